Context: an optimization exercise on an open-source flow, tuned for a short achievable clock period and few clock cycles per item. The choices shown serve that exercise and are no tape-out recipe.
Only simulation tests tie the RTL to the original design; equivalence was not proved.
Order is by start time. A run may have started before the one above it ended, and the first run may already hold edits.
The series may have gaps, and a smaller design here may also do less where the tests do not look.
No activity file was given, so power comes from the tool's default toggle rates.

===== flow/run.sh =====
#!/bin/bash
# synth_recipe.tcl (not shown) runs the flow's synth.tcl, then flattens the netlist and writes it again
# the make line also repeats each setting of config.mk as NAME=value (left out here)
make -C /OpenROAD-flow-scripts/flow DESIGN_CONFIG=/design/flow/config.mk WORK_HOME=/design/flow/orfs CLKGATE_MAP_FILE= SYNTH_SCRIPT=/design/flow/synth_recipe.tcl finish

===== flow/config.mk =====
export PLATFORM = sky130hd
export DESIGN_NAME = myCPU
export DESIGN_NICKNAME = myCPU
export VERILOG_FILES = /design/flow/design.v
export SDC_FILE = /design/flow/constraint.sdc
export NUM_CORES = 4
export LEC_CHECK = 0
export CAP_MARGIN = 20
export CORE_MARGIN = 2
export CORE_UTILIZATION = 40
export SLEW_MARGIN = 20

===== flow/constraint.sdc =====
create_clock -name core_clock -period 10.0 [get_ports {cpu_clk}]
set_input_delay 2.0000 -clock core_clock [delete_from_list [all_inputs] [get_ports {cpu_clk}]]
set_output_delay 2.0000 -clock core_clock [all_outputs]
set_load 0.01 [all_outputs]

===== flow/design.v =====
module ALU (
   input wire [31:0] A,
   input wire [31:0] B,
   input wire [ 2:0] alu_op,
   input wire [ 2:0] br_op,
   output reg [31:0] ALU_C,
   output reg        ALU_F
);
reg [31:0] sub_result;
always @(*) begin
   case (alu_op)
      3'b000: ALU_C = A + B;
      3'b001: ALU_C = A - B;
      3'b010: ALU_C = A & B;
      3'b011:  ALU_C = A | B;
      3'b100: ALU_C = A ^ B;
      3'b101: ALU_C = A << B[4:0];
      3'b110: ALU_C = A >> B[4:0];
      3'b111: ALU_C = $signed(A) >>> B[4:0];
      default: ALU_C = 0;
   endcase
end
always @(*) begin
   sub_result = A - B; 
   case (br_op)
      3'b111:
         ALU_F = 1'b0;
      3'b000:
         if (sub_result == 0)
            ALU_F = 1'b1;
         else
            ALU_F = 1'b0;
      3'b010:
         if ($signed(A) < $signed(B))
            ALU_F = 1'b1;
         else
            ALU_F = 1'b0;
      3'b001:
         if (sub_result != 0)
            ALU_F = 1'b1;
         else
            ALU_F = 1'b0;
      3'b011:
         if (!($signed(A) < $signed(B)))
            ALU_F = 1'b1;
         else
            ALU_F = 1'b0;
      default: ALU_F = 1'b0;
   endcase
end
endmodule   
module ALUB_MUX (
   input wire        alub_sel,
   input wire [31:0] rD2,
   input wire [31:0] ext,
   output reg [31:0] B
);
   always @(*) begin
      case (alub_sel)
         1'b0: B = rD2;
         1'b1: B = ext;
         default: B = rD2;
      endcase
   end
endmodule  
module BMHU (  
   input cpu_rst,
   input cpu_clk,
   input wire is_B,    
   input wire real_br,   
   input wire pre_br,    
   input wire [31:0] pc_EX_out,
   input wire [31:0] pc4_EX_out,
   input wire [31:0] ext_EX_out,
   output wire Flush_B,
   output wire [31:0] br_pc
);
   reg pre_br_ex;
   always @(posedge cpu_clk or posedge cpu_rst) begin
      if (cpu_rst)
         pre_br_ex <= 1'b0;
      else 
         pre_br_ex <= pre_br;
   end
   assign Flush_B = is_B && (pre_br_ex != real_br); 
   assign br_pc = real_br? (pc_EX_out + ext_EX_out) : pc4_EX_out;
endmodule  
module BrPredictor (
   input wire cpu_rst,
   input wire cpu_clk,
   input wire is_B,      
   input wire real_br,   
   output wire pre_br
);
   reg [1:0] current_state;
   reg [1:0] next_state;
   always @(posedge cpu_clk or posedge cpu_rst) begin
      if (cpu_rst) 
         current_state <= 2'b01;    
      else if (is_B)
         current_state <= next_state;
      else 
         current_state <= current_state;
   end
   always @(*) begin
      case (current_state)
         2'b11:  
            if (real_br) 
               next_state = 2'b11;
            else 
               next_state = 2'b10;
         2'b10:
            if (real_br) 
               next_state = 2'b11;
            else 
               next_state = 2'b01;            
         2'b01:
            if (real_br) 
               next_state = 2'b10;
            else 
               next_state = 2'b00;
         2'b00:
            if (real_br) 
               next_state = 2'b01;
            else 
               next_state = 2'b00;
         default: next_state = 2'b01;
      endcase
   end
   assign pre_br = current_state[1];
endmodule  
module Controller (
   input  wire [31:0] inst,
   output wire [ 2:0] sext_op,
   output wire        ram_we,
   output wire [ 2:0] alu_op,
   output wire        alub_sel,
   output wire        rf_we,
   output wire [ 1:0] rf_wsel,
   output wire [ 2:0] br_op,
   output wire        rR1_read,
   output wire        rR2_read,
   output wire        is_load,
   output wire        is_B,
   output wire        is_jal,
   output wire        is_jalr
);
   assign rR1_read = ~ ((opcode == 7'b0110111) || (opcode == 7'b1101111));
   assign rR2_read = ((opcode == 7'b1100011) || (opcode == 7'b0100011) || (opcode == 7'b0110011));
   assign is_load = (opcode == 7'b0000011);
   assign is_B = (opcode == 7'b1100011);
   assign is_jal = (opcode == 7'b1101111);
   assign is_jalr = (opcode == 7'b1100111);
   wire [6:0] opcode = inst[6:0];
   wire [2:0] funct3 = inst[14:12];
   wire [6:0] funct7 = inst[31:25];
   reg [16:0] ctrl_info;
   always @(*) begin
      case (opcode)
         7'b0110011:
            case (funct3)
               3'b000:
                  case (funct7)
                     7'b0000000: ctrl_info = 16'b111_00_0_000_0_1_00_111;      
                     7'b0100000: ctrl_info = 16'b111_00_0_001_0_1_00_111;      
                     default:    ctrl_info = 16'b111_00_0_000_0_0_00_111;     
                  endcase
               3'b111:  ctrl_info = 16'b111_00_0_010_0_1_00_111;      
               3'b110:  ctrl_info = 16'b111_00_0_011_0_1_00_111;      
               3'b100:  ctrl_info = 16'b111_00_0_100_0_1_00_111;      
               3'b001:  ctrl_info = 16'b111_00_0_101_0_1_00_111;      
               3'b101: 
                  case (funct7)
                     7'b0000000: ctrl_info = 16'b111_00_0_110_0_1_00_111;      
                     7'b0100000: ctrl_info = 16'b111_00_0_111_0_1_00_111;      
                     default:    ctrl_info = 16'b111_00_0_000_0_0_00_111;     
                  endcase
               default: ctrl_info = 16'b111_00_0_000_0_0_00_111;
            endcase
         7'b0010011:
            case (funct3)
               3'b000:  ctrl_info = 16'b000_00_0_000_1_1_00_111;      
               3'b111:  ctrl_info = 16'b000_00_0_010_1_1_00_111;      
               3'b110:  ctrl_info = 16'b000_00_0_011_1_1_00_111;      
               3'b100:  ctrl_info = 16'b000_00_0_100_1_1_00_111;      
               3'b001:  ctrl_info = 16'b000_00_0_101_1_1_00_111;      
               3'b101:
                  case(funct7)
                     7'b0000000:  ctrl_info = 16'b000_00_0_110_1_1_00_111;      
                     7'b0100000:  ctrl_info = 16'b000_00_0_111_1_1_00_111;      
                     default:     ctrl_info = 16'b111_00_0_000_0_0_00_111;     
                  endcase
               default: ctrl_info = 16'b111_00_0_000_0_0_00_111;    
            endcase
         7'b0000011: ctrl_info = 16'b000_00_0_000_1_1_01_111;   
         7'b1100111: ctrl_info = 16'b000_11_0_000_0_1_10_111;     
         7'b0100011: ctrl_info = 16'b001_00_1_000_1_0_10_111;     
         7'b1100011: 
            case (funct3)
               3'b000:  ctrl_info = 16'b010_10_0_000_0_0_00_000;      
               3'b001:  ctrl_info = 16'b010_10_0_000_0_0_00_001;      
               3'b100:  ctrl_info = 16'b010_10_0_000_0_0_00_010;      
               3'b101:  ctrl_info = 16'b010_10_0_000_0_0_00_011;      
               default: ctrl_info = 16'b111_00_0_000_0_0_00_111;     
            endcase
         7'b0110111: ctrl_info = 16'b011_00_0_000_0_1_11_111;    
         7'b1101111: ctrl_info = 16'b100_01_0_000_0_1_10_111;    
         default:   ctrl_info = 16'b111_00_0_000_0_0_00_111;   
      endcase
   end
   assign sext_op  = ctrl_info[15:13];
   assign ram_we   = ctrl_info[10];
   assign alu_op   = ctrl_info[9:7];
   assign alub_sel = ctrl_info[6];
   assign rf_we    = ctrl_info[5];
   assign rf_wsel  = ctrl_info[4:3];
   assign br_op    = ctrl_info[2:0];
endmodule   
module DHDU (   
   input wire is_load,     
   input wire rR1_read,
   input wire rR2_read,
   input wire [4:0] rR1_ID_in,
   input wire [4:0] rR2_ID_in,
   input wire rf_we_EX_in,
   input wire rf_we_MEM_in,
   input wire rf_we_WB_in,
   input wire [4:0] wR_EX_in,
   input wire [4:0] wR_MEM_in,
   input wire [4:0] wR_WB_in,
   output wire RAW_A_rR1,
   output wire RAW_A_rR2,
   output wire RAW_B_rR1,
   output wire RAW_B_rR2,
   output wire RAW_C_rR1,
   output wire RAW_C_rR2,
   output wire nop_data
);
   wire load_use_hazard;
   assign RAW_A_rR1 = wR_EX_in && rR1_read && rf_we_EX_in && (rR1_ID_in == wR_EX_in); 
   assign RAW_A_rR2 = wR_EX_in && rR2_read && rf_we_EX_in && (rR2_ID_in == wR_EX_in);
   assign RAW_B_rR1 = wR_MEM_in && rR1_read && rf_we_MEM_in && (rR1_ID_in == wR_MEM_in);
   assign RAW_B_rR2 = wR_MEM_in && rR2_read && rf_we_MEM_in && (rR2_ID_in == wR_MEM_in);
   assign RAW_C_rR1 = wR_WB_in && rR1_read && rf_we_WB_in && (rR1_ID_in == wR_WB_in);
   assign RAW_C_rR2 = wR_WB_in && rR2_read && rf_we_WB_in && (rR2_ID_in == wR_WB_in);
   assign load_use_hazard = is_load && (RAW_A_rR1 || RAW_A_rR2);  
   assign nop_data = load_use_hazard;
endmodule  
module ForwardU (  
   input wire RAW_A_rR1,
   input wire RAW_A_rR2,
   input wire RAW_B_rR1,
   input wire RAW_B_rR2,
   input wire RAW_C_rR1,
   input wire RAW_C_rR2,
   input wire [31:0] ALU_C_EX_out,   
   input wire [31:0] ext_EX_out,
   input wire [31:0] pc4_EX_out,
   input wire [ 1:0] rf_wsel_EX_out, 
   input wire [31:0] wD_MEM_out,   
   input wire [31:0] wD_WB_in,    
   output wire forward_en_rD1,
   output wire forward_en_rD2,
   output reg [31:0] forward_rD1,
   output reg [31:0] forward_rD2
);
   reg [31:0] wD_RAW_A;   
   always @(*) begin
      case (rf_wsel_EX_out)
         2'b00 : wD_RAW_A = ALU_C_EX_out;
         2'b10 : wD_RAW_A = pc4_EX_out;
         2'b11 : wD_RAW_A = ext_EX_out;
         default : wD_RAW_A = 32'h0;
      endcase
   end
   assign forward_en_rD1 = (RAW_A_rR1 || RAW_B_rR1 || RAW_C_rR1);
   assign forward_en_rD2 = (RAW_A_rR2 || RAW_B_rR2 || RAW_C_rR2);
   always @(*) begin
      if (RAW_A_rR1)
         forward_rD1 = wD_RAW_A;
      else if (RAW_B_rR1)
         forward_rD1 = wD_MEM_out;
      else if (RAW_C_rR1)
         forward_rD1 = wD_WB_in;
      else
         forward_rD1 = 32'h0;
   end
   always @(*) begin
      if (RAW_A_rR2)
         forward_rD2 = wD_RAW_A;
      else if (RAW_B_rR2)
         forward_rD2 = wD_MEM_out;
      else if (RAW_C_rR2)
         forward_rD2 = wD_WB_in;
      else
         forward_rD2 = 32'h0;         
   end
endmodule  
module JumpDU (     
   input wire is_jal,
   input wire is_jalr,
   input wire is_B,    
   input wire pre_br,
   output wire Flush_jump,
   output wire B_jump
);
   assign Flush_jump = is_jal || is_jalr || B_jump;
   assign B_jump = is_B && pre_br;
endmodule
module NPC (
   input wire [31:0] pc,
   input wire        op,
   input wire [31:0] new_pc,
   output reg [31:0] npc,
   output reg [31:0] pc4
);
   always @(*) begin
      case (op)
         2'b0:   npc = pc + 4;
         2'b1:   npc = new_pc;
         default:    npc = pc + 4;
      endcase  
   end
   always @(*) begin
      pc4 = pc + 4;
   end
endmodule   
module NPC_Sel (
   input wire is_jal,
   input wire is_jalr,
   input wire Flush_B,
   input wire B_jump,       
   input wire [31:0] br_pc,   
   input wire [31:0] pc_ID_in,
   input wire [31:0] ext_ID_out,
   input wire [31:0] rD1_ID_out,
   input wire forward_en_rD1,
   input wire [31:0] forward_rD1,
   output reg [31:0] new_pc,
   output wire npc_op
);
   always @(*) begin
      new_pc = 32'h0;
      if (Flush_B) 
         new_pc = br_pc;
      else if (is_jal || B_jump) 
         new_pc = pc_ID_in + ext_ID_out;
      else if (is_jalr)
         if (forward_en_rD1) 
            new_pc = forward_rD1 + ext_ID_out;
         else
            new_pc = rD1_ID_out + ext_ID_out;
   end
   assign npc_op = is_jal || is_jalr || Flush_B || B_jump;
endmodule
module PC (
   input wire        cpu_rst,
   input wire        cpu_clk,
   input wire [31:0] din,
   input wire        nop_data,
   output reg [31:0] pc
);
   always @(posedge cpu_clk or posedge cpu_rst) begin
      if (cpu_rst) 
         pc <= 32'h0;
      else if (nop_data)
         pc <= pc;
      else
         pc <= din;
   end
endmodule   
module REG_EX_MEM (
   input wire cpu_rst,
   input wire cpu_clk,
   input wire [31:0] ext_EX_out,
   output reg [31:0] ext_MEM_in,
   input wire [31:0] pc4_EX_out,
   output reg [31:0] pc4_MEM_in,
   input wire [4:0] wR_EX_out,
   output reg [4:0] wR_MEM_in,
   input wire ram_we_EX_out,
   output reg ram_we_MEM_in,
   input wire [1:0] rf_wsel_EX_out,
   output reg [1:0] rf_wsel_MEM_in,
   input wire rf_we_EX_out,
   output reg rf_we_MEM_in,
   input wire [31:0] rD2_EX_out,
   output reg [31:0] rD2_MEM_in,
   input wire [31:0] ALU_C_EX_out,
   output reg [31:0] ALU_C_MEM_in,
   input wire [31:0] pc_EX_out,
   output reg [31:0] pc_MEM_in
   , 
   input wire inst_valid_EX_out,
   output reg inst_valid_MEM_in
);
   always @(posedge cpu_clk or posedge cpu_rst) begin
      if (cpu_rst) begin
         ext_MEM_in <= 32'h0;
      end
      else begin
         ext_MEM_in <= ext_EX_out;
      end
   end
   always @(posedge cpu_clk or posedge cpu_rst) begin
      if (cpu_rst) begin
         pc4_MEM_in <= 32'h0;
      end
      else begin
         pc4_MEM_in <= pc4_EX_out;
      end
   end
   always @(posedge cpu_clk or posedge cpu_rst) begin
      if (cpu_rst) begin
         wR_MEM_in <= 5'b0;
      end
      else begin
         wR_MEM_in <= wR_EX_out;
      end
   end
   always @(posedge cpu_clk or posedge cpu_rst) begin
      if (cpu_rst) begin
         ram_we_MEM_in <= 1'b0;
      end
      else begin
         ram_we_MEM_in <= ram_we_EX_out;
      end
   end
   always @(posedge cpu_clk or posedge cpu_rst) begin
      if (cpu_rst) begin
         rf_wsel_MEM_in <= 2'b0;
      end
      else begin
         rf_wsel_MEM_in <= rf_wsel_EX_out;
      end
   end
   always @(posedge cpu_clk or posedge cpu_rst) begin
      if (cpu_rst) begin
         rf_we_MEM_in <= 1'b0;
      end
      else begin
         rf_we_MEM_in <= rf_we_EX_out;
      end
   end
   always @(posedge cpu_clk or posedge cpu_rst) begin
      if (cpu_rst) begin
         rD2_MEM_in <= 32'h0;
      end
      else begin
         rD2_MEM_in <= rD2_EX_out;
      end
   end
   always @(posedge cpu_clk or posedge cpu_rst) begin
      if (cpu_rst) begin
         ALU_C_MEM_in <= 32'h0;
      end
      else begin
         ALU_C_MEM_in <= ALU_C_EX_out;
      end
   end
   always @(posedge cpu_clk or posedge cpu_rst) begin
      if (cpu_rst) begin
         pc_MEM_in <= 32'h0;
      end
      else begin
         pc_MEM_in <= pc_EX_out;
      end
   end
   always @(posedge cpu_clk or posedge cpu_rst) begin
      if (cpu_rst)
         inst_valid_MEM_in <= 1'b0;
      else 
         inst_valid_MEM_in <= inst_valid_EX_out;
   end
endmodule  
module REG_ID_EX (
   input wire cpu_rst,
   input wire cpu_clk,
   input wire [31:0] ext_ID_out,
   output reg [31:0] ext_EX_in,
   input wire [31:0] pc4_ID_out,
   output reg [31:0] pc4_EX_in,
   input wire [4:0] wR_ID_out,
   output reg [4:0] wR_EX_in,
   input wire ram_we_ID_out,
   output reg ram_we_EX_in,
   input wire [2:0] alu_op_ID_out,
   output reg [2:0] alu_op_EX_in,
   input wire alub_sel_ID_out,
   output reg alub_sel_EX_in,
   input wire [1:0] rf_wsel_ID_out,
   output reg [1:0] rf_wsel_EX_in,
   input wire rf_we_ID_out,
   output reg rf_we_EX_in,
   input wire [2:0] br_op_ID_out,
   output reg [2:0] br_op_EX_in,
   input wire [31:0] rD1_ID_out,
   output reg [31:0] rD1_EX_in,
   input wire [31:0] rD2_ID_out,
   output reg [31:0] rD2_EX_in,
   input wire forward_en_rD1,
   input wire forward_en_rD2,
   input wire [31:0] forward_rD1,
   input wire [31:0] forward_rD2,
   input wire is_load_ID_out,
   output reg is_load_EX_in,
   input wire is_B_ID_out,
   output reg is_B_EX_in,
   input wire [31:0] pc_ID_out,
   output reg [31:0] pc_EX_in,
   input wire nop_data,
   input wire Flush_B
   , 
   input wire inst_valid_ID_out,
   output reg inst_valid_EX_in
);
   always @(posedge cpu_clk or posedge cpu_rst) begin
      if (cpu_rst)
         ext_EX_in <= 32'h0;
      else
         ext_EX_in <= ext_ID_out;
   end
   always @(posedge cpu_clk or posedge cpu_rst) begin
      if (cpu_rst)
         pc4_EX_in <= 32'h0;
      else
         pc4_EX_in <= pc4_ID_out;
   end
   always @(posedge cpu_clk or posedge cpu_rst) begin
      if (cpu_rst)
         wR_EX_in <= 5'b0;
      else if (Flush_B || nop_data)
         wR_EX_in <= 5'b0;
      else
         wR_EX_in <= wR_ID_out;
   end
   always @(posedge cpu_clk or posedge cpu_rst) begin
      if (cpu_rst)
         ram_we_EX_in <= 1'b0;
      else if (Flush_B || nop_data)
         ram_we_EX_in <= 1'b0;
      else
         ram_we_EX_in <= ram_we_ID_out;
   end
   always @(posedge cpu_clk or posedge cpu_rst) begin
      if (cpu_rst)
         alu_op_EX_in <= 3'b0;
      else if (Flush_B || nop_data)
         alu_op_EX_in <= 3'b0;
      else
         alu_op_EX_in <= alu_op_ID_out;
   end
   always @(posedge cpu_clk or posedge cpu_rst) begin
      if (cpu_rst)
         alub_sel_EX_in <= 1'b0;
      else
         alub_sel_EX_in <= alub_sel_ID_out;
   end
   always @(posedge cpu_clk or posedge cpu_rst) begin
      if (cpu_rst)
         rf_wsel_EX_in <= 2'b0;
      else if (Flush_B || nop_data)
         rf_wsel_EX_in <= 2'b0;
      else
         rf_wsel_EX_in <= rf_wsel_ID_out;
   end
   always @(posedge cpu_clk or posedge cpu_rst) begin
      if (cpu_rst)
         rf_we_EX_in <= 1'b0;
      else if (Flush_B || nop_data)
         rf_we_EX_in <= 1'b0;
      else
         rf_we_EX_in <= rf_we_ID_out;
   end
   always @(posedge cpu_clk or posedge cpu_rst) begin
      if (cpu_rst)
         br_op_EX_in <= 3'b111;
      else if (Flush_B || nop_data)
         br_op_EX_in <= 3'b111;
      else
         br_op_EX_in <= br_op_ID_out;
   end
   always @(posedge cpu_clk or posedge cpu_rst) begin
      if (cpu_rst)
         rD1_EX_in <= 32'h0;
      else if (forward_en_rD1)
         rD1_EX_in <= forward_rD1;
      else
         rD1_EX_in <= rD1_ID_out;
   end
   always @(posedge cpu_clk or posedge cpu_rst) begin
      if (cpu_rst)
         rD2_EX_in <= 32'h0;
      else if (forward_en_rD2)
         rD2_EX_in <= forward_rD2;
      else
         rD2_EX_in <= rD2_ID_out;
   end
   always @(posedge cpu_clk or posedge cpu_rst) begin
      if (cpu_rst)
         is_load_EX_in <= 1'b0;
      else if (Flush_B || nop_data)
         is_load_EX_in <= 1'b0;
      else
         is_load_EX_in <= is_load_ID_out;
   end  
   always @(posedge cpu_clk or posedge cpu_rst) begin
      if (cpu_rst)
         is_B_EX_in <= 1'b0;
      else if (Flush_B || nop_data)
         is_B_EX_in <= 1'b0;
      else
         is_B_EX_in <= is_B_ID_out;
   end  
   always @(posedge cpu_clk or posedge cpu_rst) begin
      if (cpu_rst)
         pc_EX_in <= 32'h0;
      else if (Flush_B || nop_data)
         pc_EX_in <= 32'h0;
      else
         pc_EX_in <= pc_ID_out;
   end
   always @(posedge cpu_clk or posedge cpu_rst) begin
      if (cpu_rst)
         inst_valid_EX_in <= 1'b0;
      else if (Flush_B || nop_data)
         inst_valid_EX_in <= 1'b0;
      else
         inst_valid_EX_in <= inst_valid_ID_out;
   end
endmodule  
module REG_IF_ID (
   input cpu_rst,
   input cpu_clk,
   input wire [31:0] pc4_IF_out,
   output reg [31:0] pc4_ID_in,
   input wire [31:0] inst_IF_out,
   output reg [31:0] inst_ID_in,
   input wire [31:0] pc_IF_out,
   output reg [31:0] pc_ID_in,
   input wire nop_data,
   input wire Flush_B,
   input wire Flush_jump
   , 
   output reg inst_valid_ID_in
);
   always @(posedge cpu_clk or posedge cpu_rst ) begin
      if (cpu_rst) 
         pc4_ID_in <= 32'h0;
      else if (Flush_B || (Flush_jump && !nop_data)) 
         pc4_ID_in <= 32'h0;
      else if (nop_data) 
         pc4_ID_in <= pc4_ID_in;
      else 
         pc4_ID_in <= pc4_IF_out;
   end
   always @(posedge cpu_clk or posedge cpu_rst) begin
      if (cpu_rst)
         inst_ID_in <= 32'h0;
      else if (Flush_B || (Flush_jump && !nop_data)) 
         inst_ID_in <= 32'h0;
      else if (nop_data)
         inst_ID_in <= inst_ID_in;
      else
         inst_ID_in <= inst_IF_out;
   end
   always @(posedge cpu_clk or posedge cpu_rst) begin
      if (cpu_rst)
         pc_ID_in <= 32'h0;
      else if (Flush_B || (Flush_jump && !nop_data))
         pc_ID_in <= 32'h0;
      else if (nop_data)
         pc_ID_in <= pc_ID_in;
      else
         pc_ID_in <= pc_IF_out;
   end   
   always @(posedge cpu_clk or posedge cpu_rst) begin
      if (cpu_rst)
         inst_valid_ID_in <= 1'b0;
      else if (Flush_B || (Flush_jump && !nop_data))
         inst_valid_ID_in <= 1'b0;
      else
         inst_valid_ID_in <= 1'b1;
   end
endmodule  
module REG_MEM_WB (
   input wire cpu_rst,
   input wire cpu_clk,
   input wire [4:0] wR_MEM_out,
   output reg [4:0] wR_WB_in,
   input wire rf_we_MEM_out,
   output reg rf_we_WB_in,
   input wire [31:0] wD_MEM_out,
   output reg [31:0] wD_WB_in,
   input wire [31:0] pc_MEM_out,
   output reg [31:0] pc_WB_in   
   , 
   input wire inst_valid_MEM_out,
   output reg inst_valid_WB_in
);
   always @(posedge cpu_clk or posedge cpu_rst) begin
      if (cpu_rst) begin
         wR_WB_in <= 5'b0;
      end
      else begin
         wR_WB_in <= wR_MEM_out;
      end
   end
   always @(posedge cpu_clk or posedge cpu_rst) begin
      if (cpu_rst) begin
         rf_we_WB_in <= 1'b0;
      end
      else begin
         rf_we_WB_in <= rf_we_MEM_out;
      end
   end
   always @(posedge cpu_clk or posedge cpu_rst) begin
      if (cpu_rst) begin
         wD_WB_in <= 32'h0;
      end
      else begin
         wD_WB_in <= wD_MEM_out;
      end
   end
   always @(posedge cpu_clk or posedge cpu_rst) begin
      if (cpu_rst) begin
         pc_WB_in <= 32'h0;
      end
      else begin
         pc_WB_in <= pc_MEM_out;
      end
   end
   always @(posedge cpu_clk or posedge cpu_rst) begin
      if (cpu_rst)
         inst_valid_WB_in <= 1'b0;
      else 
         inst_valid_WB_in <= inst_valid_MEM_out;
   end
endmodule  
module RF (
   input  wire        cpu_clk,
   input  wire        cpu_rst,
   input  wire [ 4:0] rR1,    
   input  wire [ 4:0] rR2,    
   input  wire [ 4:0] wR,     
   input  wire        we,     
   input  wire [31:0] wD,     
   output reg  [31:0] rD1,    
   output reg  [31:0] rD2     
);
   reg [31:0] registers [31:0];    
   integer i;
   always @(posedge cpu_clk) begin
      if (cpu_rst) begin
         for (i = 0; i < 32; i = i + 1) begin
            registers[i] <= 0;
         end
      end
      if (we) begin
         if (wR == 0) begin
            registers[wR] <= 0;
         end
         else registers[wR] <= wD;
      end
   end
   always @(*) begin
      rD1 = registers[rR1];
      rD2 = registers[rR2];
   end
endmodule   
module RF_MUX (
   input wire [ 1:0] rf_wsel,
   input wire [31:0] pc4,
   input wire [31:0] ext,
   input wire [31:0] ALU_C,
   input wire [31:0] rdo,
   output reg [31:0] wD
);
   always @(*) begin
      case (rf_wsel)
         2'b00: wD = ALU_C;
         2'b01: wD = rdo;
         2'b10: wD = pc4;
         2'b11: wD = ext;
         default: wD = 32'h00000000;
      endcase
   end
endmodule   
module SEXT (
   input wire [ 2:0] op,
   input wire [24:0] din,
   output reg [31:0] ext
);
   always @(*) begin
      case (op)
         3'b000: ext = {(din[24]? 20'hFFFFF : 20'h00000), din[24:13]};
         3'b001: ext = {(din[24]? 20'hFFFFF : 20'h00000), din[24:18], din[4:0]};
         3'b010: ext = {(din[24]? 20'hFFFFF : 20'h00000), din[0], din[23:18], din[4:1], 1'b0};
         3'b011: ext = {din[24:5], 12'h000};
         3'b100: ext = {(din[24]? 12'hFFF : 12'h000), din[12:5], din[13], din[23:14], 1'b0};
         default: ext = 32'h00000000;
      endcase
   end
endmodule  
`timescale 1ns / 1ps
module myCPU (
    input  wire         cpu_rst,
    input  wire         cpu_clk,
    output wire [15:0]  inst_addr,
    input  wire [31:0]  inst
    ,
    output wire [31:0] ram_addr,
    input  wire [31:0] ram_rdata,
    output wire        ram_wen,
    output wire [31:0] ram_wdata,
    output reg         debug_wb_have_inst,
    output reg [31:0]  debug_wb_pc,
    output reg         debug_wb_ena,
    output reg [ 4:0]  debug_wb_reg,
    output reg [31:0]  debug_wb_value
);
    wire [31:0] pc4_IF_out;
    wire [31:0] pc4_ID_in; 
    wire [31:0] inst_ID_in;
    wire [31:0] ext_ID_out;
    wire [31:0] ext_EX_in;
    wire [31:0] pc4_ID_out = pc4_ID_in;
    wire [31:0] pc4_EX_in;
    wire [4:0] wR_ID_out = wR_ID_in;
    wire [4:0] wR_EX_in;
    wire ram_we_ID_out;
    wire ram_we_EX_in;
    wire [2:0] alu_op_ID_out;
    wire [2:0] alu_op_EX_in;
    wire alub_sel_ID_out;
    wire alub_sel_EX_in;
    wire [1:0] rf_wsel_ID_out;
    wire [1:0] rf_wsel_EX_in;
    wire rf_we_ID_out;
    wire rf_we_EX_in;
    wire [2:0] br_op_ID_out;
    wire [2:0] br_op_EX_in;
    wire [31:0] rD1_ID_out;
    wire [31:0] rD1_EX_in;
    wire [31:0] rD2_ID_out;
    wire [31:0] rD2_EX_in;
    wire is_load_ID_out;
    wire is_load_EX_in;
    wire is_B_ID_out;
    wire is_B_EX_in;
    wire [31:0] ext_EX_out = ext_EX_in;
    wire [31:0] ext_MEM_in;
    wire [31:0] pc4_EX_out = pc4_EX_in;
    wire [31:0] pc4_MEM_in;
    wire [4:0] wR_EX_out = wR_EX_in;
    wire [4:0] wR_MEM_in;
    wire ram_we_EX_out = ram_we_EX_in;
    wire ram_we_MEM_in;
    wire [1:0] rf_wsel_EX_out = rf_wsel_EX_in;
    wire [1:0] rf_wsel_MEM_in;
    wire rf_we_EX_out = rf_we_EX_in;
    wire rf_we_MEM_in;
    wire [31:0] rD2_EX_out = rD2_EX_in;
    wire [31:0] rD2_MEM_in;
    wire [31:0] ALU_C_EX_out;
    wire [31:0] ALU_C_MEM_in; 
    wire [4:0] wR_MEM_out = wR_MEM_in;
    wire [4:0] wR_WB_in;
    wire rf_we_MEM_out = rf_we_MEM_in;
    wire rf_we_WB_in;
    wire [31:0] wD_MEM_out;
    wire [31:0] wD_WB_in; 
    wire [31:0] pc_ID_in;
    wire [31:0] pc_ID_out = pc_ID_in;
    wire [31:0] pc_EX_in;
    wire [31:0] pc_EX_out = pc_EX_in;
    wire [31:0] pc_MEM_in;
    wire [31:0] pc_MEM_out = pc_MEM_in;
    wire [31:0] pc_WB_in;
    wire inst_valid_ID_in;
    wire inst_valid_ID_out = inst_valid_ID_in;
    wire inst_valid_EX_in;
    wire inst_valid_EX_out = inst_valid_EX_in;
    wire inst_valid_MEM_in;
    wire inst_valid_MEM_out = inst_valid_MEM_in;
    wire inst_valid_WB_in;
    wire [31:0] npc_IF_out;
    wire [31:0] pc_IF_out;
    wire [2:0] sext_op_ID_out;
    wire [31:0] B_EX_out;
    wire [24:0] sext_din_ID_in = inst_ID_in[31:7];
    wire [4:0] rR1_ID_in = inst_ID_in[19:15];
    wire [4:0] rR2_ID_in = inst_ID_in[24:20];
    wire [4:0] wR_ID_in  = inst_ID_in[11:7];
    wire ALU_F_EX_out;
    wire rR1_read;
    wire rR2_read;
    wire RAW_A_rR1;
    wire RAW_A_rR2;
    wire RAW_B_rR1;
    wire RAW_B_rR2;
    wire RAW_C_rR1;
    wire RAW_C_rR2;
    wire nop_data;
    wire forward_en_rD1;
    wire forward_en_rD2;
    wire [31:0] forward_rD1;
    wire [31:0] forward_rD2;
    wire pre_br;
    wire [31:0] br_pc;
    wire Flush_B;
    wire is_jal;
    wire is_jalr;
    wire Flush_jump;
    wire B_jump;
    wire npc_op;
    wire [31:0] new_pc;
    wire [31:0] rdo_MEM_out = ram_rdata;
    assign ram_addr = ALU_C_MEM_in;
    assign ram_wen = ram_we_MEM_in;
    assign ram_wdata = rD2_MEM_in;
    assign inst_addr = pc_IF_out[17:2]; 
    DHDU data_hazard_detection_unit (
        .is_load(is_load_EX_in),
        .rR1_read(rR1_read),
        .rR2_read(rR2_read),
        .rR1_ID_in(rR1_ID_in),
        .rR2_ID_in(rR2_ID_in),
        .rf_we_EX_in(rf_we_EX_in),
        .rf_we_MEM_in(rf_we_MEM_in),
        .rf_we_WB_in(rf_we_WB_in),
        .wR_EX_in(wR_EX_in),
        .wR_MEM_in(wR_MEM_in),
        .wR_WB_in(wR_WB_in),
        .RAW_A_rR1(RAW_A_rR1),
        .RAW_A_rR2(RAW_A_rR2),
        .RAW_B_rR1(RAW_B_rR1),
        .RAW_B_rR2(RAW_B_rR2),
        .RAW_C_rR1(RAW_C_rR1),
        .RAW_C_rR2(RAW_C_rR2),
        .nop_data(nop_data)
    );
    ForwardU forwarding_unit (
        .RAW_A_rR1(RAW_A_rR1),
        .RAW_A_rR2(RAW_A_rR2),
        .RAW_B_rR1(RAW_B_rR1),
        .RAW_B_rR2(RAW_B_rR2),
        .RAW_C_rR1(RAW_C_rR1),
        .RAW_C_rR2(RAW_C_rR2),
        .ALU_C_EX_out(ALU_C_EX_out),
        .ext_EX_out(ext_EX_out),
        .pc4_EX_out(pc4_EX_out),
        .rf_wsel_EX_out(rf_wsel_EX_out),
        .wD_MEM_out(wD_MEM_out),
        .wD_WB_in(wD_WB_in),
        .forward_en_rD1(forward_en_rD1),
        .forward_en_rD2(forward_en_rD2),
        .forward_rD1(forward_rD1),
        .forward_rD2(forward_rD2)
    );
    BrPredictor branch_predictor_inst (
        .cpu_rst(cpu_rst),
        .cpu_clk(cpu_clk),
        .is_B(is_B_EX_in),
        .real_br(ALU_F_EX_out),
        .pre_br(pre_br)
    );
    BMHU bmhu_inst (
        .cpu_rst(cpu_rst),
        .cpu_clk(cpu_clk),
        .is_B(is_B_EX_in),
        .real_br(ALU_F_EX_out),
        .pre_br(pre_br),
        .pc_EX_out(pc_EX_out),
        .pc4_EX_out(pc4_EX_out),
        .ext_EX_out(ext_EX_out),
        .Flush_B(Flush_B),
        .br_pc(br_pc)
    );
    JumpDU jump_detection_unit (
        .is_jal(is_jal),
        .is_jalr(is_jalr),
        .is_B(is_B_ID_out),
        .pre_br(pre_br),
        .Flush_jump(Flush_jump),
        .B_jump(B_jump)
    );
    NPC_Sel npc_select (
        .is_jal(is_jal),
        .is_jalr(is_jalr),
        .Flush_B(Flush_B),
        .B_jump(B_jump),
        .br_pc(br_pc),
        .pc_ID_in(pc_ID_in),
        .ext_ID_out(ext_ID_out),
        .rD1_ID_out(rD1_ID_out),
        .forward_en_rD1(forward_en_rD1),
        .forward_rD1(forward_rD1),
        .new_pc(new_pc),
        .npc_op(npc_op)
    );
    PC pc_inst (
        .cpu_rst(cpu_rst),
        .cpu_clk(cpu_clk),
        .din(npc_IF_out),
        .nop_data(nop_data),
        .pc(pc_IF_out)
    );
    NPC npc_inst (
        .pc(pc_IF_out),
        .op(npc_op),
        .new_pc(new_pc),
        .npc(npc_IF_out),
        .pc4(pc4_IF_out)
    );
    REG_IF_ID reg_if_id (
        .cpu_rst(cpu_rst),  
        .cpu_clk(cpu_clk),
        .pc4_IF_out(pc4_IF_out),
        .pc4_ID_in(pc4_ID_in),
        .inst_IF_out(inst),
        .inst_ID_in(inst_ID_in),
        .pc_IF_out(pc_IF_out),
        .pc_ID_in(pc_ID_in),
        .nop_data(nop_data),
        .Flush_B(Flush_B),
        .Flush_jump(Flush_jump)
        ,
        .inst_valid_ID_in(inst_valid_ID_in)
    );
    SEXT sext_inst (
        .op(sext_op_ID_out),
        .din(sext_din_ID_in),
        .ext(ext_ID_out)
    );
    RF rf_inst (
        .cpu_clk(cpu_clk),
        .cpu_rst(cpu_rst),
        .rR1(rR1_ID_in),
        .rR2(rR2_ID_in),
        .wR(wR_WB_in),
        .we(rf_we_WB_in),
        .wD(wD_WB_in),
        .rD1(rD1_ID_out),
        .rD2(rD2_ID_out)
    );
    Controller controller_inst (
        .inst(inst_ID_in),
        .sext_op(sext_op_ID_out),
        .ram_we(ram_we_ID_out),
        .alu_op(alu_op_ID_out),
        .alub_sel(alub_sel_ID_out),
        .rf_we(rf_we_ID_out),
        .rf_wsel(rf_wsel_ID_out),
        .br_op(br_op_ID_out),
        .rR1_read(rR1_read),
        .rR2_read(rR2_read),
        .is_load(is_load_ID_out),
        .is_B(is_B_ID_out),
        .is_jal(is_jal),
        .is_jalr(is_jalr)
    );
    REG_ID_EX reg_id_ex (
        .cpu_rst(cpu_rst),   
        .cpu_clk(cpu_clk),
        .ext_ID_out(ext_ID_out),
        .ext_EX_in(ext_EX_in),
        .pc4_ID_out(pc4_ID_out),
        .pc4_EX_in(pc4_EX_in),
        .wR_ID_out(wR_ID_out),
        .wR_EX_in(wR_EX_in),
        .ram_we_ID_out(ram_we_ID_out),
        .ram_we_EX_in(ram_we_EX_in),
        .alu_op_ID_out(alu_op_ID_out),
        .alu_op_EX_in(alu_op_EX_in),
        .alub_sel_ID_out(alub_sel_ID_out),
        .alub_sel_EX_in(alub_sel_EX_in),
        .rf_wsel_ID_out(rf_wsel_ID_out),
        .rf_wsel_EX_in(rf_wsel_EX_in),
        .rf_we_ID_out(rf_we_ID_out),
        .rf_we_EX_in(rf_we_EX_in),
        .br_op_ID_out(br_op_ID_out),
        .br_op_EX_in(br_op_EX_in),
        .rD1_ID_out(rD1_ID_out),
        .rD1_EX_in(rD1_EX_in),
        .rD2_ID_out(rD2_ID_out),
        .rD2_EX_in(rD2_EX_in),
        .forward_en_rD1(forward_en_rD1),
        .forward_en_rD2(forward_en_rD2),
        .forward_rD1(forward_rD1),
        .forward_rD2(forward_rD2),
        .is_load_ID_out(is_load_ID_out),
        .is_load_EX_in(is_load_EX_in),
        .is_B_ID_out(is_B_ID_out),
        .is_B_EX_in(is_B_EX_in),
        .pc_ID_out(pc_ID_out),
        .pc_EX_in(pc_EX_in),
        .nop_data(nop_data),
        .Flush_B(Flush_B)
        ,
        .inst_valid_ID_out(inst_valid_ID_out),
        .inst_valid_EX_in(inst_valid_EX_in)
    );
    ALUB_MUX alub_mux_inst (
        .alub_sel(alub_sel_EX_in),
        .rD2(rD2_EX_in),
        .ext(ext_EX_in),
        .B(B_EX_out)
    );
    ALU alu_inst (
        .A(rD1_EX_in),
        .B(B_EX_out),
        .alu_op(alu_op_EX_in),
        .br_op(br_op_EX_in),
        .ALU_C(ALU_C_EX_out),
        .ALU_F(ALU_F_EX_out)
    );
    REG_EX_MEM reg_ex_mem (
    .cpu_rst(cpu_rst),
    .cpu_clk(cpu_clk),
    .ext_EX_out(ext_EX_out),
    .ext_MEM_in(ext_MEM_in),
    .pc4_EX_out(pc4_EX_out),
    .pc4_MEM_in(pc4_MEM_in),
    .wR_EX_out(wR_EX_out),
    .wR_MEM_in(wR_MEM_in),
    .ram_we_EX_out(ram_we_EX_out),
    .ram_we_MEM_in(ram_we_MEM_in),
    .rf_wsel_EX_out(rf_wsel_EX_out),
    .rf_wsel_MEM_in(rf_wsel_MEM_in),
    .rf_we_EX_out(rf_we_EX_out),
    .rf_we_MEM_in(rf_we_MEM_in),
    .rD2_EX_out(rD2_EX_out),
    .rD2_MEM_in(rD2_MEM_in),
    .ALU_C_EX_out(ALU_C_EX_out),
    .ALU_C_MEM_in(ALU_C_MEM_in),
    .pc_EX_out(pc_EX_out),
    .pc_MEM_in(pc_MEM_in)
    ,
    .inst_valid_EX_out(inst_valid_EX_out),
    .inst_valid_MEM_in(inst_valid_MEM_in)
    );
    RF_MUX rf_mux_inst (
        .rf_wsel(rf_wsel_MEM_in),
        .pc4(pc4_MEM_in),
        .ext(ext_MEM_in),
        .ALU_C(ALU_C_MEM_in),
        .rdo(rdo_MEM_out),
        .wD(wD_MEM_out)
    );
    REG_MEM_WB reg_mem_wb (
    .cpu_rst(cpu_rst),
    .cpu_clk(cpu_clk),
    .wR_MEM_out(wR_MEM_out),
    .wR_WB_in(wR_WB_in),
    .rf_we_MEM_out(rf_we_MEM_out),
    .rf_we_WB_in(rf_we_WB_in),
    .wD_MEM_out(wD_MEM_out),
    .wD_WB_in(wD_WB_in),
    .pc_MEM_out(pc_MEM_out),
    .pc_WB_in(pc_WB_in)
    ,
    .inst_valid_MEM_out(inst_valid_MEM_out),
    .inst_valid_WB_in(inst_valid_WB_in)
);
    always @(posedge cpu_clk) begin
        debug_wb_have_inst <= inst_valid_WB_in ;
        debug_wb_pc        <= pc_WB_in ;
        debug_wb_ena       <= rf_we_WB_in ;
        debug_wb_reg       <= wR_WB_in ;
        debug_wb_value     <= wD_WB_in;
    end
endmodule

==> flow_summary.yaml, run 1 <==
placed_design:
  place.gp.congestion: 1.04
  io_buffer_count: 217
  dpl-instance-area_sq_um: 95000
  hpwl_mm: 255
  placedCellCount: 9970
logic_synthesis:
  synth_enable_flop_cells: 1024
  yosys_warnings: 17
  synth-seq-area-share_pct: 51.7
  synthCells: 7110
  synth_top_area_share_pct: 34.6
  synthFlopType: "edfxtp_1"
  async_reset_ff_share_pct: 33.4
  yosys_register_bits: 1645
  yosysTopAreaCell: "edfxtp_1"
  ys_types: 103
  syn_area_sq_um: 88900
  synth_common_cells: "nor2_1, edfxtp_1, mux4_2"
  synth_area_per_cell_sq_um: 12.5
  yosysMostFrequentCell: "nor2_1"
  synth_top_cells_by_area: "edfxtp_1, mux4_2, dfrtp_1, nor2_1, ha_1"
cells_and_area:
  area_delta_synth_final_pct: 13.5
  largest_register_ffs: 1024
  final_cells: 10311
  postLayoutCellArea_sq_um: 101000
  regMostFlops: "rf_inst.registers"
  seqCellArea_sq_um: 46000
  nFillCells: 19876
  multi_input_area_sq_um: 40500
  fin_nets: 7450
  fin_util_pct: 45.5
  drive_gt1_share_pct: 19.2
detailed_routing:
  drt_first_pass_iters: 9
  dr.first_iter.drc_count: 10519
  num_vias: 67620
  routedWlPerCell_um: 37.1
  wl_mm: 382
  avgViaCountPerCell: 6.56
  drt.antenna.violating_nets: 0
  drc: 0
outcome:
  run_status: "finished clean"
floorplanning:
  num_rows: 173
  start_util_pct: 40.1
  die_h_um: 475
  ioPinCount: 218
  die_area_sq_um: 226000
  core_area_sq_um: 222000
  dieWidth_um: 475
pwr:
  power_leakage_nw: 37.0
  netSwitchingFraction_pct: 34.0
  ir_worst_vdd_mv: 0.194
  total_power_mw: 21.0
  p_sw_mw: 7.16
  p_per_area_nw_per_um2: 209
  seqPwrFrac_pct: 43.3
  p_comb_share_pct: 24.8
  internal_power_mw: 13.9
  power_frac_clock_pct: 31.9
clock_tree:
  cts.sinks: 1645
  cts_max_level: 4
  cts_tree: "yes"
  cts_setup_buffers: 0
  clk_pin_slew_ps: 60
  clockBufferDepth: 3
  numCtsBuffers: 179
  clk_latency_ps: 860
  cts_hold_buf: 0
  ctsResizeCount: 0
  cts_root_buffer: "clkbuf_16"
timing:
  rsz0062_at_grt: "no"
  clock-skew-final_ps: 58.5
  tightest_slew_ps: 1200
  fin_tns_setup_ps: 0
  finalCritPeriodShare_pct: 92.4
  final-max-slew-violation-count: 0
  max_freq_mhz: 108
  finalCriticalPeriod_ps: 9240
  final_hold_viol_count: 0
  setup_violations: 0
  relSlewSlack_pct: 17.4
global_routing:
  grt_first_pass_wirelength_mm: 524
  track_usage_pct: 33.4
  grt_overflow: 0
  grt_pass1_vias: 65418
  grt_max_degree: 155
  antenna_found_initial: 27
worst_setup_path:
  crit_arrival_ps: 9960
  critPathLaunchType: "flop"
  critPathRequiredTime_ps: 10730
  crit_fanout: 23
  critical_path.slowest_cell: "dfrtp_2"
  crit_path_end_kind: "flop"
  path_class: "flop to flop"
  cpPeakStageDelay_ps: 840
  r2r_cells: 34
min_path:
  hp-class: "flop to flop"
  hold_path_depth: 0
run:
  cap_violations: 0
metrics by stage:
| step | setup WS, ps | hold slack, ps |
|---|---|---|
| 5_1_grt | 428 | 338 |
| 3_3_place_gp | 983 | 325 |
| 2_1_floorplan | 587 | 324 |
| 6_report | 764 | 328 |
| 3_5_place_dp | 944 | 327 |
| 4_1_cts | 915 | 325 |
cells in the final DEF (no fill, tap or decap), drive strengths merged, types with 19 or more instances in the layout:
cell           instances
a211o                 19
a211oi                43
a21boi                31
a21o                  79
a21oi                293
a221oi                25
a22o                  85
a22oi                 73
a31oi                 30
and2                  51
and3                  28
buf                  247
clkbuf               240
clkdlybuf4s50        217
clkinv                61
conb                  32
dfrtp                546
dfxtp                 71
edfxtp              1024
ha                   202
inv                  164
mux2                  37
mux2i                198
mux4                 706
nand2                356
nand2b                35
nand3                 66
nor2                1295
nor2b                 34
nor3                  94
nor4                  24
o211ai                52
o21ai                270
o221ai                34
o22a                  23
o22ai                 61
or2                   19
xnor2                110
xor2                  55
power groups by stage:
stage | Clock (mW) | Combinational [mW] | Sequential [mW]
after detailed placement | 0 | 5.05 | 9.18
after CTS | 6.75 | 5.08 | 9.04
after global placement | 0 | 5.07 | 9.15
after floorplan | 0 | 2.88 | 8.64
after global routing | 7.03 | 5.43 | 9.13
final | 6.72 | 5.22 | 9.10
layout make-up:
class / instances / share of cell area (%)
diodes: 13 / 0.0322
clock buffers: 240 / 4.84
clock inverters: 87 / 0.974
inverters: 158 / 0.595
multi-input cells: 4729 / 40.2
flip-flops and latches: 1645 / 45.6
well taps: 2975 / 3.69
repair buffers: 464 / 4.16
path summary, 6_finish.rpt:
path | from | slack (ps) | end
worst max-delay path | reg_id_ex.alub_sel_EX_in | 760 | pc_inst.pc[31]
worst min-delay path | reg_ex_mem.pc_MEM_in[26] | 330 | reg_mem_wb.pc_WB_in[26]
worst max register to register | reg_id_ex.alub_sel_EX_in | 760 | pc_inst.pc[31]
worst min register to register | reg_ex_mem.pc_MEM_in[26] | 330 | reg_mem_wb.pc_WB_in[26]
max in group asynchronous | cpu_rst | 5360 | reg_ex_mem.pc4_MEM_in[8]
min in group asynchronous | cpu_rst | 2300 | reg_mem_wb.wD_WB_in[6]
routing by layer:
| metal | part of all wire, % | vias to the layer above | GRT usage (%) |
|---|---|---|---|
| met1 | 37 | 34833 | 43.1 |
| li1 | - | 27016 | - |
| met2 | 45 | 4767 | 52.0 |
| met3 | 11 | 988 | 8.38 |
| met5 | 0.045 | - | 0 |
| met4 | 6.3 | 16 | 17.6 |
cells by family (layout without fill, tap and decap cells):
| kind of cell | Yosys count | after routing | share of synthesized area, % |
|---|---|---|---|
| AOI/OAI and AO/OA | 1300 | 1300 | 9.82 |
| and+or+nand+nor | 2083 | 2083 | 9.92 |
| adders and majority gates | 208 | 208 | 2.97 |
| DFF | 1645 | 1645 | 51.7 |
| muxes | 941 | 941 | 20.6 |
| buffers and inverters | 767 | 949 | 3.40 |
| xor gates and xnor gates | 165 | 165 | 1.63 |
| other | 1 | 45 | 0.00422 |
critical path, delay by kind of cell (launching register included):
| family | cells | cell delay [ps] |
|---|---|---|
| muxes | 2 | 610 |
| AOI/OAI and AO/OA | 22 | 5480 |
| DFF | 1 | 840 |
| and+or+nand+nor | 3 | 440 |
| buffers and inverters | 4 | 810 |
| adders and majority gates | 3 | 950 |
Testbench counts, summed over its fixed seeds: cycles 30,546, instrs 22,862.
==> run 2: changes to the inputs <==
==> flow/design.v (replaced) <==
`timescale 1ns / 1ps
module myCPU (
    input  wire         cpu_rst,
    input  wire         cpu_clk,
    output wire [15:0]  inst_addr,
    input  wire [31:0]  inst,
    output wire [31:0]  ram_addr,
    input  wire [31:0]  ram_rdata,
    output wire         ram_wen,
    output wire [31:0]  ram_wdata,
    output reg          debug_wb_have_inst,
    output reg  [31:0]  debug_wb_pc,
    output reg          debug_wb_ena,
    output reg  [ 4:0]  debug_wb_reg,
    output reg  [31:0]  debug_wb_value
);
    localparam NB = 16;    
    localparam NR = 4;     
    integer k;
    reg [31:0] pc_f;
    reg        v_d;
    reg [31:0] inst_d, pc_d;
    reg        pt_d;
    reg [31:0] ptgt_d;
    reg [31:0] rv1_d, rv2_d;
    reg        v_e;
    reg [31:0] pc_e, a_e, b_e, const_e, tgt_e, pc4_e, ptgt_e;
    reg        pt_e, ptf_e;
    reg        is_br_e, is_jal_e, is_jalr_e;
    reg        sel_lw_e, sel_const_e;
    reg [2:0]  f3_e;
    reg        op_add_e, op_sub_e, op_and_e, op_or_e, op_xor_e, op_sll_e, op_srl_e, op_sra_e;
    reg        wen_e, hasrd_e;
    reg [4:0]  rd_e;
    reg [31:0] ram_addr_e, ram_wdata_e;
    reg        ram_wen_e;
    reg        wbw;
    reg [4:0]  wb_rd;
    reg [31:0] wb_val;
    reg        rst_q;       
    reg [15:0] pc_o;        
    reg [31:0] rf [1:31];
    reg        bv   [0:NB-1];
    reg [15:0] btag [0:NB-1];
    reg [15:0] btgt [0:NB-1];
    reg        bjmp [0:NB-1];
    reg        bret [0:NB-1];
    reg [1:0]  bctr [0:NB-1];
    reg [3:0]  bptr;
    reg [31:0] ras  [0:NR-1];
    assign inst_addr = pc_o;
    assign ram_addr  = ram_addr_e;
    assign ram_wdata = ram_wdata_e;
    assign ram_wen   = ram_wen_e;
    reg [NB-1:0] hit_f;
    reg          pred_f;
    reg [31:0]   ptgt_f;
    reg [15:0]   btsel_f;
    reg          rsel_f;
    always @(*) begin
        pred_f = 1'b0;
        btsel_f = 16'h0;
        rsel_f = 1'b0;
        for (k = 0; k < NB; k = k + 1) begin
            hit_f[k] = bv[k] && (btag[k] == pc_f[17:2]);
            pred_f = pred_f | (hit_f[k] & (bjmp[k] | bctr[k][1]));
            btsel_f = btsel_f | ({16{hit_f[k] & ~bret[k]}} & btgt[k]);
            rsel_f = rsel_f | (hit_f[k] & bret[k]);
        end
        ptgt_f = rsel_f ? ras[0] : {pc_f[31:18], btsel_f, 2'b00};
    end
    wire        is_jal_f = (inst[6:0] == 7'b1101111);
    wire        is_bb_f  = (inst[6:0] == 7'b1100011) & inst[31];
    wire        st_f     = ~(|hit_f) & (is_jal_f | is_bb_f);
    wire [32:0] tj_s, tb_s;
    ksadd32 u_tj_s (.a(pc_f), .b({{12{inst[31]}}, inst[19:12], inst[20], inst[30:21], 1'b0}), .cin(1'b0), .s(tj_s));
    ksadd32 u_tb_s (.a(pc_f), .b({{20{inst[31]}}, inst[7], inst[30:25], inst[11:8], 1'b0}), .cin(1'b0), .s(tb_s));
    wire [31:0] stgt_f = is_jal_f ? tj_s[31:0] : tb_s[31:0];
    wire [4:0]  rs1_f = inst[19:15];
    wire [4:0]  rs2_f = inst[24:20];
    wire [31:0] rf_rd1 = (rs1_f == 5'd0) ? 32'h0 :
                         (wbw && wb_rd == rs1_f) ? wb_val : rf[rs1_f];
    wire [31:0] rf_rd2 = (rs2_f == 5'd0) ? 32'h0 :
                         (wbw && wb_rd == rs2_f) ? wb_val : rf[rs2_f];
    wire [6:0] op_d  = inst_d[6:0];
    wire [2:0] f3_d  = inst_d[14:12];
    wire [4:0] rd_d  = inst_d[11:7];
    wire [4:0] rs1_d = inst_d[19:15];
    wire [4:0] rs2_d = inst_d[24:20];
    wire is_lui_d  = (op_d == 7'b0110111);
    wire is_jal_d  = (op_d == 7'b1101111);
    wire is_jalr_d = (op_d == 7'b1100111);
    wire is_br_d   = (op_d == 7'b1100011);
    wire is_lw_d   = (op_d == 7'b0000011);
    wire is_sw_d   = (op_d == 7'b0100011);
    wire is_r_d    = (op_d == 7'b0110011);
    wire is_i_d    = (op_d == 7'b0010011);
    wire hasrd_d = is_r_d | is_i_d | is_lw_d | is_lui_d | is_jal_d | is_jalr_d;
    wire wen_d   = hasrd_d & (rd_d != 5'd0);
    wire [31:0] immI = {{20{inst_d[31]}}, inst_d[31:20]};
    wire [31:0] immS = {{20{inst_d[31]}}, inst_d[31:25], inst_d[11:7]};
    wire [31:0] immB = {{20{inst_d[31]}}, inst_d[7], inst_d[30:25], inst_d[11:8], 1'b0};
    wire [31:0] immU = {inst_d[31:12], 12'h0};
    wire [31:0] immJ = {{12{inst_d[31]}}, inst_d[19:12], inst_d[20], inst_d[30:21], 1'b0};
    wire alu_d = is_r_d | is_i_d;
    wire op_add_d = alu_d & (f3_d == 3'b000) & ~(is_r_d & inst_d[30]);
    wire op_sub_d = is_r_d & (f3_d == 3'b000) & inst_d[30];
    wire op_and_d = alu_d & (f3_d == 3'b111);
    wire op_or_d  = alu_d & (f3_d == 3'b110);
    wire op_xor_d = alu_d & (f3_d == 3'b100);
    wire op_sll_d = alu_d & (f3_d == 3'b001);
    wire op_srl_d = alu_d & (f3_d == 3'b101) & ~inst_d[30];
    wire op_sra_d = alu_d & (f3_d == 3'b101) & inst_d[30];
    wire [31:0] pc4_d = pc_d + 32'd4;
    wire [32:0] tgtj_s, tgtb_s;
    ksadd32 u_tgtj_s (.a(pc_d), .b(immJ), .cin(1'b0), .s(tgtj_s));
    ksadd32 u_tgtb_s (.a(pc_d), .b(immB), .cin(1'b0), .s(tgtb_s));
    wire [31:0] tgt_d = is_jal_d ? tgtj_s[31:0] : tgtb_s[31:0];
    wire [31:0] res_e;
    reg fe1, fe2, fw1, fw2;
    wire [31:0] old1 = fw1 ? wb_val : rv1_d;
    wire [31:0] old2 = fw2 ? wb_val : rv2_d;
    wire [31:0] fwd1 = fe1 ? res_e : old1;
    wire [31:0] fwd2 = fe2 ? res_e : old2;
    wire [32:0] agui_s, agus_s;
    ksadd32 u_agui_s (.a(old1), .b(immI), .cin(1'b0), .s(agui_s));
    ksadd32 u_agus_s (.a(old1), .b(immS), .cin(1'b0), .s(agus_s));
    wire [31:0] agu_d = is_sw_d ? agus_s[31:0] : agui_s[31:0];
    wire stall = v_d & (is_lw_d | is_sw_d) & fe1;
    wire [32:0] add_s;
    ksadd32 u_add_s (.a(a_e), .b(b_e), .cin(1'b0), .s(add_s));
    wire [32:0] sub_s;
    ksadd32 u_sub_s (.a(a_e), .b(~b_e), .cin(1'b1), .s(sub_s));
    wire [31:0] add_e = add_s[31:0];
    wire [31:0] sub_e = sub_s[31:0];
    wire [31:0] sra_e = $signed(a_e) >>> b_e[4:0];
    wire [31:0] alu_e =
          ({32{op_add_e}} & add_e)
        | ({32{op_sub_e}} & sub_e)
        | ({32{op_and_e}} & (a_e & b_e))
        | ({32{op_or_e }} & (a_e | b_e))
        | ({32{op_xor_e}} & (a_e ^ b_e))
        | ({32{op_sll_e}} & (a_e << b_e[4:0]))
        | ({32{op_srl_e}} & (a_e >> b_e[4:0]))
        | ({32{op_sra_e}} & sra_e);
    assign res_e = alu_e
                 | ({32{sel_lw_e}} & ram_rdata)
                 | ({32{sel_const_e}} & const_e);
    wire eq_e = (a_e == b_e);
    wire [32:0] cmp_s;
    ksadd32 u_cmp_s (.a({~a_e[31], a_e[30:0]}), .b({b_e[31], ~b_e[30:0]}), .cin(1'b1), .s(cmp_s));
    wire lt_e = ~cmp_s[32];
    wire taken_e = f3_e[2] ? (lt_e ^ f3_e[0]) : (eq_e ^ f3_e[0]);
    wire [31:0] jc  = {ptgt_e[31:1], a_e[0] ^ b_e[0]};
    wire [31:0] jx  = a_e ^ b_e;
    wire jmatch_e = ((jx ^ jc) == {((a_e[30:0] & b_e[30:0]) | (jx[30:0] & ~jc[30:0])), 1'b0});
    wire [31:0] rc  = {ras[0][31:1], a_e[0] ^ b_e[0]};
    wire rmatch_e = ((jx ^ rc) == {((a_e[30:0] & b_e[30:0]) | (jx[30:0] & ~rc[30:0])), 1'b0});
    wire [31:0] jt_e = {add_e[31:1], 1'b0};
    wire tne_e = (tgt_e != ptgt_e);
    wire ctl_e = is_br_e | is_jal_e | is_jalr_e;
    wire mis_o = v_e & (  (is_jalr_e & ~(pt_e & jmatch_e))
                        | (~ctl_e & pt_e)
                        | (is_jal_e & ptf_e & tne_e));
    wire mis_t = mis_o | (v_e & is_br_e & (~pt_e | (ptf_e & tne_e)));
    wire mis_n = mis_o | (v_e & is_br_e & pt_e);
    wire mis_e = taken_e ? mis_t : mis_n;
    wire [31:0] redir_t = is_jalr_e ? jt_e : ctl_e ? tgt_e : pc4_e;
    wire [31:0] redir_n = is_jalr_e ? jt_e : is_jal_e ? tgt_e : pc4_e;
    wire [32:0] cmpd_s;
    ksadd32 u_cmpd_s (.a({~old1[31], old1[30:0]}), .b({old2[31], ~old2[30:0]}), .cin(1'b1), .s(cmpd_s));
    wire eq_d = (old1 == old2);
    wire lt_d = ~cmpd_s[32];
    wire taken_d = f3_d[2] ? (lt_d ^ f3_d[0]) : (eq_d ^ f3_d[0]);
    wire fixb_d = v_d & is_br_d & ~fe1 & ~fe2 & (taken_d ^ pt_d);
    wire [31:0] jtd = {agui_s[31:1], 1'b0};
    wire [31:0] jdc = {ptgt_d[31:1], old1[0] ^ immI[0]};
    wire [31:0] jdx = old1 ^ immI;
    wire jdmatch = ((jdx ^ jdc) == {((old1[30:0] & immI[30:0]) | (jdx[30:0] & ~jdc[30:0])), 1'b0});
    wire fixj_d = v_d & is_jalr_d & ~fe1 & ~(pt_d & jdmatch);
    wire fix_d = fixb_d | fixj_d;
    wire [31:0] fixpc_d = is_jalr_d ? jtd : taken_d ? tgt_d : pc4_d;
    wire pt_id = fixb_d ? taken_d : (pt_d | fixj_d);
    wire [31:0] pc_nm = fix_d ? fixpc_d : stall ? pc_f : pred_f ? ptgt_f : st_f ? stgt_f : pc_f + 32'd4;
    wire [31:0] pc_next = taken_e ? (mis_t ? redir_t : pc_nm) : (mis_n ? redir_n : pc_nm);
    always @(posedge cpu_clk) begin
        rst_q <= cpu_rst;
        if (cpu_rst)
            pc_o <= 16'h0;
        else
            pc_o <= pc_next[17:2];
    end
    always @(posedge cpu_clk or posedge cpu_rst) begin
        if (cpu_rst) begin
            pc_f <= 32'h0;
            v_d  <= 1'b0;
            pt_d <= 1'b0;
            fe1  <= 1'b0;
            fe2  <= 1'b0;
            fw1  <= 1'b0;
            fw2  <= 1'b0;
        end else begin
            if (stall) begin
                fe1 <= 1'b0;
                fe2 <= 1'b0;
                fw1 <= 1'b0;
                fw2 <= 1'b0;
            end else begin
                fe1 <= v_d & wen_d & (rd_d == rs1_f);
                fe2 <= v_d & wen_d & (rd_d == rs2_f);
                fw1 <= v_e & wen_e & (rd_e == rs1_f);
                fw2 <= v_e & wen_e & (rd_e == rs2_f);
            end
            pc_f <= pc_next;
            if (mis_e | fix_d)
                v_d <= 1'b0;
            else if (!stall)
                v_d <= 1'b1;
            if (!stall)
                pt_d <= pred_f | st_f;
        end
    end
    always @(posedge cpu_clk) begin
        if (stall) begin
            rv1_d <= fwd1;
            rv2_d <= fwd2;
        end else begin
            inst_d <= inst;
            pc_d   <= pc_f;
            ptgt_d <= pred_f ? ptgt_f : stgt_f;
            rv1_d  <= rf_rd1;
            rv2_d  <= rf_rd2;
        end
    end
    always @(posedge cpu_clk or posedge cpu_rst) begin
        if (cpu_rst) begin
            v_e       <= 1'b0;
            ram_wen_e <= 1'b0;
        end else begin
            v_e       <= v_d & ~mis_e & ~stall;
            ram_wen_e <= v_d & is_sw_d & ~mis_e & ~stall;
        end
    end
    always @(posedge cpu_clk) begin
        pc_e      <= pc_d;
        a_e       <= fwd1;
        b_e       <= ((is_r_d | is_br_d) & fe2) ? res_e :
                     (is_r_d | is_br_d) ? old2 : immI;
        const_e   <= is_lui_d ? immU : pc4_d;
        tgt_e     <= tgt_d;
        pc4_e     <= pc4_d;
        ptgt_e    <= fixj_d ? jtd : ptgt_d;
        pt_e      <= pt_id;
        ptf_e     <= pt_d & ~fix_d;
        is_br_e   <= is_br_d;
        is_jal_e  <= is_jal_d;
        is_jalr_e <= is_jalr_d;
        sel_lw_e    <= is_lw_d;
        sel_const_e <= is_lui_d | is_jal_d | is_jalr_d;
        f3_e      <= f3_d;
        op_add_e  <= op_add_d;
        op_sub_e  <= op_sub_d;
        op_and_e  <= op_and_d;
        op_or_e   <= op_or_d;
        op_xor_e  <= op_xor_d;
        op_sll_e  <= op_sll_d;
        op_srl_e  <= op_srl_d;
        op_sra_e  <= op_sra_d;
        wen_e     <= wen_d;
        hasrd_e   <= hasrd_d;
        rd_e      <= rd_d;
        ram_addr_e  <= agu_d;
        ram_wdata_e <= fwd2;
    end
    always @(posedge cpu_clk or posedge cpu_rst) begin
        if (cpu_rst) begin
            debug_wb_have_inst <= 1'b0;
            wbw <= 1'b0;
        end else begin
            debug_wb_have_inst <= v_e;
            wbw <= v_e & wen_e;
        end
    end
    always @(posedge cpu_clk) begin
        debug_wb_pc    <= pc_e;
        debug_wb_ena   <= hasrd_e;
        wb_rd          <= rd_e;
        wb_val         <= res_e;
        if (v_e) begin
            debug_wb_reg   <= rd_e;
            debug_wb_value <= res_e;
        end
    end
    always @(posedge cpu_clk) begin
        for (k = 1; k < 32; k = k + 1) begin
            if (rst_q)
                rf[k] <= 32'h0;
            else if (wbw && wb_rd == k)
                rf[k] <= wb_val;
        end
    end
    reg [NB-1:0] hit_e;
    always @(*) begin
        for (k = 0; k < NB; k = k + 1)
            hit_e[k] = bv[k] && (btag[k] == pc_e[17:2]);
    end
    wire hitany_e = |hit_e;
    wire upd_e = v_e & ctl_e;
    wire ret_e = is_jalr_e & (rd_e == 5'd0) & rmatch_e;
    wire alloc_e = v_e & ~hitany_e & ctl_e;
    wire push_e = v_e & (is_jal_e | is_jalr_e) & wen_e;
    wire pop_e  = v_e & ret_e;
    always @(posedge cpu_clk or posedge cpu_rst) begin
        if (cpu_rst) begin
            for (k = 0; k < NB; k = k + 1) begin
                bv[k]   <= 1'b0;
                bjmp[k] <= 1'b0;
                bret[k] <= 1'b0;
                bctr[k] <= 2'b00;
            end
            bptr <= 4'd0;
        end else begin
            for (k = 0; k < NB; k = k + 1) begin
                if (alloc_e && bptr == k) begin
                    bv[k]   <= 1'b1;
                    bjmp[k] <= ~is_br_e;
                    bret[k] <= ret_e;
                    bctr[k] <= taken_e ? 2'b10 : 2'b01;
                end else if (upd_e && hit_e[k]) begin
                    if (is_br_e) begin
                        if (taken_e && bctr[k] != 2'b11) bctr[k] <= bctr[k] + 2'b01;
                        if (!taken_e && bctr[k] != 2'b00) bctr[k] <= bctr[k] - 2'b01;
                    end
                    if (is_jalr_e) bret[k] <= ret_e;
                end
            end
            if (alloc_e) bptr <= bptr + 4'd1;
        end
    end
    reg [NB-1:0] jw_slot;
    reg [31:0]   jw_tgt;
    always @(posedge cpu_clk or posedge cpu_rst) begin
        if (cpu_rst)
            jw_slot <= {NB{1'b0}};
        else
            for (k = 0; k < NB; k = k + 1)
                jw_slot[k] <= v_e & is_jalr_e & (alloc_e ? (bptr == k) : hit_e[k]);
    end
    always @(posedge cpu_clk) begin
        jw_tgt <= jt_e;
        for (k = 0; k < NB; k = k + 1) begin
            if (alloc_e && bptr == k) begin
                btag[k] <= pc_e[17:2];
                btgt[k] <= tgt_e[17:2];
            end else if (jw_slot[k])
                btgt[k] <= jw_tgt[17:2];
        end
    end
    always @(posedge cpu_clk or posedge cpu_rst) begin
        if (cpu_rst) begin
            for (k = 0; k < NR; k = k + 1) ras[k] <= 32'h0;
        end else if (push_e) begin
            ras[0] <= pc4_e;
            for (k = 1; k < NR; k = k + 1) ras[k] <= ras[k-1];
        end else if (pop_e) begin
            for (k = 0; k < NR - 1; k = k + 1) ras[k] <= ras[k+1];
        end
    end
endmodule
module ksadd32 (
    input  wire [31:0] a,
    input  wire [31:0] b,
    input  wire        cin,
    output wire [32:0] s
);
    wire [31:0] x = a ^ b;
    wire [31:0] g0 = (a & b) | {31'b0, x[0] & cin};
    wire [31:0] g1, p1, g2, p2, g3, p3, g4, p4, g5, p5;
    assign g1 = g0 | (x  & {g0[30:0], 1'b0});  assign p1 = x  & {x[30:0],  1'b0};
    assign g2 = g1 | (p1 & {g1[29:0], 2'b0});  assign p2 = p1 & {p1[29:0], 2'b0};
    assign g3 = g2 | (p2 & {g2[27:0], 4'b0});  assign p3 = p2 & {p2[27:0], 4'b0};
    assign g4 = g3 | (p3 & {g3[23:0], 8'b0});  assign p4 = p3 & {p3[23:0], 8'b0};
    assign g5 = g4 | (p4 & {g4[15:0], 16'b0}); assign p5 = p4 & {p4[15:0], 16'b0};
    assign s = {g5[31], x ^ {g5[30:0], cin}};
endmodule
--- a/flow/config.mk
+++ b/flow/config.mk
@@ -7,5 +7,10 @@
 export LEC_CHECK = 0
 export CAP_MARGIN = 20
 export CORE_MARGIN = 2
-export CORE_UTILIZATION = 40
+export CORE_UTILIZATION = 35
+export PLACE_DENSITY = 0.45
+export SETUP_SLACK_MARGIN = 5
 export SLEW_MARGIN = 20
+export SYNTH_HIERARCHICAL = 1
+export SYNTH_MINIMUM_KEEP_SIZE = 0
+export TNS_END_PERCENT = 100
==> flow_summary.yaml, run 2 <==
timing:
  finalCriticalPeriod_ps: 5150
  setup_slack_ps: 4850
  clock-skew-final_ps: 71.5
  fin_tns_setup_ps: 0
  tightest_slew_ps: 1350
  relSlewSlack_pct: 9.98
  final-max-slew-violation-count: 0
  setup_violations: 0
  max_freq_mhz: 194
  holdWs_ps: 325
  finalCritPeriodShare_pct: 51.5
  rsz0062_at_grt: "yes"
  final_hold_viol_count: 0
clock_tree:
  numCtsBuffers: 290
  clockBufferDepth: 4
  cts_root_buffer: "clkbuf_16"
  cts_max_level: 5
  clk_pin_slew_ps: 60
  cts_tree: "yes"
  clk_latency_ps: 960
  cts.sinks: 2384
  cts_hold_buf: 0
detailed_routing:
  dr.first_iter.drc_count: 21246
  drt_first_pass_iters: 11
  avgViaCountPerCell: 6.39
  routedWlPerCell_um: 37.8
  wl_mm: 777
  drt.antenna.violating_nets: 0
  drc: 0
  num_vias: 131390
global_routing:
  antenna_found_initial: 56
  grt.busiest_layer: "met2"
  grt_first_pass_wirelength_mm: 1040
  grt_max_degree: 191
  grt_pass1_vias: 120245
  track_usage_pct: 38.2
  grt_overflow: 0
  use_met1_pct: 49.7
  use_met2_pct: 55.6
  met3_usage_pct: 9.85
worst_setup_path:
  crit_path_end_kind: "flop"
  critPathRequiredTime_ps: 10790
  r2r_cells: 16
  critPathLaunchType: "primary input"
  r2r_end: "pc_f[13]"
  rrSetupSlack_ps: 4980
  crit_fanout: 24
  crit_arrival_ps: 5940
  r2r-start: "b_e[28]"
  path_class: "primary input to flop"
cells_and_area:
  postLayoutCellArea_sq_um: 155000
  top_regs: "rf x992, btag x256, btgt x256"
  final_cell_mix: "nand2_1, a21oi_1, dfxtp_1"
  drive_gt1_share_pct: 13.6
  final_common_cell: "nand2_1"
  area_delta_synth_final_pct: 15.0
  fin_nets: 15748
  regMostFlops: "rf"
  largest_register_ffs: 992
floorplanning:
  die_area_sq_um: 391000
  start_util_pct: 35.1
  ioPinCount: 218
  die_h_um: 625
  core_area_sq_um: 385000
  num_rows: 228
  dieWidth_um: 625
min_path:
  min_from: "pc_e[30]"
  hold_path_depth: 0
  min_to: "debug_wb_pc[30]"
  hp-class: "flop to flop"
placed_design:
  io_buffer_count: 217
  hpwl_mm: 509
  place.gp.congestion: 0.999
  preCtsSetupSlack_ps: 3090
  dpl-instance-area_sq_um: 144000
logic_synthesis:
  synth_area_per_cell_sq_um: 8.82
  synthCells: 15326
  yosys_warnings: 47
  syn_area_sq_um: 135000
pwr:
  internal_power_mw: 20.8
  p_comb_share_pct: 30.3
  power_frac_clock_pct: 32.6
  netSwitchingFraction_pct: 38.3
  ir_worst_vdd_mv: 0.179
  p_sw_mw: 12.9
  power_leakage_nw: 55.7
  total_power_mw: 33.7
  p_per_area_nw_per_um2: 217
  seqPwrFrac_pct: 37.1
run:
  cap_violations: 0
outcome:
  run_status: "finished clean"
run 2: worst max path at each step:
| stage | slack (ps) | from | cells past startpoint | end |
|---|---|---|---|---|
| finish | 4850 | inst[21] | 12 | rv2_d[24] |
| CTS | 5000 | inst[19] | 12 | rv1_d[28] |
| floorplan | 4140 | cpu_rst | 3 | bctr[0][0] |
| detailed placement | 3090 | b_e[0] | 21 | pc_o[3] |
| global placement | 3190 | b_e[0] | 22 | pc_f[5] |
| global route | 4900 | tgt_e[11] | 13 | pc_o[3] |
run 2: what timing repair did:
| action | 4_1_cts | 5_1_grt |
|---|---|---|
| resized for setup | 130 | 151 |
| hold endpoints to repair | 0 | 0 |
| setup buffers | 31 | 33 |
| pin swaps | 11 | 17 |
| setup endpoints to repair | 458 | 190 |
| gates cloned | 6 | 2 |
run 2: power by group through the flow:
stage,combinational [mW],clock (mW),sequential [mW]
floorplan,6.16,0,11.7
global placement,9.84,0,12.7
detailed placement,9.80,0,12.6
CTS,9.94,11.1,12.4
global route,10.8,11.4,12.5
finish,10.2,11.0,12.5
run 2: layer usage:
metal | vias to the layer above | wire length, um
met4 | 22 | 64200
met2 | 8981 | 321000
met1 | 64723 | 310000
met5 | - | 335
met3 | 2480 | 81800
li1 | 55184 | -
run 2: worst max-delay path, cell delays in order:
cell and delay (ps):
clkdlybuf4s50_1 480, buf_6 220, nand2_1 630, nor2_4 270, buf_4 450, a22o_1 300
a221oi_1 210, nand4_1 120, nor3_1 790, nor3_1 90, a21oi_1 170, o22ai_1 100
run 2: through the flow:
| stage | utilization [%] | std cells |
|---|---|---|
| final | 40.4 | 20560 |
| after global placement | 37.3 | 19886 |
| after detailed placement | 37.3 | 19887 |
| after CTS | 40.0 | 20455 |
| after floorplan | - | 15338 |
| after global routing | 40.3 | 20523 |
run 2: area by class of cell:
class | instances | area (sq um)
diodes | 68 | 170
clock buffers | 415 | 8380
clock inverters | 116 | 1210
fillers | 38345 | 230000
inverters | 452 | 1720
multi-input cells | 11307 | 75100
flip-flops and latches | 2384 | 55700
well taps | 5060 | 6330
repair buffers | 758 | 6860
Testbench counts for the RTL of run 2, summed over its fixed seeds: cycles 24,186, instrs 22,862.
==> run 3: changes to the inputs <==
--- a/flow/design.v
+++ b/flow/design.v
@@ -167,21 +167,8 @@
     wire mis_e = taken_e ? mis_t : mis_n;
     wire [31:0] redir_t = is_jalr_e ? jt_e : ctl_e ? tgt_e : pc4_e;
     wire [31:0] redir_n = is_jalr_e ? jt_e : is_jal_e ? tgt_e : pc4_e;
-    wire [32:0] cmpd_s;
-    ksadd32 u_cmpd_s (.a({~old1[31], old1[30:0]}), .b({old2[31], ~old2[30:0]}), .cin(1'b1), .s(cmpd_s));
-    wire eq_d = (old1 == old2);
-    wire lt_d = ~cmpd_s[32];
-    wire taken_d = f3_d[2] ? (lt_d ^ f3_d[0]) : (eq_d ^ f3_d[0]);
-    wire fixb_d = v_d & is_br_d & ~fe1 & ~fe2 & (taken_d ^ pt_d);
-    wire [31:0] jtd = {agui_s[31:1], 1'b0};
-    wire [31:0] jdc = {ptgt_d[31:1], old1[0] ^ immI[0]};
-    wire [31:0] jdx = old1 ^ immI;
-    wire jdmatch = ((jdx ^ jdc) == {((old1[30:0] & immI[30:0]) | (jdx[30:0] & ~jdc[30:0])), 1'b0});
-    wire fixj_d = v_d & is_jalr_d & ~fe1 & ~(pt_d & jdmatch);
-    wire fix_d = fixb_d | fixj_d;
-    wire [31:0] fixpc_d = is_jalr_d ? jtd : taken_d ? tgt_d : pc4_d;
-    wire pt_id = fixb_d ? taken_d : (pt_d | fixj_d);
-    wire [31:0] pc_nm = fix_d ? fixpc_d : stall ? pc_f : pred_f ? ptgt_f : st_f ? stgt_f : pc_f + 32'd4;
+    wire pt_id = pt_d;
+    wire [31:0] pc_nm = stall ? pc_f : pred_f ? ptgt_f : st_f ? stgt_f : pc_f + 32'd4;
     wire [31:0] pc_next = taken_e ? (mis_t ? redir_t : pc_nm) : (mis_n ? redir_n : pc_nm);
     always @(posedge cpu_clk) begin
         rst_q <= cpu_rst;
@@ -212,7 +199,7 @@
                 fw2 <= v_e & wen_e & (rd_e == rs2_f);
             end
             pc_f <= pc_next;
-            if (mis_e | fix_d)
+            if (mis_e)
                 v_d <= 1'b0;
             else if (!stall)
                 v_d <= 1'b1;
@@ -249,9 +236,9 @@
         const_e   <= is_lui_d ? immU : pc4_d;
         tgt_e     <= tgt_d;
         pc4_e     <= pc4_d;
-        ptgt_e    <= fixj_d ? jtd : ptgt_d;
+        ptgt_e    <= ptgt_d;
         pt_e      <= pt_id;
-        ptf_e     <= pt_d & ~fix_d;
+        ptf_e     <= pt_d;
         is_br_e   <= is_br_d;
         is_jal_e  <= is_jal_d;
         is_jalr_e <= is_jalr_d;
==> flow/flow/run.sh (new file) <==
#!/bin/bash
set -euo pipefail
MARGIN=6.5
export BUFFER_PORTS_ARGS="-buffer_cell sky130_fd_sc_hd__buf_4"
sed -e "s/SETUP_SLACK_MARGIN=[0-9.]*/SETUP_SLACK_MARGIN=${MARGIN}/" standard.sh > standard_margin.sh
grep -q "SETUP_SLACK_MARGIN=${MARGIN}" standard_margin.sh
bash standard_margin.sh > flow_make.log 2>&1
==> flow/standard.sh (new file) <==
#!/bin/bash
# synth_recipe.tcl (not shown) runs the flow's synth.tcl, then flattens the netlist and writes it again
# the make line also repeats each setting of config.mk as NAME=value (left out here)
make -C /OpenROAD-flow-scripts/flow DESIGN_CONFIG=/design/flow/config.mk WORK_HOME=/design/flow/orfs CLKGATE_MAP_FILE= SYNTH_SCRIPT=/design/flow/synth_recipe.tcl "${@:-finish}"
--- a/flow/config.mk
+++ b/flow/config.mk
@@ -6,11 +6,13 @@
 export NUM_CORES = 4
 export LEC_CHECK = 0
 export CAP_MARGIN = 20
+export CELL_PAD_IN_SITES_DETAIL_PLACEMENT = 1
+export CELL_PAD_IN_SITES_GLOBAL_PLACEMENT = 1
 export CORE_MARGIN = 2
-export CORE_UTILIZATION = 35
-export PLACE_DENSITY = 0.45
+export CORE_UTILIZATION = 25
+export PLACE_DENSITY = 0.35
 export SETUP_SLACK_MARGIN = 5
 export SLEW_MARGIN = 20
 export SYNTH_HIERARCHICAL = 1
 export SYNTH_MINIMUM_KEEP_SIZE = 0
-export TNS_END_PERCENT = 100
+export TNS_END_PERCENT = 10
removed: flow/run.sh
==> flow_summary.yaml, run 3 <==
global_routing:
  antenna_found_initial: 134
  grt_overflow: 0
  track_usage_pct: 35.4
  use_met2_pct: 53.7
  met3_usage_pct: 6.96
  grt_pass1_vias: 130362
  grt_max_degree: 166
  grt.busiest_layer: "met2"
  use_met1_pct: 49.0
  grt_first_pass_wirelength_mm: 1280
timing:
  final_hold_viol_count: 0
  setup_violations: 0
  setup_slack_ps: 5530
  finalCritPeriodShare_pct: 44.7
  fin_tns_setup_ps: 0
  tightest_slew_ps: 1360
  max_freq_mhz: 224
  final-max-slew-violation-count: 0
  rsz0062_at_grt: "yes"
  relSlewSlack_pct: 9.33
  finalCriticalPeriod_ps: 4470
  holdWs_ps: 303
  clock-skew-final_ps: 66.8
cells_and_area:
  final_cell_mix: "nand2_1, a21oi_1, dfxtp_1"
  regMostFlops: "rf"
  nFillCells: 59193
  top_regs: "rf x992, btag x256, btgt x256"
  final_common_cell: "nand2_1"
  drive_gt1_share_pct: 22.8
  area_delta_synth_final_pct: 28.3
  fin_nets: 15872
  fin_util_pct: 32.1
  largest_register_ffs: 992
clock_tree:
  cts.sinks: 2383
  clockBufferDepth: 4
  cts_root_buffer: "clkbuf_16"
  cts_tree: "yes"
  cts_max_level: 5
  clk_latency_ps: 1030
  numCtsBuffers: 325
  clk_pin_slew_ps: 70
detailed_routing:
  drt.antenna.violating_nets: 0
  wl_mm: 1000
  drt_first_pass_iters: 9
  num_vias: 134591
  dr.first_iter.drc_count: 17566
  avgViaCountPerCell: 5.93
  routedWlPerCell_um: 44.2
  drc: 0
worst_setup_path:
  critPathRequiredTime_ps: 10880
  critPathLaunchType: "flop"
  crit_path_end_kind: "flop"
  path_class: "flop to flop"
  crit_arrival_ps: 5350
  crit_fanout: 3
min_path:
  hp-class: "flop to flop"
floorplanning:
  num_rows: 267
  ioPinCount: 218
  dieWidth_um: 731
  die_h_um: 731
  die_area_sq_um: 534000
  start_util_pct: 25.1
  core_area_sq_um: 527000
logic_synthesis:
  synth_area_per_cell_sq_um: 8.93
  yosys_warnings: 47
  synthCells: 14801
  syn_area_sq_um: 132000
placed_design:
  io_buffer_count: 217
  place.gp.congestion: 0.914
  preCtsSetupSlack_ps: 3390
  hpwl_mm: 628
pwr:
  total_power_mw: 36.0
  ir_worst_vdd_mv: 0.178
  p_per_area_nw_per_um2: 212
  power_leakage_nw: 61.4
run:
  cap_violations: 0
outcome:
  run_status: "finished clean"
[run 3: changes by cell type in the layout (fill, tap and decap cells not counted), sizes merged, moves of 107 or more]
cell           delta
inv             -143
nand4           +115
xor2            -218
a22oi           +107
xnor2           +146
nor3            -128
nand4b          +122
a22o            -125
clkdlybuf4s50   -212
a221oi          -173
buf             +842
[run 3: routing by layer]
layer | vias up | part of all wire (%)
met3 | 1739 | 8.3
li1 | 54907 | -
met5 | - | 0.041
met1 | 70896 | 44
met4 | 32 | 5.1
met2 | 7017 | 43
[run 3: worst paths after layout]
path	slack [ps]	start	depth (start not counted)	to
max in group asynchronous	6670	cpu_rst	4	bjmp[12]
max reg2reg	5530	b_e[0]	17	b_e[16]
min reg2reg	300	ptgt_d[1]	0	ptgt_e[1]
min in group asynchronous	1280	cpu_rst	2	pc_f[16]
min	300	ptgt_d[1]	0	ptgt_e[1]
max	5530	b_e[0]	17	b_e[16]
[run 3: power breakdown]
group          internal [mW]  switching (mW)  leakage (nW)
clock network           7.29            5.23          5.41
logic                   4.18            6.92          34.4
registers               10.9            1.48          21.7
[run 3: per-stage QoR]
stage                     std cells  area [sq um]
after detailed placement      21323        143000
after floorplan               14812        133000
final                         22692        170000
after global routing          22657        169000
after CTS                     22422        164000
after global placement        21318        143000
[run 3: worst max-delay path: stages, from the launching register on]
cell	delay, ps
dfxtp_4	400
buf_4	140
fa_2	220
inv_2	50
fa_2	340
nand2b_4	170
a21oi_4	240
buf_4	180
o2111ai_4	140
a21oi_2	170
nor2b_2	80
xnor2_4	150
a222oi_1	750
nand3_1	370
a2111oi_4	400
a21oi_1	120
buf_4	170
mux2_2	250
[run 3: what timing repair did]
item	4_1_cts	5_1_grt
gates resized for setup	1035	551
cloned	54	43
buffers inserted	451	173
hold buffers	0	0
pin swaps	220	246
setup endpoints to repair	1839	1598
[run 3: final cells by class]
class                   instances  area [sq um]  area share (%)
multi-input cells           10899         76300            45.0
well taps                    6994          8750            5.16
clock inverters               126          1660           0.979
flip-flops and latches       2383         55700            32.9
clock buffers                 468          9400            5.54
inverters                     328          1340           0.788
diodes                         52           130          0.0767
repair buffers               1440         16200            9.58
repair inverters                2          36.3          0.0214
Testbench counts for the RTL of run 3, summed over its fixed seeds: cycles 24,429, instrs 22,862.
==> run 4: changes to the inputs <==
--- a/flow/config.mk
+++ b/flow/config.mk
@@ -9,8 +9,8 @@
 export CELL_PAD_IN_SITES_DETAIL_PLACEMENT = 1
 export CELL_PAD_IN_SITES_GLOBAL_PLACEMENT = 1
 export CORE_MARGIN = 2
-export CORE_UTILIZATION = 25
-export PLACE_DENSITY = 0.35
+export CORE_UTILIZATION = 35
+export PLACE_DENSITY = 0.45
 export SETUP_SLACK_MARGIN = 5
 export SLEW_MARGIN = 20
 export SYNTH_HIERARCHICAL = 1
==> flow_summary.yaml, run 4 <==
floorplanning:
  start_util_pct: 35.2
  num_rows: 225
  ioPinCount: 218
  die_h_um: 618
  die_area_sq_um: 382000
  dieWidth_um: 618
  core_area_sq_um: 376000
detailed_routing:
  routedWlPerCell_um: 42.3
  drt.antenna.violating_nets: 0
  avgViaCountPerCell: 6.68
  top_layer_used: "met5"
  wl_mm: 873
  wl_met1_mm: 344
  wl_met2_mm: 357
  dr.first_iter.drc_count: 21107
  drc: 0
  drt_first_pass_iters: 10
  met3_length_mm: 105
  num_vias: 137907
worst_setup_path:
  crit_fanout: 5
  critPathRequiredTime_ps: 10790
  path_class: "flop to flop"
  critPathLaunchType: "flop"
  critical_path.slowest_cell: "a222oi_1"
  crit_arrival_ps: 5050
  cpPeakStageDelay_ps: 620
  crit_path_end_kind: "flop"
  worstPathCellList: "buf_12 > fa_2 > buf_6 > a21oi_4 > nand4b_1 > buf_4 > a21oi_4 > a2111oi_4 > o221a_4 > o31ai_4 > xor2_2 > a222oi_1 > o2111ai_2 > buf_6 > mux2_4 > o2bb2ai_2"
placed_design:
  place.gp.congestion: 0.969
  io_buffer_count: 217
  hpwl_mm: 535
timing:
  final-max-slew-violation-count: 0
  setup_violations: 0
  rsz0062_at_grt: "yes"
  clock-skew-final_ps: 83.8
  final_hold_viol_count: 0
  tightest_slew_ps: 1290
  fin_tns_setup_ps: 0
  relSlewSlack_pct: 14.1
  max_freq_mhz: 235
  finalCriticalPeriod_ps: 4260
  finalCritPeriodShare_pct: 42.6
cells_and_area:
  final_common_cell: "nand2_1"
  regMostFlops: "rf"
  top_regs: "rf x992, btag x256, btgt x256"
  final_cell_mix: "nand2_1, a21oi_1, dfxtp_1"
  largest_register_ffs: 992
  drive_gt1_share_pct: 22.4
  area_delta_synth_final_pct: 25.5
  fin_nets: 15842
pwr:
  power_leakage_nw: 60.3
  p_per_area_nw_per_um2: 209
  ir_worst_vdd_mv: 0.168
  total_power_mw: 34.6
clock_tree:
  numCtsBuffers: 298
  clk_pin_slew_ps: 60
  cts_tree: "yes"
  cts.sinks: 2383
  cts_root_buffer: "clkbuf_16"
  clk_latency_ps: 990
  cts_max_level: 5
  cts_hold_buf: 0
  clockBufferDepth: 4
logic_synthesis:
  syn_area_sq_um: 132000
  synthCells: 14801
  synth_area_per_cell_sq_um: 8.93
  yosys_warnings: 47
outcome:
  run_status: "finished clean"
global_routing:
  antenna_found_initial: 93
  grt_pass1_vias: 131945
  grt_overflow: 0
  track_usage_pct: 43.0
  grt_first_pass_wirelength_mm: 1140
  grt_max_degree: 195
run:
  cap_violations: 0
min_path:
  hp-class: "flop to flop"
run 4: worst max-delay path: cells and delay by family, from the launching register on:
family | cells | cell delay [ps]
flops | 1 | 380
compound gates | 8 | 1900
mux | 1 | 280
xor+xnor | 1 | 230
fa+ha+maj | 1 | 360
simple gates | 1 | 300
buf+inv | 4 | 650
run 4: metrics by stage:
step           cell area (sq um)  std cells  utilization (%)  hold slack, ps  setup slack, ps
3_3_place_gp              140000      19284             37.2             312             3680
3_5_place_dp              140000      19286             37.2             314             3670
4_1_cts                   159000      20236             42.3             320             5820
6_report                  166000      20635             44.1             327             5740
5_1_grt                   166000      20587             44.1             335             5670
2_1_floorplan             133000      14812                -             310             5740
run 4: report_power, final:
group | internal (mW) | total [mW] | leakage [nW] | switching (mW)
Sequential | 10.9 | 12.3 | 21.7 | 1.41
Clock | 6.55 | 11.3 | 4.89 | 4.77
Combinational | 4.30 | 11.0 | 33.7 | 6.70
run 4: layout make-up:
cell class	count	area, sq um
fill	41753	210000
clock buffer	427	8580
multi-input combinational	10895	76400
tap	4994	6250
timing repair buffer	1441	16000
clock inverter	113	1360
sequential	2383	55700
antenna	52	130
timing repair inverter	2	27.5
inverter	328	1340
run 4: what timing repair did:
action / CTS / global route
gates resized for setup: 994 / 729
cloned: 42 / 34
setup endpoints to repair: 1518 / 1274
setup buffers: 368 / 311
pin swaps: 206 / 242
run 4: worst paths after layout:
kind / start / to / slack [ps] / cells after the start
setup / recovery: b_e[0] / rv1_d[29] / 5740 / 16
hold / removal: pc_e[21] / debug_wb_pc[21] / 330 / 0
setup reg to reg: b_e[0] / rv1_d[29] / 5740 / 16
hold reg to reg: pc_e[21] / debug_wb_pc[21] / 330 / 0
max in group asynchronous: cpu_rst / jw_slot[3] / 6640 / 4
min in group asynchronous: cpu_rst / bv[1] / 1240 / 2
run 4: per-layer routing:
metal | vias to the layer above | GRT usage, %
li1 | 54846 | -
met1 | 70445 | 56.0
met2 | 9804 | 61.6
met3 | 2758 | 13.6
met4 | 54 | 26.6
met5 | - | 0.202
==> run 5: changes to the inputs <==
==> flow/flow/run.sh (replaced) <==
#!/bin/bash
set -euo pipefail
MARGIN=6.5
export BUFFER_PORTS_ARGS="-buffer_cell sky130_fd_sc_hd__buf_4"
sed -e "s/SETUP_SLACK_MARGIN=[0-9.]*/SETUP_SLACK_MARGIN=${MARGIN} ADDER_MAP_FILE=/" standard.sh > standard_margin.sh
grep -q "SETUP_SLACK_MARGIN=${MARGIN} ADDER_MAP_FILE=" standard_margin.sh
bash standard_margin.sh > flow_make.log 2>&1
==> flow_summary.yaml, run 5 <==
timing:
  final-max-slew-violation-count: 0
  final_hold_viol_count: 0
  max_freq_mhz: 232
  tightest_slew_ps: 1280
  finalCritPeriodShare_pct: 43.0
  holdWs_ps: 324
  fin_tns_setup_ps: 0
  clock-skew-final_ps: 81.8
  relSlewSlack_pct: 13.9
  rsz0062_at_grt: "yes"
  setup_violations: 0
  finalCriticalPeriod_ps: 4300
cells_and_area:
  final_cell_mix: "nand2_1, a21oi_1, dfxtp_1"
  seqCellArea_sq_um: 55800
  multi_input_area_sq_um: 78400
  final_common_cell: "nand2_1"
  drive_gt1_share_pct: 21.3
  top_regs: "rf x992, btag x256, btgt x256"
  regMostFlops: "rf"
  area_delta_synth_final_pct: 25.1
  postLayoutCellArea_sq_um: 167000
  fin_nets: 15929
  largest_register_ffs: 992
  final_cells: 21190
  nFillCells: 42465
placed_design:
  hpwl_mm: 530
  dpl-instance-area_sq_um: 142000
  placedCellCount: 19873
  place.gp.congestion: 0.973
  io_buffer_count: 217
clock_tree:
  cts_max_level: 5
  clk_pin_slew_ps: 60
  clk_latency_ps: 1020
  numCtsBuffers: 298
  clockBufferDepth: 4
  cts.sinks: 2383
  cts_tree: "yes"
  cts_root_buffer: "clkbuf_16"
  cts_hold_buf: 0
logic_synthesis:
  syn_area_sq_um: 134000
  yosys_warnings: 47
  synthCells: 15326
  synth_area_per_cell_sq_um: 8.72
outcome:
  run_status: "finished clean"
detailed_routing:
  avgViaCountPerCell: 6.62
  num_vias: 140278
  drc: 0
  dr.first_iter.drc_count: 20757
  routedWlPerCell_um: 41.1
  drt.antenna.violating_nets: 0
  wl_mm: 870
  drt_first_pass_iters: 10
worst_setup_path:
  critPathRequiredTime_ps: 10820
  r2r-start: "a_e[8]"
  critPathLaunchType: "flop"
  crit_arrival_ps: 5120
  crit_path_end_kind: "flop"
  path_class: "flop to flop"
  rrSetupSlack_ps: 5700
  crit_fanout: 26
  startpoint: "a_e[8]"
pwr:
  p_per_area_nw_per_um2: 207
  total_power_mw: 34.6
  power_leakage_nw: 59.3
  p_comb_share_pct: 31.4
  internal_power_mw: 21.5
  ir_worst_vdd_mv: 0.174
  p_sw_mw: 13.1
  seqPwrFrac_pct: 35.7
  netSwitchingFraction_pct: 37.9
  power_frac_clock_pct: 32.8
floorplanning:
  dieWidth_um: 622
  start_util_pct: 35.2
  die_h_um: 622
  core_area_sq_um: 379000
  num_rows: 226
  die_area_sq_um: 387000
  ioPinCount: 218
global_routing:
  grt_first_pass_wirelength_mm: 1140
  grt_max_degree: 203
  antenna_found_initial: 86
  grt_overflow: 0
  track_usage_pct: 42.2
  grt_pass1_vias: 133529
run:
  cap_violations: 0
min_path:
  min_from: "pc_e[26]"
  hp-class: "flop to flop"
==> run 5: worst paths after layout <==
kind | to | cells after the start
max in group asynchronous | bctr[11][1] | 4
setup reg to reg | rv1_d[16] | 18
hold reg to reg | debug_wb_pc[26] | 0
hold / removal | debug_wb_pc[26] | 0
min in group asynchronous | bv[8] | 3
setup / recovery | rv1_d[16] | 18
==> run 5: area by class of cell <==
cell class	count	area share (%)
Timing Repair inverter	3	0.0157
Sequential cell	2383	33.4
Inverter	239	0.677
Multi-Input combinational cell	11517	46.9
Antenna cell	60	0.0898
Clock buffer	445	5.20
Timing Repair Buffer	1421	9.23
Tap cell	5016	3.75
Clock inverter	106	0.766
==> run 5: timing repair <==
item,CTS,global route
resized for setup,906,768
buffers inserted,288,337
gates cloned,45,36
endpoints found under the setup margin,1438,1253
pin swaps,137,169
==> run 5: per-stage QoR <==
stage / setup slack (ps) / utilization (%)
finish: 5700 / 44.1
global route: 5660 / 44.0
CTS: 5750 / 42.1
detailed placement: 3460 / 37.3
global placement: 3480 / 37.3
floorplan: 1660 / -
==> run 5: power by group through the flow <==
stage | logic (mW) | clock network (mW) | registers (mW)
floorplan | 5.53 | 0 | 11.7
global placement | 8.53 | 0 | 12.6
detailed placement | 8.65 | 0 | 12.6
CTS | 10.4 | 11.4 | 12.3
global route | 11.3 | 11.8 | 12.4
finish | 10.9 | 11.4 | 12.4
==> run 5: metal layers <==
layer / vias up / routed length, um / part of all wire [%] / GRT usage [%]
met4: 48 / 66400 / 7.6 / 25.9
met3: 2672 / 97100 / 11 / 11.1
li1: 56576 / - / - / -
met5: - / 480 / 0.055 / 0.0864
met2: 9428 / 363000 / 42 / 62.0
met1: 71554 / 343000 / 39 / 55.1
==> run 5: critical path: stages (launching register included) <==
cell	delay (ps)
dfxtp_1	320
buf_8	170
and2_2	260
maj3_1	390
nor2_2	160
nand2_1	90
o21a_4	270
a31oi_2	280
xor2_1	120
buf_4	190
a22oi_2	240
nand2_1	80
a21oi_1	180
o2111ai_2	290
a31oi_1	230
o21ai_0	120
buf_4	200
mux2_2	370
o2bb2ai_1	150

[static timing again, ports no longer ideal]
The flow's constraints put no driver on any port. The routed layouts listed below were extracted and timed again, unchanged, in two steps. Step 1 sets driving cells, clkbuf_16 on the clock port and buf_2 on the other inputs (assumed; they add their load-dependent delay and slew). Step 2 also shifts input and output timing later by t, the mid clock arrival at the registers, as if the neighbouring blocks saw the same clock. Three values: ideal ports, drivers, drivers and shift; two values: the first two.
| run | t, ns | setup slack, ns | worst setup path after step 2 |
|---|---|---|---|
| run 1 | 0.922 | 0.764 / 0.764 / 0.764 | register to register |
| run 2 | 1.062 | 4.850 / 4.953 / 3.891 | input to register |
| run 3 | 1.129 | 5.532 / 5.504 / 4.376 | input to register |
| run 4 | 1.067 | 5.738 / 5.719 / 4.651 | input to register |
| run 5 | 1.092 | 5.698 / 5.698 / 4.619 | input to register |
After both steps every run listed still meets setup and hold. The setup slack of run 3, which loses most, moves by -0.028 ns with the drivers and by -1.156 ns with both steps.
